Source: an optimization exercise on an open RTL-to-GDS flow (aim: small area). Production flows keep margins and buffers that such runs may drop.
RTL that was checked went through simulation tests only; none was proved equivalent to the original.
Runs are listed by start time; runs that overlapped did not see each other's results, and the first one shown may already differ from the original design.
Not every run is shown, and edits may drop behaviour that the tests do not exercise.
No functional check of the RTL was part of run 3.

==> flow/run.sh <==
#!/bin/bash
# synth_recipe.tcl (not shown) runs the flow's synth.tcl, then flattens the netlist and writes it again
# the make line also repeats each setting of config.mk as NAME=value (left out here)
make -C /OpenROAD-flow-scripts/flow DESIGN_CONFIG=/design/flow/config.mk WORK_HOME=/design/flow/orfs CLKGATE_MAP_FILE= SYNTH_SCRIPT=/design/flow/synth_recipe.tcl finish
==> flow/config.mk <==
export PLATFORM = sky130hd
export DESIGN_NAME = DIS
export DESIGN_NICKNAME = DIS
export VERILOG_FILES = /design/flow/design.v
export SDC_FILE = /design/flow/constraint.sdc
export NUM_CORES = 4
export LEC_CHECK = 0
export CAP_MARGIN = 20
export CORE_MARGIN = 2
export CORE_UTILIZATION = 40
export SLEW_MARGIN = 20
==> flow/constraint.sdc <==
create_clock -name core_clock -period 20.0 [get_ports {CLK}]
set_input_delay 4.0000 -clock core_clock [delete_from_list [all_inputs] [get_ports {CLK}]]
set_output_delay 4.0000 -clock core_clock [all_outputs]
set_load 0.01 [all_outputs]
==> flow/design.v <==
module DIS (
    input CLK,  
    input RSTBAR,  
    input TOG,  
    input [15:0] IN,  
    output reg [1:0] ENBAR,  
    output reg [6:0] SEG1,  
    output reg [6:0] SEG2,
    output reg [6:0] SEG3
);
    wire [6:0] curSegs[5:0];  
    reg counter;
    wire [6:0] seglut[0:9];  
    assign seglut[0] = 7'b1000000;
    assign seglut[1] = 7'b1111001;
    assign seglut[2] = 7'b0100100;
    assign seglut[3] = 7'b0110000;
    assign seglut[4] = 7'b0011001;
    assign seglut[5] = 7'b0010010;
    assign seglut[6] = 7'b0000010;
    assign seglut[7] = 7'b1111000;
    assign seglut[8] = 7'b0000000;
    assign seglut[9] = 7'b0010000;
    wire [6:0] minus = 7'b0111111;
    wire [6:0] off = 7'b1111111;
    always @(posedge CLK, negedge RSTBAR) begin
        if (!RSTBAR) begin
            counter = 1'b0;
            ENBAR = 2'b01;
            SEG1 = 7'h7f;
            SEG2 = 7'h7f;
            SEG3 = 7'h7f;
        end
        else begin
            counter = ~counter;
            SEG1 = curSegs[counter];
            SEG2 = curSegs[counter+2];
            SEG3 = curSegs[counter+4];
            ENBAR = ENBAR << 1;
            if (ENBAR == 0)
                ENBAR = 1;
        end
    end
    wire [15:0] mag = TOG && IN[15] ? (~IN) + 1 : IN;
    wire [5:0] signPlace = mag < 10 ? 6'b000010 :
                          mag < 100 ? 6'b000100 :
                         mag < 1000 ? 6'b001000 :
                        mag < 10000 ? 6'b010000 :
                                      6'b100000 ;
    assign curSegs[0] = seglut[mag % 10];
    assign curSegs[1] = (mag/10) > 0 ? seglut[(mag/10) % 10] :
                 TOG && IN[15] && signPlace[1] ? minus : off;
    assign curSegs[2] = (mag/100) > 0 ? seglut[(mag/100) % 10] :
                 TOG && IN[15] && signPlace[2] ? minus : off;
    assign curSegs[3] = (mag/1000) > 0 ? seglut[(mag/1000) % 10] :
                 TOG && IN[15] && signPlace[3] ? minus : off;
    assign curSegs[4] = (mag/10000) > 0 ? seglut[(mag/10000) % 10] :
                 TOG && IN[15] && signPlace[4] ? minus : off;
    assign curSegs[5] = TOG && IN[15] && signPlace[5] ? minus : off;
endmodule
==> key figures, run 1 <==
Run status
  – Result of the run: timing/DRC/antenna clean

Timing
  – Slew Limit Fails: 0
  – RSZ-0062 raised after global routing: no
  – Total negative slack for setup checks: 0 ns
  – Maximum operating frequency: 52.7 MHz
  – Total setup violations reported at the end of the flow: 0
  – Final clock skew: 0.00158 ns
  – Post-route fraction of the period consumed by the critical path: 94.9%
  – Slew at the pin with the worst max-slew slack: 1.06 ns
  – Final count of hold timing violations: 0
  – Final critical path time including I/O delays and setup: 18.99 ns
  – Max_slew headroom: 28.7%

Routing
  – Post-detailed-route count of antenna-violating nets: 0
  – 1st-iter DRT viols: 1928
  – Aggregate routed wire length: 45.1 mm
  – Vias after detailed routing: 16100
  – Routed vias/inst: 6.75
  – Wire length per cell: 18.9 um
  – Number of search-and-repair iterations in the first detailed-routing pass: 7
  – DRC errors left: 0

Layout
  – Layout cell share with drive strength beyond 1: 7.81%
  – Filler cell count: 3259
  – Area taken by flip-flops and latches: 628 um2
  – NumNets Final: 2026
  – Area of the multi-input gates: 0.0115 mm2
  – Number of antenna cells inserted: 0
  – Area growth from synthesis to final layout: 6.89%

Logic synthesis
  – Part of the Yosys area used for sequential elements: 4.92%
  – Flip-flop and latch count after synthesis: 24
  – Number of distinct library cell variants in the gate-level netlist after synthesis: 115
  – Top cells by area in the synthesized netlist: nand2_1 (6.8%), nor2_1 (6.8%), a21oi_1 (6.3%)
  – Nets in the synthesized netlist: 2065
  – Prevailing post-synth register cell: dfstp_2
  – Async S/R FF share, synth: 100%
  – Cell area after technology mapping: 0.0128 mm2
  – Most numerous cell in the Yosys netlist: nand2_1
  – Top cell types by occurrence after synthesis: nand2_1 (232), nor2_1 (231), a21oi_1 (161), o21ai_0 (139), nand3_1 (100)
  – Post-Synthesis Cells: 2024
  – Post-synth EDFFs: 0
  – Total number of yosys warnings: 1
  – Share of the synthesized area in the top cell type: 6.82%
  – Top cell type by total area after synthesis: nand2_1
  – Per-instance average area after synthesis: 6.30 um2

Clocking
  – H-tree lvl count: 1
  – Sink count of the clock tree: 24
  – CTS Buf Count: 3
  – Cell at the root of the clock tree: clkbuf_16
  – Worst skew pair latency: 0.26 ns
  – Clock tree from TritonCTS: yes
  – Max Buffers Root-to-Sink: 2
  – Clock edge transition at the registers on the reported setup and hold paths: 0.06 ns

Hold path
  – Endpoint of the worst hold-timing path: ENBAR[1]
  – HP Class: register to register
  – Worst Min Path Start: ENBAR[0]
  – Worst hold path depth: 0

Setup path
  – Number of cells on the worst reg-to-reg path: 4
  – Critical Path Fanout Max: 19
  – Data required time at the worst endpoint: 20.17 ns
  – Max stage delay cell, worst path: nor3b_1
  – Largest incremental delay on the critical path: 0.76 ns
  – Worst EP arrival: 19.16 ns
  – Capturing point of the worst reg2reg path: SEG2[5]
  – Critical Path Sink Type: register
  – CP startpoint kind: input pin
  – Beginning of the worst register-to-register path: counter
  – Crit Path Category: input pin to register
  – Internal reg-to-reg setup slack: 18.01 ns

Floorplan
  – Total core area: 0.0315 mm2
  – Width of the die: 183 um
  – Die ar.: 0.0333 mm2
  – Height of the die: 183 um
  – I/O pin count: 42
  – Std-Cell Rows: 65
  – Effective utilization at floorplan: 40.5%

Place
  – Placed wire-length estimate: 34.7 mm
  – Final weighted congestion of routability-driven global placement: 0.998
  – PortBufs: 41

Global routing
  – Number of global-route vias before repair: 14700
  – Overflow left after global routing: 0
  – Maximum number of pins on one net before global-route repair: 33
  – Wire length of the first global-routing pass: 74.1 mm
  – Antenna violations before repair: 0
  – GR Util All Layers: 26.2%

Job
  – Number of max-cap violations: 0
[critical path, delay by kind of cell]
family	cells	cell delay, ns
xor+xnor	1	0.28
buf+inv	4	1.24
simple gates	19	7.41
fa+ha+maj	2	0.71
compound gates	19	5.46
[flip-flops by register name, indices dropped and copies added, names as in the netlist]
name     cells
SEG3         7
ENBAR        2
counter      1
SEG1         7
SEG2         7
[logic make-up after synthesis]
group	after synthesis	synth area share, %
simple gates	881	33.7
buf+inv	171	5.52
fa+ha+maj	40	3.57
mux	47	3.85
xor+xnor	107	7.52
flops	24	4.92
compound gates	754	40.9
[cell usage in the layout, fill, tap and decap left out, drive strengths merged, types with 26 or more instances in the layout]
master         netlist  layout
a31oi               51      51
o21ai              161     161
clkdlybuf4s50        0      40
nor3                72      72
mux2i               39      39
nand2              234     234
and2                34      34
inv                 38      38
nor2               231     231
nand4               27      27
o31ai               35      35
o211ai              26      26
xnor2               82      82
a211oi              35      35
a21oi              162     162
buf                 35      43
nand3              102     102
nor4                28      28
[metal layers]
metal  vias to the layer above  wire, um  GRT usage (%)
met5                         -         0              0
met4                         0      1240           7.45
met3                        96      3440           2.04
met2                       787     20900           44.2
met1                      7541     19600           35.8
li1                       7681         -              -
[cell type report]
cell class	count	share of cell area [%]
repair buffers	83	5.28
clock buffers	3	0.550
well taps	402	3.69
clock inverters	1	0.220
flip-flops and latches	24	4.60
multi-input cells	1829	84.4
inverters	44	1.21
[worst max-delay path by stage]
stage	from	end	slack [ns]	cells after the start
after floorplan	IN[5]	SEG1[6]	4.37	49
after global placement	IN[2]	SEG1[6]	1.36	46
after detailed placement	IN[7]	SEG1[6]	1.17	45
after CTS	IN[7]	SEG1[2]	1.39	43
after global routing	IN[7]	SEG1[2]	0.03	43
final	IN[2]	SEG1[6]	1.01	45
[per-stage QoR]
stage / worst slack, ns / instances / hold slack (ns) / util [%] / instance area (um2)
after CTS: 1.39 / 2386 / 0.412 / 43.3 / 13600
after global routing: 0.0321 / 2386 / 0.418 / 43.3 / 13600
final: 1.01 / 2386 / 0.409 / 43.3 / 13600
after floorplan: 4.37 / 2024 / 0.420 / - / 12800
after global placement: 1.36 / 2382 / 0.399 / 43.0 / 13500
after detailed placement: 1.17 / 2382 / 0.404 / 43.0 / 13500
[timing repair]
action	CTS	global route
hold endpoints to repair	0	0
setup endpoints to repair	0	4
gates resized for setup	0	1
hold buffers	0	0
setup buffers	0	0
Power of run 1 is not shown: the default activity estimate is doubtful for this run.
==> run 2: changes to the inputs <==
==> flow/design.v (replaced) <==
module DIS (
    input CLK,
    input RSTBAR,
    input TOG,
    input [15:0] IN,
    output [1:0] ENBAR,
    output [6:0] SEG1,
    output [6:0] SEG2,
    output [6:0] SEG3
);
    reg p;
    reg neg_r;
    reg in15_r;
    reg [14:0] in_r;
    always @(posedge CLK, negedge RSTBAR)
        if (!RSTBAR) begin
            p <= 1'b0;
            neg_r <= 1'b1;
            in15_r <= 1'b0;
        end else begin
            p <= ~p;
            neg_r <= TOG & IN[15];
            in15_r <= IN[15];
        end
    always @(posedge CLK)
        in_r <= IN[14:0];
    assign ENBAR = {p, ~p};
    wire blank = neg_r & ~in15_r;
    wire [15:0] x = {in15_r, in_r};
    wire [15:0] mag = neg_r ? -x : x;
    function [3:0] dd;
        input [3:0] d;
        case (d)
            4'd0: dd = 4'b0000;
            4'd1: dd = 4'b0001;
            4'd2: dd = 4'b0010;
            4'd3: dd = 4'b0011;
            4'd4: dd = 4'b0100;
            4'd5: dd = 4'b1000;
            4'd6: dd = 4'b1001;
            4'd7: dd = 4'b1010;
            4'd8: dd = 4'b1011;
            4'd9: dd = 4'b1100;
            default: dd = 4'bxxxx;
        endcase
    endfunction
    function [19:0] bcd;
        input [15:0] b;
        integer i, j;
        reg [19:0] r;
        reg [3:0] t;
        reg cy;
        begin
            r = 0;
            for (i = 15; i >= 0; i = i - 1) begin
                cy = b[i];
                for (j = 0; j < 5; j = j + 1) begin
                    t = dd(r[4*j +: 4]);
                    r[4*j +: 4] = {t[2:0], cy};
                    cy = t[3];
                end
            end
            bcd = r;
        end
    endfunction
    wire [19:0] d = bcd(mag);
    wire nz1 = |d[19:4];
    wire nz2 = |d[19:8];
    wire nz3 = |d[19:12];
    wire nz4 = |d[19:16];
    wire [3:0] c0 = blank ? 4'd15 : d[3:0];
    wire [3:0] c1 = nz1 ? d[7:4]   : neg_r ? 4'd10 : 4'd15;
    wire [3:0] c2 = blank ? 4'd15 : nz2 ? d[11:8]  : (neg_r & nz1) ? 4'd10 : 4'd15;
    wire [3:0] c3 = nz3 ? d[15:12] : (neg_r & nz2) ? 4'd10 : 4'd15;
    wire [3:0] c4 = blank ? 4'd15 : nz4 ? d[19:16] : (neg_r & nz3) ? 4'd10 : 4'd15;
    wire [3:0] c5 = (neg_r & nz4) ? 4'd10 : 4'd15;
    function [6:0] seg;
        input [3:0] c;
        case (c)
            4'd0: seg = 7'b1000000;
            4'd1: seg = 7'b1111001;
            4'd2: seg = 7'b0100100;
            4'd3: seg = 7'b0110000;
            4'd4: seg = 7'b0011001;
            4'd5: seg = 7'b0010010;
            4'd6: seg = 7'b0000010;
            4'd7: seg = 7'b1111000;
            4'd8: seg = 7'b0000000;
            4'd9: seg = 7'b0010000;
            4'd10: seg = 7'b0111111;
            default: seg = 7'b1111111;
        endcase
    endfunction
    assign SEG1 = seg(p ? c1 : c0);
    assign SEG2 = seg(p ? c3 : c2);
    assign SEG3 = seg(p ? c5 : c4);
endmodule
--- a/flow/config.mk
+++ b/flow/config.mk
@@ -7,2 +7,3 @@
 export LEC_CHECK = 0
+export ABC_AREA = 1
 export CAP_MARGIN = 20
==> key figures, run 2 <==
Global routing
  – Maximum number of pins on one net before global-route repair: 24 (-27%)
  – Number of global-route vias before repair: 4464 (-70%)
  – Overflow left after global routing: 0 (unchanged)
  – GR Util All Layers: 16.5% (-9.7 points)
  – Wire length of the first global-routing pass: 18.5 mm (-75%)
  – Antenna violations before repair: 0 (unchanged)

Floorplan
  – Width of the die: 112 um (-39%)
  – Height of the die: 112 um (-39%)
  – Std-Cell Rows: 39 (-40%)
  – I/O pin count: 42 (unchanged)
  – Total core area: 0.0114 mm2 (-64%)
  – Die ar.: 0.0125 mm2 (-63%)
  – Effective utilization at floorplan: 40.9% (+0.36 points)

Timing
  – Slew at the pin with the worst max-slew slack: 0.665 ns (-0.399 ns)
  – Final clock skew: 0 ns (-0.00158 ns)
  – Maximum operating frequency: 92.3 MHz (+75%)
  – RSZ-0062 raised after global routing: no
  – Max_slew headroom: 55.2% (+26 points)
  – Final count of hold timing violations: 0 (unchanged)
  – Final critical path time including I/O delays and setup: 10.83 ns (-8.15 ns)
  – Post-route fraction of the period consumed by the critical path: 54.2% (-41 points)
  – Total negative slack for setup checks: 0 ns (unchanged)
  – Slew Limit Fails: 0 (unchanged)
  – Total setup violations reported at the end of the flow: 0 (unchanged)

Place
  – PortBufs: 41 (unchanged)
  – Final weighted congestion of routability-driven global placement: 0.850 (-15%)
  – Placed wire-length estimate: 8.64 mm (-75%)

Layout
  – Area growth from synthesis to final layout: 13.8%
  – Commonest non-fill, non-tap cells in the layout: nand2_1 (294), nor2_1 (97), nand3_1 (92), inv_1 (91), nand2_2 (52)
  – Register with the most flip-flops: in_r
  – Number of antenna cells inserted: 0 (unchanged)
  – Layout cell share with drive strength beyond 1: 19.2% (+11 points)
  – Most frequent standard cell in the layout excluding fill and tap cells: nand2_1
  – NumNets Final: 955 (-53%)
  – Flip-flop count of the largest register after layout: 15

Setup path
  – Crit Path Category: register to output pin
  – Most prevalent standard cell on the critical path: nand2_1
  – Beginning of the worst register-to-register path: p
  – CP startpoint kind: register
  – Capturing point of the worst reg2reg path: p
  – Critical Path Sink Type: output pin
  – Largest incremental delay on the critical path: 0.77 ns (about the same)
  – Number of cells on the worst reg-to-reg path: 1 (-3)
  – Data required time at the worst endpoint: 16.00 ns (-4.17 ns)
  – Kind of cell with the highest combined delay on the critical path: simple AND/OR/NAND/NOR gates
  – Internal reg-to-reg setup slack: 19.08 ns (+1.07 ns)
  – Critical Path Fanout Max: 23 (+4)
  – Worst EP arrival: 6.83 ns (-12.33 ns)
  – Max stage delay cell, worst path: dfstp_2
  – Combined buffer and inverter count along the critical path: 9 (+5)

Logic synthesis
  – Number of distinct library cell variants in the gate-level netlist after synthesis: 38 (-67%)
  – Share of the synthesized area in the top cell type: 23.7% (+17 points)
  – Per-instance average area after synthesis: 5.27 um2 (-16%)
  – Synth Area in Simple Gates: 61.9% (+28 points)
  – Async S/R FF share, synth: 16.7% (-83 points)
  – Top cells by area in the synthesized netlist: nand2_1 (24%), nand3_1 (9.9%), nor2_1 (7.8%)
  – Share of synthesized area spent on multiplexers: 0% (-3.9 points)
  – Top cell type by total area after synthesis: nand2_1
  – Dominant combinational cell family by area after synthesis: simple AND/OR/NAND/NOR gates
  – Cell area after technology mapping: 0.00465 mm2 (-64%)
  – Prevailing post-synth register cell: dfxtp_1
  – Post-synth EDFFs: 0 (unchanged)
  – Total number of yosys warnings: 1 (unchanged)
  – Share of synthesized cell area in full adder, half adder and majority cells: 3.23% (-0.34 points)
  – Top cell types by occurrence after synthesis: nand2_1 (294), nor2_1 (97), nand3_1 (92), inv_1 (91), nand2_2 (52)
  – Nets in the synthesized netlist: 913 (-56%)
  – Xor and xnor area share after synthesis: 1.69% (-5.8 points)
  – Most numerous cell in the Yosys netlist: nand2_1
  – Flip-flop and latch count after synthesis: 18 (-25%)
  – Fraction of the mapped netlist area in compound gates: 13.1% (-28 points)
  – Post-Synthesis Cells: 882 (-56%)
  – Part of the Yosys area used for sequential elements: 8.10% (+3.2 points)

Routing
  – Vias after detailed routing: 5034 (-69%)
  – Aggregate routed wire length: 10.0 mm (-78%)
  – 1st-iter DRT viols: 235 (-88%)
  – DRC errors left: 0 (unchanged)
  – Number of search-and-repair iterations in the first detailed-routing pass: 4 (-3)
  – Wire length per cell: 9.40 um (-50%)
  – Routed vias/inst: 4.72 (-30%)
  – Post-detailed-route count of antenna-violating nets: 0 (unchanged)

Hold path
  – HP Class: register to register
  – Endpoint of the worst hold-timing path: p
  – Worst Min Path Start: p
  – Worst hold path depth: 1 (+1)

Clocking
  – H-tree lvl count: 1 (unchanged)
  – CTS Buf Count: 3 (unchanged)
  – Clock tree from TritonCTS: yes
  – Worst skew pair latency: 0.24 ns (-0.02 ns)
  – Post-CTS Hold Buffers: 0 (unchanged)
  – Clock edge transition at the registers on the reported setup and hold paths: 0.05 ns (about the same)
  – Cell at the root of the clock tree: clkbuf_16
  – Sink count of the clock tree: 18 (-25%)
  – CTS resizes: 0 (unchanged)
  – Number of setup buffers added after CTS: 0 (unchanged)
  – Max Buffers Root-to-Sink: 2 (unchanged)

Job
  – Number of max-cap violations: 0 (unchanged)

Run status
  – Result of the run: timing/DRC/antenna clean
-- run 2: cell count changes after synthesis, moves of 39 or more --
cell	change
nor3_1	-66
a31oi_1	-49
mux2i_1	-39
xnor2_1	-81
nand2_1	+62
inv_2	+45
inv_1	+54
o21ai_0	-123
nand2_2	+50
a21oi_1	-132
nor2_1	-134
clkbuf_1	-92
-- run 2: logic make-up after synthesis --
logic type / Yosys count
simple gates: 609
compound gates: 89
xor+xnor: 9
flops: 18
buf+inv: 145
fa+ha+maj: 12
-- run 2: metrics by stage --
step / setup WS, ns / area, um2 / hold slack (ns) / cells / utilization (%)
finish: 9.17 / 5290 / 0.814 / 1066 / 46.5
global route: 8.29 / 5290 / 0.851 / 1066 / 46.5
CTS: 9.18 / 5290 / 0.836 / 1066 / 46.5
detailed placement: 9.46 / 5210 / 0.827 / 1062 / 45.8
global placement: 9.40 / 5210 / 0.816 / 1062 / 45.8
floorplan: 10.73 / 4650 / 0.631 / 882 / -
-- run 2: final cells by class --
| type | instances | area, um2 |
|---|---|---|
| clock buffers | 4 | 78.8 |
| fillers | 1268 | 6080 |
| inverters | 141 | 532 |
| multi-input cells | 719 | 3710 |
| flip-flops and latches | 18 | 377 |
| well taps | 143 | 179 |
| repair buffers | 41 | 410 |
-- run 2: routing by layer --
layer	global-route usage, %	part of all wire [%]
met5	0	0
met4	2.39	0.46
met3	0.490	1.2
met2	27.2	42
met1	24.6	56
-- run 2: worst max-delay path by stage --
stage | from | end | slack (ns) | cells past startpoint
3_3_place_gp | neg_r | SEG1[3] | 9.40 | 51
2_1_floorplan | in_r[1] | SEG2[3] | 10.73 | 54
4_1_cts | neg_r | SEG1[3] | 9.18 | 49
6_report | neg_r | SEG1[3] | 9.17 | 51
5_1_grt | in_r[0] | SEG1[3] | 8.29 | 57
3_5_place_dp | neg_r | SEG1[3] | 9.46 | 49
Power of run 2 is left out: the tool's default activity adds up to more than one toggle a clock period on the data nets, which glitch-free logic cannot reach.
==> run 3: changes to the inputs <==
==> flow/design.v (replaced) <==
module DIS (
    input CLK,
    input RSTBAR,
    input TOG,
    input [15:0] IN,
    output [1:0] ENBAR,
    output [6:0] SEG1,
    output [6:0] SEG2,
    output [6:0] SEG3
);
    reg p;
    reg neg_r;
    reg in15_r;
    reg [14:0] in_r;
    always @(posedge CLK, negedge RSTBAR)
        if (!RSTBAR) begin
            p <= 1'b0;
            neg_r <= 1'b1;
            in15_r <= 1'b0;
        end else begin
            p <= ~p;
            neg_r <= TOG & IN[15];
            in15_r <= IN[15];
        end
    always @(posedge CLK)
        in_r <= IN[14:0];
    assign ENBAR = {p, ~p};
    wire blank = neg_r & ~in15_r;
    wire [15:0] x = {in15_r, in_r};
    wire [15:0] mag = neg_r ? -x : x;
    function [3:0] dd;
        input [2:0] c;
        input b;
        begin
        dd[3] = (~c[1] & c[0]) | (c[2] & ~c[1]) | (c[2] & b);
        dd[2] = (c[1] & ~b) | (~c[1] & c[0] & b) | (c[2] & ~c[1] & b);
        dd[1] = (~c[2] & c[0] & ~b) | (~c[2] & ~c[1] & b);
        dd[0] = (~c[2] & b) | (~c[2] & c[0]) | (c[2] & ~c[1] & ~b);
        end
    endfunction
    function [19:0] bcd;
        input [15:0] v;
        integer i, j;
        reg [19:0] r;
        reg [3:0] t;
        reg cy;
        begin
            for (j = 0; j < 5; j = j + 1) r[4*j +: 4] = {3'd0, 1'b0};
            for (i = 15; i >= 0; i = i - 1) begin
                cy = v[i];
                for (j = 0; j < 5; j = j + 1) begin
                    t = dd(r[4*j+1 +: 3], r[4*j]);
                    r[4*j +: 4] = {t[2:0], cy};
                    cy = t[3];
                end
            end
            bcd = r;
        end
    endfunction
    wire [19:0] d = bcd(mag);
    wire [4:0] z;
    genvar k;
    generate for (k = 0; k < 5; k = k + 1) begin : zd
        assign z[k] = d[4*k +: 4] == {3'd0, 1'b0};
    end endgenerate
    wire nz1 = ~&z[4:1];
    wire nz2 = ~&z[4:2];
    wire nz3 = ~&z[4:3];
    wire nz4 = ~z[4];
    localparam [3:0] MINUS = 4'b0101;
    localparam [3:0] BLANK = 4'b0100;
    wire [3:0] c0 = blank ? BLANK : d[3:0];
    wire [3:0] c1 = nz1 ? d[7:4]   : neg_r ? MINUS : BLANK;
    wire [3:0] c2 = blank ? BLANK : nz2 ? d[11:8]  : (neg_r & nz1) ? MINUS : BLANK;
    wire [3:0] c3 = nz3 ? d[15:12] : (neg_r & nz2) ? MINUS : BLANK;
    wire [3:0] c4 = blank ? BLANK : nz4 ? d[19:16] : (neg_r & nz3) ? MINUS : BLANK;
    wire [3:0] c5 = (neg_r & nz4) ? MINUS : BLANK;
    function [6:0] seg;
        input [3:0] c;
        case (c)
            4'b0000: seg = 7'b1000000;
            4'b0001: seg = 7'b1111001;
            4'b0010: seg = 7'b0000010;
            4'b0011: seg = 7'b1111000;
            4'b0100: seg = 7'b1111111;
            4'b0101: seg = 7'b0111111;
            4'b0110: seg = 7'b0100100;
            4'b0111: seg = 7'b0110000;
            4'b1000: seg = 7'b0000000;
            4'b1001: seg = 7'b0010000;
            4'b1010: seg = 7'b1111111;
            4'b1011: seg = 7'b1111111;
            4'b1100: seg = 7'b1111111;
            4'b1101: seg = 7'b1111111;
            4'b1110: seg = 7'b0011001;
            4'b1111: seg = 7'b0010010;
        endcase
    endfunction
    assign SEG1 = seg(p ? c1 : c0);
    assign SEG2 = seg(p ? c3 : c2);
    assign SEG3 = seg(p ? c5 : c4);
endmodule
==> flow/flow/run.sh (new file) <==
#!/bin/bash
# Own layout flow: the standard flow (standard.sh) with two changes:
#  - synthesis runs synth_recipe.tcl unchanged, except that the final ABC
#    technology mapping uses the area-oriented script flow/abc.script;
#  - port buffers use sky130_fd_sc_hd__buf_1 (every port still gets one).
# Each tool's output goes to a log file in the work folder.
set -euo pipefail
W=$PWD
cat > "$W/my_synth.tcl" <<T
proc abc {args} {
  set i [lsearch -exact \$args -script]
  if {\$i >= 0} { lset args [expr {\$i + 1}] $W/flow/abc.script }
  yosys abc {*}\$args
}
source $W/synth_recipe.tcl
T
bash standard.sh SYNTH_SCRIPT="$W/my_synth.tcl" synth > "$W/synth.log" 2>&1
bash standard.sh SYNTH_SCRIPT="$W/my_synth.tcl" \
  BUFFER_PORTS_ARGS="-buffer_cell sky130_fd_sc_hd__buf_1" finish > "$W/layout.log" 2>&1
test -f out/final.def
==> flow/flow/abc.script (new file) <==
strash; dc2; dch -f; map -a; strash; dc2; dch -f; map -a; topo
==> flow/standard.sh (new file) <==
#!/bin/bash
# synth_recipe.tcl (not shown) runs the flow's synth.tcl, then flattens the netlist and writes it again
# the make line also repeats each setting of config.mk as NAME=value (left out here)
make -C /OpenROAD-flow-scripts/flow DESIGN_CONFIG=/design/flow/config.mk WORK_HOME=/design/flow/orfs CLKGATE_MAP_FILE= SYNTH_SCRIPT=/design/flow/synth_recipe.tcl "${@:-finish}"
removed: flow/run.sh
==> key figures, run 3 <==
Timing
  – Post-route fraction of the period consumed by the critical path: 72.1% (+18 points)
  – Slew Limit Fails: 0 (unchanged)
  – RSZ-0062 raised after global routing: no
  – Max_slew headroom: 52.8% (-2.4 points)
  – Total setup violations reported at the end of the flow: 0 (unchanged)
  – Final count of hold timing violations: 0 (unchanged)
  – Final critical path time including I/O delays and setup: 14.41 ns (+3.58 ns)
  – Maximum operating frequency: 69.4 MHz (-25%)
  – Total negative slack for setup checks: 0 ns (unchanged)
  – Final clock skew: 0 ns (unchanged)
  – Slew at the pin with the worst max-slew slack: 0.700 ns (+0.0355 ns)

Routing
  – Post-detailed-route count of antenna-violating nets: 0 (unchanged)
  – Vias after detailed routing: 4002 (-21%)
  – Routed vias/inst: 4.92 (+4.2%)
  – Aggregate routed wire length: 7.64 mm (-24%)
  – DRC errors left: 0 (unchanged)
  – 1st-iter DRT viols: 149 (-37%)
  – Wire length per cell: 9.40 um (about the same)
  – Number of search-and-repair iterations in the first detailed-routing pass: 4 (unchanged)

Global routing
  – Maximum number of pins on one net before global-route repair: 14 (-42%)
  – Overflow left after global routing: 0 (unchanged)
  – Number of global-route vias before repair: 3510 (-21%)
  – Antenna violations before repair: 0 (unchanged)
  – Wire length of the first global-routing pass: 13.4 mm (-28%)
  – GR Util All Layers: 17.1% (+0.61 points)

Setup path
  – Largest incremental delay on the critical path: 0.43 ns (-0.34 ns)
  – Internal reg-to-reg setup slack: 18.95 ns (-0.13 ns)
  – Data required time at the worst endpoint: 16.00 ns (about the same)
  – Number of cells on the worst reg-to-reg path: 1 (unchanged)
  – CP startpoint kind: register
  – Max stage delay cell, worst path: o21ai_0
  – Crit Path Category: register to output pin
  – Critical Path Fanout Max: 7 (-70%)
  – Most prevalent standard cell on the critical path: clkinv_1
  – Capturing point of the worst reg2reg path: p
  – Critical Path Sink Type: output pin
  – Beginning of the worst register-to-register path: p
  – Worst EP arrival: 10.41 ns (+3.58 ns)

Logic synthesis
  – Cell area after technology mapping: 0.00342 mm2 (-26%)
  – Share of synthesized area spent on multiplexers: 0.292% (+0.29 points)
  – Share of synthesized cell area in full adder, half adder and majority cells: 7.68% (+4.4 points)
  – Share of the synthesized area in the top cell type: 17.8% (-6.0 points)
  – Prevailing post-synth register cell: dfxtp_1
  – Xor and xnor area share after synthesis: 3.33% (+1.6 points)
  – Number of distinct library cell variants in the gate-level netlist after synthesis: 29 (-24%)
  – Flip-flop and latch count after synthesis: 18 (unchanged)
  – Top cells by area in the synthesized netlist: nand2_1 (18%), clkinv_1 (14%), o21ai_0 (12%)
  – Synth Area in Simple Gates: 35.5% (-26 points)
  – Nets in the synthesized netlist: 704 (-23%)
  – Most numerous cell in the Yosys netlist: nand2_1
  – Post-synth EDFFs: 0 (unchanged)
  – Top cell type by total area after synthesis: nand2_1
  – Part of the Yosys area used for sequential elements: 11.0% (+2.9 points)
  – Async S/R FF share, synth: 16.7% (unchanged)
  – Top cell types by occurrence after synthesis: nand2_1 (162), clkinv_1 (132), nor2_1 (99), o21ai_0 (84), a21oi_1 (58)
  – Post-Synthesis Cells: 664 (-25%)
  – Fraction of the mapped netlist area in compound gates: 27.5% (+14 points)
  – Dominant combinational cell family by area after synthesis: simple AND/OR/NAND/NOR gates
  – Total number of yosys warnings: 1 (unchanged)
  – Per-instance average area after synthesis: 5.16 um2 (-2.2%)

Clocking
  – Sink count of the clock tree: 18 (unchanged)
  – Post-CTS Hold Buffers: 0 (unchanged)
  – Cell at the root of the clock tree: clkbuf_8
  – CTS Buf Count: 3 (unchanged)
  – Clock edge transition at the registers on the reported setup and hold paths: 0.06 ns (about the same)
  – Number of setup buffers added after CTS: 0 (unchanged)
  – Worst skew pair latency: 0.25 ns (about the same)
  – CTS resizes: 0 (unchanged)
  – H-tree lvl count: 1 (unchanged)
  – Max Buffers Root-to-Sink: 2 (unchanged)
  – Clock tree from TritonCTS: yes

Layout
  – Flip-flop count of the largest register after layout: 15 (unchanged)
  – Commonest non-fill, non-tap cells in the layout: nand2_1 (162), clkinv_1 (132), nor2_1 (99), o21ai_0 (84), a21oi_1 (58)
  – NumNets Final: 749 (-22%)
  – Number of standard cells in the layout, taps in and fillers out: 813 (-24%)
  – Most frequent standard cell in the layout excluding fill and tap cells: nand2_1
  – End-of-flow core utilization: 45.4% (-1.2 points)
  – Register with the most flip-flops: in_r
  – Number of antenna cells inserted: 0 (unchanged)
  – Layout cell share with drive strength beyond 1: 2.68% (-16 points)
  – Area growth from synthesis to final layout: 9.43%

Place
  – Post-Place Cells: 809 (-24%)
  – Placed wire-length estimate: 6.50 mm (-25%)
  – Final weighted congestion of routability-driven global placement: 0.831 (-2.3%)
  – PortBufs: 41 (unchanged)

Floorplan
  – Total core area: 0.00826 mm2 (-27%)
  – I/O pin count: 42 (unchanged)
  – Width of the die: 96.5 um (-14%)
  – Std-Cell Rows: 33 (-15%)
  – Effective utilization at floorplan: 41.5% (+0.55 points)
  – Die ar.: 0.00931 mm2 (-26%)
  – Height of the die: 96.5 um (-14%)

Hold path
  – Worst Min Path Start: p
  – Endpoint of the worst hold-timing path: p
  – Worst hold path depth: 1 (unchanged)
  – HP Class: register to register

Run status
  – Result of the run: timing/DRC/antenna clean

Job
  – Number of max-cap violations: 0 (unchanged)
## run 3: changes by cell type after synthesis, sizes merged, moves of 5 or more
cell,change
or2,+11
clkinv,+129
nor2,-31
nand4,-17
o21ai,+45
nor3,+5
a21oi,+17
inv,-138
nand2,-190
ha,+9
o21bai,+5
nand3,-84
## run 3: area by class of cell
type,count,area [um2]
fill,904,4510
multi-input combinational,513,2540
inverter,132,495
sequential,18,377
timing repair buffer,41,154
tap,105,131
clock buffer,4,45.0
## run 3: worst max-delay path by stage
stage	start	end	slack [ns]	depth (start not counted)
after global routing	in_r[2]	SEG1[3]	4.10	64
after floorplan	in_r[1]	SEG1[3]	7.28	66
final	in_r[2]	SEG1[3]	5.59	64
after global placement	in_r[2]	SEG1[3]	6.39	64
after detailed placement	in_r[2]	SEG1[3]	5.95	64
after CTS	in_r[2]	SEG1[3]	5.63	64
## run 3: routing by layer
metal | vias to the layer above | share of wire (%) | track usage, %
li1 | 2235 | - | -
met1 | 1706 | 49 | 21.6
met2 | 52 | 48 | 31.9
met3 | 9 | 2.1 | 0.621
met4 | 0 | 1.2 | 4.34
met5 | - | 0 | 0
## run 3: stage by stage
step                      setup WS, ns  instance area (um2)  hold slack (ns)
after floorplan                   7.28                 3420            0.610
after global placement            6.39                 3700            0.737
after detailed placement          5.95                 3700            0.735
after CTS                         5.63                 3750            0.751
after global routing              4.10                 3750            0.781
final                             5.59                 3750            0.771
## run 3: worst max-delay path: cells and delay by family, from the launching register on
family,cells,cell delay [ns]
fa+ha+maj,3,0.92
xor+xnor,1,0.24
flops,1,0.33
compound gates,18,3.43
buf+inv,16,1.81
simple gates,26,3.42
## run 3: kinds of logic (layout without fill, tap and decap cells)
group	count (synthesis)	in the layout
simple gates	304	304
compound gates	174	174
buf+inv	133	177
fa+ha+maj	21	21
flops	18	18
xor+xnor	13	13
mux	1	1
Power of run 3 is left out for the same reason.
==> run 4: changes to the inputs <==
--- a/flow/design.v
+++ b/flow/design.v
@@ -29,3 +29,9 @@
     wire [15:0] x = {in15_r, in_r};
-    wire [15:0] mag = neg_r ? -x : x;
+    wire [15:0] t;
+    assign t[0] = 1'b0;
+    genvar i;
+    generate for (i = 1; i < 16; i = i + 1) begin : ng
+        assign t[i] = t[i-1] | (neg_r & x[i-1]);
+    end endgenerate
+    wire [15:0] mag = x ^ t;
     function [3:0] dd;
@@ -34,6 +40,6 @@
         begin
-        dd[3] = (~c[1] & c[0]) | (c[2] & ~c[1]) | (c[2] & b);
-        dd[2] = (c[1] & ~b) | (~c[1] & c[0] & b) | (c[2] & ~c[1] & b);
-        dd[1] = (~c[2] & c[0] & ~b) | (~c[2] & ~c[1] & b);
-        dd[0] = (~c[2] & b) | (~c[2] & c[0]) | (c[2] & ~c[1] & ~b);
+        dd[3] = (c[2] & c[0]) | (c[2] & b);
+        dd[2] = (c[0] & b) | (~c[2] & c[0]) | (c[2] & ~c[1] & ~b);
+        dd[1] = (~c[2] & b) | (c[2] & c[0] & ~b);
+        dd[0] = (~c[1] & c[0]) | (~c[2] & b) | (c[2] & ~b);
         end
@@ -69,4 +75,4 @@
     wire nz4 = ~z[4];
-    localparam [3:0] MINUS = 4'b0101;
-    localparam [3:0] BLANK = 4'b0100;
+    localparam [3:0] MINUS = 4'b0011;
+    localparam [3:0] BLANK = 4'b0010;
     wire [3:0] c0 = blank ? BLANK : d[3:0];
@@ -82,16 +88,16 @@
             4'b0001: seg = 7'b1111001;
-            4'b0010: seg = 7'b0000010;
-            4'b0011: seg = 7'b1111000;
+            4'b0010: seg = 7'b1111111;
+            4'b0011: seg = 7'b0111111;
             4'b0100: seg = 7'b1111111;
-            4'b0101: seg = 7'b0111111;
+            4'b0101: seg = 7'b1111111;
             4'b0110: seg = 7'b0100100;
             4'b0111: seg = 7'b0110000;
-            4'b1000: seg = 7'b0000000;
-            4'b1001: seg = 7'b0010000;
-            4'b1010: seg = 7'b1111111;
-            4'b1011: seg = 7'b1111111;
+            4'b1000: seg = 7'b0011001;
+            4'b1001: seg = 7'b0010010;
+            4'b1010: seg = 7'b0000000;
+            4'b1011: seg = 7'b0010000;
             4'b1100: seg = 7'b1111111;
             4'b1101: seg = 7'b1111111;
-            4'b1110: seg = 7'b0011001;
-            4'b1111: seg = 7'b0010010;
+            4'b1110: seg = 7'b0000010;
+            4'b1111: seg = 7'b1111000;
         endcase
--- a/flow/flow/run.sh
+++ b/flow/flow/run.sh
@@ -2,4 +2,5 @@
 # Own layout flow: the standard flow (standard.sh) with two changes:
-#  - synthesis runs synth_recipe.tcl unchanged, except that the final ABC
-#    technology mapping uses the area-oriented script flow/abc.script;
+#  - synthesis runs synth_recipe.tcl unchanged, except that adders are not
+#    extracted into ha/fa cells and the final ABC technology mapping uses
+#    the area-oriented script flow/abc.script;
 #  - port buffers use sky130_fd_sc_hd__buf_1 (every port still gets one).
@@ -9,2 +10,3 @@
 cat > "$W/my_synth.tcl" <<T
+proc extract_fa {args} {}
 proc abc {args} {
==> flow/flow/abc.script (replaced) <==
strash; &get -n; &deepsyn -T 120; &put; dch -f; amap; topo
==> key figures, run 4 <==
Timing
  – RSZ-0062 raised after global routing: no
  – Total negative slack for setup checks: 0 ns (unchanged)
  – Maximum operating frequency: 62.8 MHz (-9.5%)
  – Post-route fraction of the period consumed by the critical path: 79.7% (+7.6 points)
  – Total setup violations reported at the end of the flow: 0 (unchanged)
  – Max_slew headroom: 59.9% (+7.1 points)
  – Final setup slack of the worst path: 4.07 ns (-1.52 ns)
  – Final critical path time including I/O delays and setup: 15.93 ns (+1.52 ns)
  – Final count of hold timing violations: 0 (unchanged)
  – Slew at the pin with the worst max-slew slack: 0.599 ns (-0.101 ns)
  – Slew Limit Fails: 0 (unchanged)
  – Final clock skew: 0 ns (unchanged)

Logic synthesis
  – Nets in the synthesized netlist: 419 (-40%)
  – Post-Synthesis Cells: 400 (-40%)
  – Total number of yosys warnings: 1 (unchanged)
  – Share of the synthesized area in the top cell type: 20.6% (+2.8 points)
  – Per-instance average area after synthesis: 5.48 um2 (+6.2%)
  – Part of the Yosys area used for sequential elements: 17.2% (+6.2 points)
  – Cell area after technology mapping: 0.00219 mm2 (-36%)
  – Post-synth EDFFs: 0 (unchanged)
  – Prevailing post-synth register cell: dfxtp_1
  – Async S/R FF share, synth: 16.7% (unchanged)
  – Flip-flop and latch count after synthesis: 18 (unchanged)
  – Top cell type by total area after synthesis: nor2_1
  – Top cells by area in the synthesized netlist: nor2_1 (21%), dfxtp_1 (14%), o21ai_0 (11%)
  – Number of distinct library cell variants in the gate-level netlist after synthesis: 31 (+6.9%)
  – Most numerous cell in the Yosys netlist: nor2_1
  – Top cell types by occurrence after synthesis: nor2_1 (120), o21ai_0 (50), a21oi_1 (49), clkinv_1 (46), nand2_1 (27)

Setup path
  – Crit Path Category: register to output pin
  – Largest incremental delay on the critical path: 0.63 ns (+0.20 ns)
  – Critical Path Fanout Max: 15 (+8)
  – Critical Path Sink Type: output pin
  – Max stage delay cell, worst path: dfstp_2
  – Internal reg-to-reg setup slack: 19.10 ns (+0.15 ns)
  – CP startpoint kind: register
  – Worst EP arrival: 11.93 ns (+1.52 ns)
  – Most prevalent standard cell on the critical path: nor2_1
  – Data required time at the worst endpoint: 16.00 ns (about the same)

Clocking
  – CTS resizes: 0 (unchanged)
  – Post-CTS Hold Buffers: 0 (unchanged)
  – CTS Buf Count: 3 (unchanged)
  – Clock edge transition at the registers on the reported setup and hold paths: 0.06 ns (about the same)
  – Sink count of the clock tree: 18 (unchanged)
  – Cell at the root of the clock tree: clkbuf_8
  – H-tree lvl count: 1 (unchanged)
  – Number of setup buffers added after CTS: 0 (unchanged)
  – Max Buffers Root-to-Sink: 2 (unchanged)
  – Worst skew pair latency: 0.25 ns (about the same)
  – Clock tree from TritonCTS: yes

Floorplan
  – Effective utilization at floorplan: 42.1% (+0.64 points)
  – Total core area: 0.00520 mm2 (-37%)
  – Width of the die: 78.0 um (-19%)
  – Std-Cell Rows: 26 (-21%)
  – Height of the die: 78.0 um (-19%)
  – I/O pin count: 42 (unchanged)
  – Die ar.: 0.00608 mm2 (-35%)

Layout
  – Finished layout cell area: 0.00248 mm2 (-34%)
  – Layout cell share with drive strength beyond 1: 1.35% (-1.3 points)
  – Register with the most flip-flops: in_r
  – NumNets Final: 464 (-38%)
  – Flip-flop count of the largest register after layout: 15 (unchanged)
  – Commonest non-fill, non-tap cells in the layout: nor2_1 (120), o21ai_0 (50), a21oi_1 (49), clkinv_1 (46), buf_1 (41)
  – Number of antenna cells inserted: 0 (unchanged)
  – Area growth from synthesis to final layout: 13.4%
  – Most frequent standard cell in the layout excluding fill and tap cells: nor2_1

Place
  – Place WS: 4.47 ns (-1.48 ns)
  – PortBufs: 41 (unchanged)
  – Placed wire-length estimate: 4.35 mm (-33%)
  – Standard cell area after detailed placement: 0.00243 mm2 (-34%)
  – Final weighted congestion of routability-driven global placement: 0.798 (-4.0%)

Job
  – Number of max-cap violations: 0 (unchanged)

Routing
  – Wire length per cell: 10.2 um (+8.2%)
  – 1st-iter DRT viols: 152 (+2.0%)
  – Routed vias/inst: 5.15 (+4.5%)
  – DRC errors left: 0 (unchanged)
  – Number of search-and-repair iterations in the first detailed-routing pass: 4 (unchanged)
  – Aggregate routed wire length: 5.23 mm (-32%)
  – Vias after detailed routing: 2645 (-34%)
  – Post-detailed-route count of antenna-violating nets: 0 (unchanged)

Global routing
  – Number of global-route vias before repair: 2171 (-38%)
  – Maximum number of pins on one net before global-route repair: 16 (+2)
  – GR Util All Layers: 17.3% (+0.21 points)
  – Wire length of the first global-routing pass: 8.91 mm (-34%)
  – Antenna violations before repair: 0 (unchanged)
  – Overflow left after global routing: 0 (unchanged)

Hold path
  – HP Class: register to register

Run status
  – Result of the run: timing/DRC/antenna clean
==> run 4: area by class of cell <==
| type | instances | area, um2 |
|---|---|---|
| Sequential cell | 18 | 377 |
| Inverter | 46 | 173 |
| Clock buffer | 4 | 55.1 |
| Fill cell | 578 | 2720 |
| Multi-Input combinational cell | 334 | 1630 |
| Tap cell | 70 | 87.6 |
| Timing Repair Buffer | 42 | 161 |
==> run 4: cell families (layout without fill, tap and decap cells) <==
kind of cell	count (synthesis)	after routing	synth area share [%]
compound gates	147	147	38.6
buf+inv	48	92	8.40
flops	18	18	17.2
simple gates	187	187	35.8
==> run 4: stage by stage <==
step	hold slack [ns]	cells	utilization, %
floorplan	0.604	400	-
global placement	0.669	510	46.7
detailed placement	0.665	510	46.7
CTS	0.681	514	47.7
global route	0.723	514	47.7
finish	0.678	514	47.7
==> run 4: path summary, 6_finish.rpt <==
path,from,to,cells past startpoint
max,neg_r,SEG1[0],69
min,p,p,1
max reg2reg,p,p,1
min reg2reg,p,p,1
max in group asynchronous,RSTBAR,neg_r,1
min in group asynchronous,RSTBAR,in15_r,1
==> run 4: worst max-delay path: cells and delay by family (launching register included) <==
| kind | cells | cell delay [ns] |
|---|---|---|
| compound gates | 24 | 5.07 |
| flops | 1 | 0.63 |
| simple gates | 35 | 4.29 |
| buf+inv | 10 | 1.68 |
==> run 4: per-layer routing <==
metal  part of all wire (%)  global-route usage, %  wire length (um)
met1                     53                   24.4              2770
met2                     44                   28.9              2290
met3                    2.6                   1.40               136
met4                   0.65                   3.68                34
met5                      0                      0                 0
Power of run 4 is left out for the same reason.
==> run 5: changes to the inputs <==
--- a/flow/config.mk
+++ b/flow/config.mk
@@ -11,2 +11,5 @@
 export CORE_UTILIZATION = 40
+export CTS_BUF_LIST = sky130_fd_sc_hd__clkbuf_4
+export CTS_CLUSTER_DIAMETER = 100
+export CTS_CLUSTER_SIZE = 20
 export SLEW_MARGIN = 20
==> key figures, run 5 <==
Run status
  – Result of the run: timing/DRC/antenna clean

Logic synthesis
  – Async S/R FF share, synth: 16.7% (unchanged)
  – Most numerous cell in the Yosys netlist: nor2_1
  – Post-synth EDFFs: 0 (unchanged)
  – Share of the synthesized area in the top cell type: 20.6% (unchanged)
  – Top cell types by occurrence after synthesis: nor2_1 (120), o21ai_0 (50), a21oi_1 (49), clkinv_1 (46), nand2_1 (27)
  – Nets in the synthesized netlist: 419 (unchanged)
  – Number of distinct library cell variants in the gate-level netlist after synthesis: 31 (unchanged)
  – Post-Synthesis Cells: 400 (unchanged)
  – Prevailing post-synth register cell: dfxtp_1
  – Top cell type by total area after synthesis: nor2_1
  – Part of the Yosys area used for sequential elements: 17.2% (unchanged)
  – Total number of yosys warnings: 1 (unchanged)
  – Cell area after technology mapping: 0.00219 mm2 (unchanged)
  – Top cells by area in the synthesized netlist: nor2_1 (21%), dfxtp_1 (14%), o21ai_0 (11%)
  – Flip-flop and latch count after synthesis: 18 (unchanged)
  – Per-instance average area after synthesis: 5.48 um2 (unchanged)

Routing
  – Number of search-and-repair iterations in the first detailed-routing pass: 4 (unchanged)
  – 1st-iter DRT viols: 169 (+11%)
  – Wire length per cell: 10.1 um (-0.75%)
  – Post-detailed-route count of antenna-violating nets: 0 (unchanged)
  – Routed vias/inst: 5.15 (+0.11%)
  – Vias after detailed routing: 2648 (+0.11%)
  – Aggregate routed wire length: 5.19 mm (-0.75%)
  – DRC errors left: 0 (unchanged)

Floorplan
  – Die ar.: 0.00608 mm2 (unchanged)
  – Std-Cell Rows: 26 (unchanged)
  – I/O pin count: 42 (unchanged)
  – Height of the die: 78.0 um (unchanged)
  – Effective utilization at floorplan: 42.1% (unchanged)
  – Width of the die: 78.0 um (unchanged)
  – Total core area: 0.00520 mm2 (unchanged)

Clocking
  – CTS Buf Count: 3 (unchanged)
  – Max Buffers Root-to-Sink: 2 (unchanged)
  – Number of setup buffers added after CTS: 0 (unchanged)
  – Post-CTS Hold Buffers: 0 (unchanged)
  – H-tree lvl count: 1 (unchanged)
  – Clock tree from TritonCTS: yes
  – Sink count of the clock tree: 18 (unchanged)
  – Clock edge transition at the registers on the reported setup and hold paths: 0.09 ns (+0.03 ns)
  – CTS resizes: 0 (unchanged)
  – Cell at the root of the clock tree: clkbuf_4
  – Worst skew pair latency: 0.29 ns (+0.04 ns)

Layout
  – Finished layout cell area: 0.00245 mm2 (-1.2%)
  – NumNets Final: 464 (unchanged)
  – Register with the most flip-flops: in_r
  – Filler cell count: 584 (+1.0%)
  – Number of antenna cells inserted: 0 (unchanged)
  – Area growth from synthesis to final layout: 12.1%
  – Commonest non-fill, non-tap cells in the layout: nor2_1 (120), o21ai_0 (50), a21oi_1 (49), clkinv_1 (47), buf_1 (41)
  – Most frequent standard cell in the layout excluding fill and tap cells: nor2_1
  – Flip-flop count of the largest register after layout: 15 (unchanged)
  – Layout cell share with drive strength beyond 1: 1.13% (-0.23 points)

Timing
  – Final clock skew: 0 ns (unchanged)
  – Final count of hold timing violations: 0 (unchanged)
  – Maximum operating frequency: 62.8 MHz (about the same)
  – Total negative slack for setup checks: 0 ns (unchanged)
  – Slew at the pin with the worst max-slew slack: 0.624 ns (+0.0253 ns)
  – Slew Limit Fails: 0 (unchanged)
  – Total setup violations reported at the end of the flow: 0 (unchanged)
  – Final critical path time including I/O delays and setup: 15.93 ns (-0.00751 ns)
  – RSZ-0062 raised after global routing: no
  – Post-route fraction of the period consumed by the critical path: 79.6% (about the same)
  – Max_slew headroom: 58.2% (-1.7 points)
  – Tightest hold margin: 0.689 ns (+0.0108 ns)

Setup path
  – Data required time at the worst endpoint: 16.00 ns (about the same)
  – Crit Path Category: register to output pin
  – Most prevalent standard cell on the critical path: nor2_1
  – CP startpoint kind: register
  – Largest incremental delay on the critical path: 0.64 ns (about the same)
  – Max stage delay cell, worst path: dfstp_2
  – Critical Path Fanout Max: 15 (unchanged)
  – Worst EP arrival: 11.93 ns (about the same)
  – Critical Path Sink Type: output pin

Place
  – Standard cell area after detailed placement: 0.00243 mm2 (unchanged)
  – Placed wire-length estimate: 4.35 mm (unchanged)
  – PortBufs: 41 (unchanged)
  – Final weighted congestion of routability-driven global placement: 0.798 (unchanged)

Global routing
  – GR Util All Layers: 17.3% (-0.024 points)
  – Overflow left after global routing: 0 (unchanged)
  – Maximum number of pins on one net before global-route repair: 16 (unchanged)
  – Antenna violations before repair: 0 (unchanged)
  – Number of global-route vias before repair: 2173 (+0.092%)
  – Wire length of the first global-routing pass: 8.90 mm (about the same)

Hold path
  – HP Class: register to register

Job
  – Number of max-cap violations: 0 (unchanged)
-- run 5: metrics by stage --
step | util (%) | std cells | setup slack (ns)
2_1_floorplan | - | 400 | 6.20
3_3_place_gp | 46.7 | 510 | 4.80
3_5_place_dp | 46.7 | 510 | 4.47
4_1_cts | 47.2 | 514 | 4.07
5_1_grt | 47.2 | 514 | 2.29
6_report | 47.2 | 514 | 4.07
-- run 5: layout make-up --
class                   instances  area, um2  share of cell area [%]
multi-input cells             334       1630                    66.4
flip-flops and latches         18        377                    15.3
clock buffers                   3       22.5                   0.917
well taps                      70       87.6                    3.57
repair buffers                 42        161                    6.57
inverters                      46        173                    7.03
clock inverters                 1       3.75                   0.153
-- run 5: logic make-up (layout without fill, tap and decap cells) --
kind of cell,Yosys count,count (layout),synth area share [%]
and+or+nand+nor,187,187,35.8
AOI/OAI and AO/OA,147,147,38.6
buffers and inverters,48,92,8.40
DFF,18,18,17.2
-- run 5: layer usage --
metal,global-route usage (%),wire (um),vias to the layer above
li1,-,-,1482
met3,1.05,125,5
met4,4.21,53,0
met2,28.6,2260,40
met5,0,0,-
met1,24.5,2750,1121
-- run 5: worst paths after layout --
kind	start	endpoint	slack, ns	cells past startpoint
max in group asynchronous	RSTBAR	neg_r	16.29	1
setup reg to reg	p	p	19.09	1
min in group asynchronous	RSTBAR	in15_r	3.49	1
setup / recovery	neg_r	SEG1[0]	4.07	69
hold / removal	p	p	0.69	1
hold reg to reg	p	p	0.69	1
-- run 5: critical path, delay by kind of cell, from the launching register on --
family	cells	cell delay [ns]
AO/OA/AOI/OAI	24	5.04
buffers and inverters	10	1.67
flip-flops	1	0.64
AND/OR/NAND/NOR	35	4.27
Power of run 5 is left out for the same reason.
==> run 6: changes to the inputs <==
--- a/flow/config.mk
+++ b/flow/config.mk
@@ -12,4 +12,2 @@
 export CTS_BUF_LIST = sky130_fd_sc_hd__clkbuf_4
-export CTS_CLUSTER_DIAMETER = 100
-export CTS_CLUSTER_SIZE = 20
 export SLEW_MARGIN = 20
==> key figures, run 6 <==
Floorplan
  – I/O pin count: 42 (unchanged)
  – Std-Cell Rows: 26 (unchanged)
  – Height of the die: 78.0 um (unchanged)
  – Effective utilization at floorplan: 42.1% (unchanged)
  – Die ar.: 0.00608 mm2 (unchanged)
  – Width of the die: 78.0 um (unchanged)
  – Total core area: 0.00520 mm2 (unchanged)

Place
  – Post-Place Cells: 510 (unchanged)
  – Placed wire-length estimate: 4.35 mm (unchanged)
  – Final weighted congestion of routability-driven global placement: 0.798 (unchanged)
  – PortBufs: 41 (unchanged)

Setup path
  – Critical Path Fanout Max: 15 (unchanged)
  – Critical Path Sink Type: output pin
  – Data required time at the worst endpoint: 16.00 ns (about the same)
  – Largest incremental delay on the critical path: 0.64 ns (about the same)
  – CP startpoint kind: register
  – Worst EP arrival: 11.93 ns (about the same)
  – Crit Path Category: register to output pin
  – Beginning of the worst register-to-register path: p
  – Most prevalent standard cell on the critical path: nor2_1
  – Capturing point of the worst reg2reg path: p
  – Internal reg-to-reg setup slack: 19.09 ns (about the same)
  – Max stage delay cell, worst path: dfstp_2
  – Number of cells on the worst reg-to-reg path: 1 (unchanged)

Timing
  – Maximum operating frequency: 62.8 MHz (unchanged)
  – Final count of hold timing violations: 0 (unchanged)
  – Max_slew headroom: 58.2% (unchanged)
  – Total negative slack for setup checks: 0 ns (unchanged)
  – Total setup violations reported at the end of the flow: 0 (unchanged)
  – Post-route fraction of the period consumed by the critical path: 79.6% (unchanged)
  – Slew at the pin with the worst max-slew slack: 0.624 ns (unchanged)
  – Final clock skew: 0 ns (unchanged)
  – Slew Limit Fails: 0 (unchanged)
  – Final critical path time including I/O delays and setup: 15.93 ns (unchanged)
  – RSZ-0062 raised after global routing: no

Layout
  – Register with the most flip-flops: in_r
  – Flip-flop count of the largest register after layout: 15 (unchanged)
  – Area growth from synthesis to final layout: 12.1% (unchanged)
  – Layout cell share with drive strength beyond 1: 1.13% (unchanged)
  – Commonest non-fill, non-tap cells in the layout: nor2_1 (120), o21ai_0 (50), a21oi_1 (49), clkinv_1 (47), buf_1 (41)
  – Number of antenna cells inserted: 0 (unchanged)
  – NumNets Final: 464 (unchanged)
  – Number of standard cells in the layout, taps in and fillers out: 514 (unchanged)
  – Most frequent standard cell in the layout excluding fill and tap cells: nor2_1

Logic synthesis
  – Post-synth EDFFs: 0 (unchanged)
  – Post-Synthesis Cells: 400 (unchanged)
  – Prevailing post-synth register cell: dfxtp_1
  – Most numerous cell in the Yosys netlist: nor2_1
  – Flip-flop and latch count after synthesis: 18 (unchanged)
  – Async S/R FF share, synth: 16.7% (unchanged)
  – Number of distinct library cell variants in the gate-level netlist after synthesis: 31 (unchanged)
  – Part of the Yosys area used for sequential elements: 17.2% (unchanged)
  – Share of the synthesized area in the top cell type: 20.6% (unchanged)
  – Nets in the synthesized netlist: 419 (unchanged)
  – Cell area after technology mapping: 0.00219 mm2 (unchanged)
  – Top cells by area in the synthesized netlist: nor2_1 (21%), dfxtp_1 (14%), o21ai_0 (11%)
  – Top cell types by occurrence after synthesis: nor2_1 (120), o21ai_0 (50), a21oi_1 (49), clkinv_1 (46), nand2_1 (27)
  – Top cell type by total area after synthesis: nor2_1
  – Per-instance average area after synthesis: 5.48 um2 (unchanged)
  – Total number of yosys warnings: 1 (unchanged)

Run status
  – Result of the run: timing/DRC/antenna clean

Routing
  – Vias after detailed routing: 2648 (unchanged)
  – Post-detailed-route count of antenna-violating nets: 0 (unchanged)
  – Routed vias/inst: 5.15 (unchanged)
  – 1st-iter DRT viols: 169 (unchanged)
  – Aggregate routed wire length: 5.19 mm (unchanged)
  – DRC errors left: 0 (unchanged)
  – Wire length per cell: 10.1 um (unchanged)
  – Number of search-and-repair iterations in the first detailed-routing pass: 4 (unchanged)

Clocking
  – CTS resizes: 0 (unchanged)
  – Max Buffers Root-to-Sink: 2 (unchanged)
  – H-tree lvl count: 1 (unchanged)
  – Clock tree from TritonCTS: yes
  – Cell at the root of the clock tree: clkbuf_4
  – Post-CTS Hold Buffers: 0 (unchanged)
  – CTS Buf Count: 3 (unchanged)
  – Worst skew pair latency: 0.29 ns (about the same)
  – Number of setup buffers added after CTS: 0 (unchanged)
  – Clock edge transition at the registers on the reported setup and hold paths: 0.09 ns (about the same)
  – Sink count of the clock tree: 18 (unchanged)

Hold path
  – Worst hold path depth: 1 (unchanged)
  – Endpoint of the worst hold-timing path: p
  – HP Class: register to register
  – Worst Min Path Start: p

Global routing
  – Antenna violations before repair: 0 (unchanged)
  – Wire length of the first global-routing pass: 8.90 mm (unchanged)
  – Number of global-route vias before repair: 2173 (unchanged)
  – Maximum number of pins on one net before global-route repair: 16 (unchanged)
  – Overflow left after global routing: 0 (unchanged)
  – GR Util All Layers: 17.3% (unchanged)

Job
  – Number of max-cap violations: 0 (unchanged)
[run 6: layout make-up]
class | count | area [um2]
multi-input combinational | 334 | 1630
inverter | 46 | 173
fill | 584 | 2750
timing repair buffer | 42 | 161
sequential | 18 | 377
clock buffer | 3 | 22.5
tap | 70 | 87.6
clock inverter | 1 | 3.75
[run 6: stage by stage]
stage / hold WS [ns] / instance area [um2] / util [%] / worst slack [ns]
after floorplan: 0.604 / 2190 / - / 6.20
final: 0.689 / 2450 / 47.2 / 4.07
after CTS: 0.689 / 2450 / 47.2 / 4.07
after global routing: 0.731 / 2450 / 47.2 / 2.29
after global placement: 0.669 / 2430 / 46.7 / 4.80
after detailed placement: 0.665 / 2430 / 46.7 / 4.47
[run 6: how the worst max path moves through the flow]
stage,startpoint,to,slack (ns),depth (start not counted)
after floorplan,neg_r,SEG1[0],6.20,67
after global placement,neg_r,SEG1[0],4.80,69
after detailed placement,neg_r,SEG1[0],4.47,69
after CTS,neg_r,SEG1[0],4.07,69
after global routing,neg_r,SEG1[0],2.29,69
final,neg_r,SEG1[0],4.07,69
[run 6: worst max-delay path, delay by kind of cell, from the launching register on]
kind / cells / cell delay (ns)
compound gates: 24 / 5.04
simple gates: 35 / 4.27
buf+inv: 10 / 1.67
flops: 1 / 0.64
[run 6: metal layers]
| layer | up-vias | share of wire, % | global-route usage [%] |
|---|---|---|---|
| li1 | 1482 | - | - |
| met1 | 1121 | 53 | 24.5 |
| met2 | 40 | 43 | 28.6 |
| met3 | 5 | 2.4 | 1.05 |
| met4 | 0 | 1.0 | 4.21 |
| met5 | - | 0 | 0 |
[run 6: logic make-up after synthesis]
| group | synth area share (%) |
|---|---|
| flops | 17.2 |
| compound gates | 38.6 |
| simple gates | 35.8 |
| buf+inv | 8.40 |
Power of run 6 is left out for the same reason.
==> run 7: changes to the inputs <==
==> flow/design.v (replaced) <==
module DIS (
    input CLK,
    input RSTBAR,
    input TOG,
    input [15:0] IN,
    output [1:0] ENBAR,
    output [6:0] SEG1,
    output [6:0] SEG2,
    output [6:0] SEG3
);
    reg p;
    reg pos_r;
    reg in15_r;
    reg [14:0] in_r;
    always @(posedge CLK, negedge RSTBAR)
        if (!RSTBAR) begin
            p <= 1'b0;
            pos_r <= 1'b0;
            in15_r <= 1'b0;
        end else begin
            p <= ~p;
            pos_r <= ~(TOG & IN[15]);
            in15_r <= IN[15];
        end
    always @(posedge CLK)
        in_r <= IN[14:0];
    assign ENBAR = {p, ~p};
    wire neg_r = ~pos_r;
    wire blank = neg_r & ~in15_r;
    wire [15:0] x = {in15_r, in_r};
    wire [15:0] t;
    assign t[0] = 1'b0;
    genvar i;
    generate for (i = 1; i < 16; i = i + 1) begin : ng
        assign t[i] = t[i-1] | (neg_r & x[i-1]);
    end endgenerate
    wire [15:0] mag = x ^ t;
    function [3:0] dstep;
        input [2:0] r;
        input [0:0] b;
        begin
            dstep[3] = (r[2] & r[0]) | (r[2] & b[0]);
            dstep[2] = (r[0] & b[0]) | (~r[2] & r[0]) | (r[2] & ~r[1] & ~b[0]);
            dstep[1] = (~r[2] & b[0]) | (r[2] & r[0] & ~b[0]);
            dstep[0] = (~r[1] & r[0]) | (~r[2] & b[0]) | (r[2] & ~b[0]);
        end
    endfunction
    function [3:0] dstepF;
        input [2:0] r;
        input [0:0] b;
        begin
            dstepF[3] = (r[2] & r[0]) | (r[2] & b[0]);
            dstepF[2] = (~r[2] & b[0]) | (r[2] & r[0] & ~b[0]);
            dstepF[1] = (r[2] & r[1]) | (r[1] & ~b[0]) | (~r[2] & ~r[1] & b[0]);
            dstepF[0] = (r[0]) | (~r[2] & b[0]) | (r[2] & ~b[0]);
        end
    endfunction
    wire [14:0] qq0;
    reg [2:0] r0_0;
    always @* case (mag[15:14])
        2'd0: r0_0 = 3'd0;
        2'd1: r0_0 = 3'd3;
        2'd2: r0_0 = 3'd4;
        2'd3: r0_0 = 3'd7;
        default: r0_0 = 3'd0;
    endcase
    assign qq0[14] = 1'b0;
    assign qq0[13] = 1'b0;
    wire [2:0] r0_1;
    assign {qq0[12], r0_1} = dstep(r0_0, mag[13]);
    wire [2:0] r0_2;
    assign {qq0[11], r0_2} = dstep(r0_1, mag[12]);
    wire [2:0] r0_3;
    assign {qq0[10], r0_3} = dstep(r0_2, mag[11]);
    wire [2:0] r0_4;
    assign {qq0[9], r0_4} = dstep(r0_3, mag[10]);
    wire [2:0] r0_5;
    assign {qq0[8], r0_5} = dstep(r0_4, mag[9]);
    wire [2:0] r0_6;
    assign {qq0[7], r0_6} = dstep(r0_5, mag[8]);
    wire [2:0] r0_7;
    assign {qq0[6], r0_7} = dstep(r0_6, mag[7]);
    wire [2:0] r0_8;
    assign {qq0[5], r0_8} = dstep(r0_7, mag[6]);
    wire [2:0] r0_9;
    assign {qq0[4], r0_9} = dstep(r0_8, mag[5]);
    wire [2:0] r0_10;
    assign {qq0[3], r0_10} = dstep(r0_9, mag[4]);
    wire [2:0] r0_11;
    assign {qq0[2], r0_11} = dstep(r0_10, mag[3]);
    wire [2:0] r0_12;
    assign {qq0[1], r0_12} = dstep(r0_11, mag[2]);
    wire [2:0] r0_13;
    assign {qq0[0], r0_13} = dstepF(r0_12, mag[1]);
    wire [3:0] d0 = {r0_13, mag[0]};
    wire [12:0] q1 = qq0[12:0];
    wire [11:0] qq1;
    reg [2:0] r1_0;
    always @* case (q1[12:11])
        2'd0: r1_0 = 3'd0;
        2'd1: r1_0 = 3'd3;
        2'd2: r1_0 = 3'd4;
        2'd3: r1_0 = 3'd7;
        default: r1_0 = 3'd0;
    endcase
    assign qq1[11] = 1'b0;
    assign qq1[10] = 1'b0;
    wire [2:0] r1_1;
    assign {qq1[9], r1_1} = dstep(r1_0, q1[10]);
    wire [2:0] r1_2;
    assign {qq1[8], r1_2} = dstep(r1_1, q1[9]);
    wire [2:0] r1_3;
    assign {qq1[7], r1_3} = dstep(r1_2, q1[8]);
    wire [2:0] r1_4;
    assign {qq1[6], r1_4} = dstep(r1_3, q1[7]);
    wire [2:0] r1_5;
    assign {qq1[5], r1_5} = dstep(r1_4, q1[6]);
    wire [2:0] r1_6;
    assign {qq1[4], r1_6} = dstep(r1_5, q1[5]);
    wire [2:0] r1_7;
    assign {qq1[3], r1_7} = dstep(r1_6, q1[4]);
    wire [2:0] r1_8;
    assign {qq1[2], r1_8} = dstep(r1_7, q1[3]);
    wire [2:0] r1_9;
    assign {qq1[1], r1_9} = dstep(r1_8, q1[2]);
    wire [2:0] r1_10;
    assign {qq1[0], r1_10} = dstepF(r1_9, q1[1]);
    wire [3:0] d1 = {r1_10, q1[0]};
    wire [9:0] q2 = qq1[9:0];
    wire [8:0] qq2;
    reg [2:0] r2_0;
    always @* case (q2[9:8])
        2'd0: r2_0 = 3'd0;
        2'd1: r2_0 = 3'd3;
        2'd2: r2_0 = 3'd4;
        2'd3: r2_0 = 3'd7;
        default: r2_0 = 3'd0;
    endcase
    assign qq2[8] = 1'b0;
    assign qq2[7] = 1'b0;
    wire [2:0] r2_1;
    assign {qq2[6], r2_1} = dstep(r2_0, q2[7]);
    wire [2:0] r2_2;
    assign {qq2[5], r2_2} = dstep(r2_1, q2[6]);
    wire [2:0] r2_3;
    assign {qq2[4], r2_3} = dstep(r2_2, q2[5]);
    wire [2:0] r2_4;
    assign {qq2[3], r2_4} = dstep(r2_3, q2[4]);
    wire [2:0] r2_5;
    assign {qq2[2], r2_5} = dstep(r2_4, q2[3]);
    wire [2:0] r2_6;
    assign {qq2[1], r2_6} = dstep(r2_5, q2[2]);
    wire [2:0] r2_7;
    assign {qq2[0], r2_7} = dstepF(r2_6, q2[1]);
    wire [3:0] d2 = {r2_7, q2[0]};
    wire [6:0] q3 = qq2[6:0];
    wire [5:0] qq3;
    reg [2:0] r3_0;
    always @* case (q3[6:4])
        3'd0: r3_0 = 3'd0;
        3'd1: r3_0 = 3'd3;
        3'd2: r3_0 = 3'd4;
        3'd3: r3_0 = 3'd7;
        3'd4: r3_0 = 3'd5;
        default: r3_0 = 3'd0;
    endcase
    assign qq3[5] = 1'b0;
    assign qq3[4] = 1'b0;
    assign qq3[3] = 1'b0;
    wire [2:0] r3_1;
    assign {qq3[2], r3_1} = dstep(r3_0, q3[3]);
    wire [2:0] r3_2;
    assign {qq3[1], r3_2} = dstep(r3_1, q3[2]);
    wire [2:0] r3_3;
    assign {qq3[0], r3_3} = dstepF(r3_2, q3[1]);
    wire [3:0] d3 = {r3_3, q3[0]};
    wire [2:0] q4 = qq3[2:0];
    reg [2:0] r4;
    always @* case (q4[2:1])
        2'd0: r4 = 3'd0;
        2'd1: r4 = 3'd7;
        2'd2: r4 = 3'd3;
        2'd3: r4 = 3'd5;
        default: r4 = 3'd0;
    endcase
    wire [3:0] d4 = {r4, q4[0]};
    wire [4:0] z = {d4 == 4'b0000, d3 == 4'b0000, d2 == 4'b0000, d1 == 4'b0000, d0 == 4'b0000};
    wire nz1 = ~&z[4:1];
    wire nz2 = ~&z[4:2];
    wire nz3 = ~&z[4:3];
    wire nz4 = ~z[4];
    localparam [3:0] MINUS = 4'b0101;
    localparam [3:0] BLANK = 4'b0100;
    wire [3:0] c0 = blank ? BLANK : d0;
    wire [3:0] c1 = nz1 ? d1 : neg_r ? MINUS : BLANK;
    wire [3:0] c2 = blank ? BLANK : nz2 ? d2 : (neg_r & nz1) ? MINUS : BLANK;
    wire [3:0] c3 = nz3 ? d3 : (neg_r & nz2) ? MINUS : BLANK;
    wire [3:0] c4 = blank ? BLANK : nz4 ? d4 : (neg_r & nz3) ? MINUS : BLANK;
    wire [3:0] c5 = (neg_r & nz4) ? MINUS : BLANK;
    function [6:0] seg;
        input [3:0] c;
        case (c)
            4'b0000: seg = 7'b1000000;
            4'b0001: seg = 7'b1111001;
            4'b0010: seg = 7'b0000000;
            4'b0011: seg = 7'b0010000;
            4'b0100: seg = 7'b1111111;
            4'b0101: seg = 7'b0111111;
            4'b0110: seg = 7'b0011001;
            4'b0111: seg = 7'b0010010;
            4'b1000: seg = 7'b1111111;
            4'b1001: seg = 7'b1111111;
            4'b1010: seg = 7'b0000010;
            4'b1011: seg = 7'b1111000;
            4'b1100: seg = 7'b1111111;
            4'b1101: seg = 7'b1111111;
            4'b1110: seg = 7'b0100100;
            4'b1111: seg = 7'b0110000;
        endcase
    endfunction
    assign SEG1 = seg(p ? c1 : c0);
    assign SEG2 = seg(p ? c3 : c2);
    assign SEG3 = seg(p ? c5 : c4);
endmodule
--- a/flow/flow/run.sh
+++ b/flow/flow/run.sh
@@ -1,6 +1,6 @@
 #!/bin/bash
-# Own layout flow: the standard flow (standard.sh) with two changes:
+# Own layout flow: the standard flow (standard.sh) with these changes:
 #  - synthesis runs synth_recipe.tcl unchanged, except that adders are not
-#    extracted into ha/fa cells and the final ABC technology mapping uses
-#    the area-oriented script flow/abc.script;
+#    extracted into ha/fa cells and the final ABC technology mapping is run
+#    once per script in flow/abc*.script, keeping the smallest result;
 #  - port buffers use sky130_fd_sc_hd__buf_1 (every port still gets one).
@@ -13,4 +13,21 @@
   set i [lsearch -exact \$args -script]
-  if {\$i >= 0} { lset args [expr {\$i + 1}] $W/flow/abc.script }
-  yosys abc {*}\$args
+  design -save pre_abc
+  set best_area 1e18
+  foreach s [lsort [glob $W/flow/abc*.script]] {
+    design -load pre_abc
+    lset args [expr {\$i + 1}] \$s
+    yosys abc {*}\$args
+    tee -q -o $W/abc_stat.txt stat {*}\$::lib_args
+    set f [open $W/abc_stat.txt r]
+    set txt [read \$f]
+    close \$f
+    regexp {Chip area for module \S+: ([0-9.]+)} \$txt -> area
+    puts "ABC script \$s: area \$area"
+    if {\$area < \$best_area} {
+      set best_area \$area
+      design -save best_abc
+    }
+  }
+  design -load best_abc
+  puts "ABC best area \$best_area"
 }
==> flow/flow/abc0.script (new file) <==
strash; dc2; dch -f; amap; strash; dc2; dch -f; amap; topo
==> flow/flow/abc1.script (new file) <==
strash; &get -n; &deepsyn -T 100 -S 1; &put; dch -f; amap; topo
==> flow/flow/abc2.script (new file) <==
strash; &get -n; &deepsyn -T 100 -S 2; &put; dch -f; amap; topo
==> flow/flow/abc3.script (new file) <==
strash; &get -n; &deepsyn -T 100 -S 3; &put; dch -f; amap; topo
==> flow/flow/abc4.script (new file) <==
strash; &get -n; &deepsyn -T 100 -S 4; &put; dch -f; amap; topo
removed: flow/flow/abc.script
==> key figures, run 7 <==
Layout
  – Commonest non-fill, non-tap cells in the layout: nor2_1 (134), o21ai_0 (65), clkinv_1 (46), nand2_1 (42), buf_1 (41)
  – Filler cell count: 567 (-2.9%)
  – Area growth from synthesis to final layout: 12.1% (about the same)
  – End-of-flow core utilization: 47.1% (-0.072 points)
  – NumNets Final: 475 (+2.4%)
  – Flip-flop count of the largest register after layout: 15 (unchanged)
  – Layout cell share with drive strength beyond 1: 0.879% (-0.25 points)
  – Number of antenna cells inserted: 0 (unchanged)
  – Most frequent standard cell in the layout excluding fill and tap cells: nor2_1
  – Area of the multi-input gates: 0.00163 mm2 (about the same)
  – Register with the most flip-flops: in_r
  – Area taken by flip-flops and latches: 375 um2 (-0.33%)

Job
  – Number of max-cap violations: 0 (unchanged)

Setup path
  – Start point of the critical path: pos_r
  – Largest incremental delay on the critical path: 0.66 ns (+0.02 ns)
  – Crit Path Category: register to output pin
  – Data required time at the worst endpoint: 16.00 ns (about the same)
  – Beginning of the worst register-to-register path: p
  – Worst EP arrival: 10.57 ns (-1.36 ns)
  – Critical Path Sink Type: output pin
  – CP startpoint kind: register
  – Critical Path Fanout Max: 14 (-1)
  – Most prevalent standard cell on the critical path: nor2_1
  – Max stage delay cell, worst path: dfrtp_1

Logic synthesis
  – Top cells by area in the synthesized netlist: nor2_1 (23%), o21ai_0 (15%), dfxtp_1 (14%)
  – Async S/R FF share, synth: 16.7% (unchanged)
  – Most numerous cell in the Yosys netlist: nor2_1
  – Per-instance average area after synthesis: 5.32 um2 (-2.8%)
  – Cell area after technology mapping: 0.00219 mm2 (-0.17%)
  – Flip-flop and latch count after synthesis: 18 (unchanged)
  – Top cell type by total area after synthesis: nor2_1
  – Nets in the synthesized netlist: 430 (+2.6%)
  – Number of distinct library cell variants in the gate-level netlist after synthesis: 31 (unchanged)
  – Post-Synthesis Cells: 411 (+2.8%)
  – Top cell types by occurrence after synthesis: nor2_1 (134), o21ai_0 (65), clkinv_1 (45), nand2_1 (42), a21oi_1 (39)
  – Share of the synthesized area in the top cell type: 23.0% (+2.4 points)
  – Prevailing post-synth register cell: dfxtp_1
  – Total number of yosys warnings: 1 (unchanged)
  – Post-synth EDFFs: 0 (unchanged)
  – Part of the Yosys area used for sequential elements: 17.2% (-0.028 points)

Floorplan
  – Effective utilization at floorplan: 42.0% (-0.072 points)
  – Width of the die: 77.9 um (about the same)
  – Die ar.: 0.00608 mm2 (-0.15%)
  – Total core area: 0.00520 mm2 (unchanged)
  – Height of the die: 77.9 um (about the same)
  – I/O pin count: 42 (unchanged)
  – Std-Cell Rows: 26 (unchanged)

Timing
  – Slew Limit Fails: 0 (unchanged)
  – Total setup violations reported at the end of the flow: 0 (unchanged)
  – Final clock skew: 0 ns (unchanged)
  – Final count of hold timing violations: 0 (unchanged)
  – Maximum operating frequency: 68.7 MHz (+9.3%)
  – Post-route fraction of the period consumed by the critical path: 72.8% (-6.8 points)
  – Total negative slack for setup checks: 0 ns (unchanged)
  – Max_slew headroom: 59.6% (+1.3 points)
  – RSZ-0062 raised after global routing: no
  – Final critical path time including I/O delays and setup: 14.57 ns (-1.36 ns)
  – Slew at the pin with the worst max-slew slack: 0.600 ns (-0.0240 ns)

Routing
  – Aggregate routed wire length: 5.09 mm (-1.9%)
  – 1st-iter DRT viols: 123 (-27%)
  – Number of search-and-repair iterations in the first detailed-routing pass: 4 (unchanged)
  – Wire length per cell: 9.69 um (-4.0%)
  – Post-detailed-route count of antenna-violating nets: 0 (unchanged)
  – Vias after detailed routing: 2715 (+2.5%)
  – Routed vias/inst: 5.17 (+0.38%)
  – DRC errors left: 0 (unchanged)

Run status
  – Result of the run: timing/DRC/antenna clean

Clocking
  – Worst skew pair latency: 0.30 ns (about the same)
  – Cell at the root of the clock tree: clkbuf_4
  – H-tree lvl count: 1 (unchanged)
  – Sink count of the clock tree: 18 (unchanged)
  – Post-CTS Hold Buffers: 0 (unchanged)
  – Clock edge transition at the registers on the reported setup and hold paths: 0.10 ns (about the same)
  – Number of setup buffers added after CTS: 0 (unchanged)
  – Clock tree from TritonCTS: yes
  – CTS resizes: 0 (unchanged)
  – Max Buffers Root-to-Sink: 2 (unchanged)
  – CTS Buf Count: 3 (unchanged)

Global routing
  – Maximum number of pins on one net before global-route repair: 15 (-1)
  – Antenna violations before repair: 0 (unchanged)
  – Number of global-route vias before repair: 2218 (+2.1%)
  – Overflow left after global routing: 0 (unchanged)
  – GR Util All Layers: 17.1% (-0.23 points)
  – Wire length of the first global-routing pass: 8.89 mm (about the same)

Place
  – Final weighted congestion of routability-driven global placement: 0.834 (+4.5%)
  – Placed wire-length estimate: 4.25 mm (-2.3%)
  – PortBufs: 41 (unchanged)

Hold path
  – Worst Min Path Start: p
  – HP Class: register to register
run 7: cell types whose count changed after synthesis, sizes merged, moves of 5 or more:
cell,before,now
o32ai,8,1
o21ai,50,65
a21oi,49,39
or2,10,3
nand2b,5,0
nor2,120,134
nand2,27,42
nor3,13,7
run 7: path summary, 6_finish.rpt:
path	end	slack, ns	depth (start not counted)
min in group asynchronous	in15_r	3.48	1
worst min-delay path	p	0.69	1
worst max register to register	p	19.10	1
max in group asynchronous	p	16.37	1
worst min register to register	p	0.69	1
worst max-delay path	SEG2[1]	5.43	59
run 7: layout make-up:
cell class | count | area share [%]
sequential | 18 | 15.3
multi-input combinational | 346 | 66.6
tap | 70 | 3.57
clock inverter | 1 | 0.153
clock buffer | 3 | 0.919
inverter | 45 | 6.89
timing repair buffer | 42 | 6.59
run 7: per-stage QoR:
stage / cells / setup slack [ns] / instance area [um2] / hold slack (ns)
final: 525 / 5.43 / 2450 / 0.686
after CTS: 525 / 5.52 / 2450 / 0.670
after detailed placement: 521 / 5.95 / 2420 / 0.648
after global routing: 525 / 3.78 / 2450 / 0.721
after floorplan: 411 / 7.39 / 2190 / 0.602
after global placement: 521 / 6.09 / 2420 / 0.673
run 7: logic make-up (layout without fill, tap and decap cells):
| kind of cell | count (synthesis) | in the layout | synth area share (%) |
|---|---|---|---|
| DFF | 18 | 18 | 17.2 |
| AOI/OAI and AO/OA | 147 | 147 | 38.3 |
| and+or+nand+nor | 198 | 198 | 35.9 |
| xor gates and xnor gates | 1 | 1 | 0.401 |
| buffers and inverters | 47 | 91 | 8.24 |
run 7: metal layers:
layer	vias up	GRT usage, %	routed length, um
li1	1507	-	-
met1	1144	23.3	2570
met2	59	29.0	2210
met3	5	1.05	251
met4	0	4.91	57
met5	-	0	0
run 7: critical path, delay by kind of cell, from the launching register on:
family | cells | cell delay (ns)
buffers and inverters | 10 | 1.50
DFF | 1 | 0.66
and+or+nand+nor | 22 | 2.49
AOI/OAI and AO/OA | 27 | 5.60
Power of run 7 is left out for the same reason.
==> run 8: changes to the inputs <==
==> flow/flow/abc1.script (replaced) <==
strash; &get -n; &deepsyn -T 90 -S 1; &put; dch -f; amap; topo
==> flow/flow/abc2.script (replaced) <==
strash; &get -n; &deepsyn -T 90 -S 2; &put; dch -f; amap; topo
==> flow/flow/abc3.script (replaced) <==
strash; &get -n; &deepsyn -T 90 -S 3; &put; dch -f; amap; topo
==> flow/flow/abc4.script (replaced) <==
strash; &get -n; &deepsyn -T 90 -S 4; &put; dch -f; amap; topo
==> flow/flow/abc5.script (new file) <==
strash; &get -n; &deepsyn -T 90 -S 5; &put; dch -f; amap; topo
==> flow/flow/abc6.script (new file) <==
strash; &get -n; &deepsyn -T 90 -S 6; &put; dch -f; amap; topo
==> flow/flow/abc7.script (new file) <==
strash; &get -n; &deepsyn -T 90 -S 7; &put; dch -f; amap; topo
==> flow/flow/abc8.script (new file) <==
strash; &get -n; &deepsyn -T 90 -S 8; &put; dch -f; amap; topo
removed: flow/flow/abc0.script
==> key figures, run 8 <==
Timing
  – Final critical path time including I/O delays and setup: 16.02 ns (+1.45 ns)
  – RSZ-0062 raised after global routing: no
  – Final clock skew: 0 ns (unchanged)
  – Max_slew headroom: 65.6% (+6.1 points)
  – Slew Limit Fails: 0 (unchanged)
  – Total setup violations reported at the end of the flow: 0 (unchanged)
  – Final count of hold timing violations: 0 (unchanged)
  – Total negative slack for setup checks: 0 ns (unchanged)
  – Slew at the pin with the worst max-slew slack: 0.516 ns (-0.0848 ns)
  – Post-route fraction of the period consumed by the critical path: 80.1% (+7.3 points)
  – Maximum operating frequency: 62.4 MHz (-9.1%)

Run status
  – Result of the run: timing/DRC/antenna clean

Layout
  – Area taken by flip-flops and latches: 375 um2 (unchanged)
  – Flip-flop count of the largest register after layout: 15 (unchanged)
  – Area of the multi-input gates: 0.00163 mm2 (-0.15%)
  – Commonest non-fill, non-tap cells in the layout: nor2_1 (141), o21ai_0 (58), buf_1 (41), clkinv_1 (38), a21oi_1 (34)
  – Area growth from synthesis to final layout: 12.3%
  – Filler cell count: 578 (+1.9%)
  – Number of antenna cells inserted: 0 (unchanged)
  – Most frequent standard cell in the layout excluding fill and tap cells: nor2_1
  – NumNets Final: 462 (-2.7%)
  – Layout cell share with drive strength beyond 1: 0.905% (+0.026 points)
  – Register with the most flip-flops: in_r

Global routing
  – Number of global-route vias before repair: 2302 (+3.8%)
  – Overflow left after global routing: 0 (unchanged)
  – Wire length of the first global-routing pass: 8.82 mm (-0.85%)
  – Antenna violations before repair: 0 (unchanged)
  – GR Util All Layers: 17.0% (-0.087 points)
  – Maximum number of pins on one net before global-route repair: 17 (+2)

Floorplan
  – Total core area: 0.00514 mm2 (-1.2%)
  – Width of the die: 77.4 um (-0.71%)
  – I/O pin count: 42 (unchanged)
  – Die ar.: 0.00599 mm2 (-1.4%)
  – Std-Cell Rows: 26 (unchanged)
  – Effective utilization at floorplan: 41.9% (-0.10 points)
  – Height of the die: 77.4 um (-0.71%)

Logic synthesis
  – Nets in the synthesized netlist: 417 (-3.0%)
  – Most numerous cell in the Yosys netlist: nor2_1
  – Part of the Yosys area used for sequential elements: 17.4% (+0.26 points)
  – Flip-flop and latch count after synthesis: 18 (unchanged)
  – Total number of yosys warnings: 1 (unchanged)
  – Top cells by area in the synthesized netlist: nor2_1 (25%), dfxtp_1 (14%), o21ai_0 (13%)
  – Top cell type by total area after synthesis: nor2_1
  – Async S/R FF share, synth: 16.7% (unchanged)
  – Post-Synthesis Cells: 398 (-3.2%)
  – Per-instance average area after synthesis: 5.41 um2 (+1.7%)
  – Post-synth EDFFs: 0 (unchanged)
  – Prevailing post-synth register cell: dfxtp_1
  – Top cell types by occurrence after synthesis: nor2_1 (141), o21ai_0 (58), clkinv_1 (37), a21oi_1 (34), nand2_1 (33)
  – Cell area after technology mapping: 0.00215 mm2 (-1.5%)
  – Share of the synthesized area in the top cell type: 24.6% (+1.6 points)
  – Number of distinct library cell variants in the gate-level netlist after synthesis: 27 (-13%)

Routing
  – 1st-iter DRT viols: 90 (-27%)
  – Post-detailed-route count of antenna-violating nets: 0 (unchanged)
  – DRC errors left: 0 (unchanged)
  – Routed vias/inst: 5.07 (-2.0%)
  – Aggregate routed wire length: 5.09 mm (about the same)
  – Wire length per cell: 9.94 um (+2.5%)
  – Vias after detailed routing: 2595 (-4.4%)
  – Number of search-and-repair iterations in the first detailed-routing pass: 4 (unchanged)

Job
  – Number of max-cap violations: 0 (unchanged)

Place
  – Placed wire-length estimate: 4.33 mm (+1.9%)
  – Final weighted congestion of routability-driven global placement: 0.838 (+0.43%)
  – PortBufs: 41 (unchanged)

Setup path
  – Critical Path Sink Type: output pin
  – Data required time at the worst endpoint: 16.00 ns (about the same)
  – Crit Path Category: register to output pin
  – Start point of the critical path: pos_r
  – Max stage delay cell, worst path: dfrtp_1
  – Critical Path Fanout Max: 16 (+2)
  – Most prevalent standard cell on the critical path: nor2_1
  – CP startpoint kind: register
  – Largest incremental delay on the critical path: 0.68 ns (+0.02 ns)
  – Beginning of the worst register-to-register path: p
  – Worst EP arrival: 12.02 ns (+1.45 ns)

Clocking
  – Post-CTS Hold Buffers: 0 (unchanged)
  – Max Buffers Root-to-Sink: 2 (unchanged)
  – CTS Buf Count: 3 (unchanged)
  – Cell at the root of the clock tree: clkbuf_4
  – Worst skew pair latency: 0.28 ns (-0.02 ns)
  – Number of setup buffers added after CTS: 0 (unchanged)
  – Clock tree from TritonCTS: yes
  – H-tree lvl count: 1 (unchanged)
  – CTS resizes: 0 (unchanged)
  – Sink count of the clock tree: 18 (unchanged)
  – Clock edge transition at the registers on the reported setup and hold paths: 0.09 ns (about the same)

Hold path
  – HP Class: register to register
  – Worst Min Path Start: p
[run 8: cell count changes in the layout (fill, tap and decap cells not counted), sizes merged, moves of 3 or more]
cell,change
nand2,-9
clkinv,-8
nor2,+7
o21ai,-7
a21oi,-5
nor2b,+4
o32a,+4
a22oi,-3
o32ai,+3
[run 8: cells by family (layout without fill, tap and decap cells)]
logic type	Yosys count	in the layout	share of synthesized area (%)
compound gates	140	140	38.1
flops	18	18	17.4
buf+inv	39	83	6.97
simple gates	201	201	37.5
[run 8: final timing paths]
check                           to  slack [ns]  cells after the start
min in group asynchronous    pos_r        3.50                      1
min reg2reg                      p        0.65                      1
min                              p        0.65                      1
max in group asynchronous   in15_r       16.34                      1
max reg2reg                      p       19.14                      1
max                        SEG1[4]        3.98                     73
[run 8: stage by stage]
stage / cell area [um2] / worst slack, ns / cells / hold slack [ns] / util (%)
2_1_floorplan: 2150 / 5.88 / 398 / 0.591 / -
3_3_place_gp: 2390 / 4.61 / 508 / 0.643 / 46.5
3_5_place_dp: 2390 / 4.33 / 508 / 0.639 / 46.5
4_1_cts: 2420 / 3.96 / 512 / 0.664 / 47.1
5_1_grt: 2420 / 1.75 / 512 / 0.724 / 47.1
6_report: 2420 / 3.98 / 512 / 0.651 / 47.1
[run 8: layout make-up]
class,count,share of cell area (%)
Tap cell,70,3.62
Inverter,37,5.74
Sequential cell,18,15.5
Multi-Input combinational cell,341,67.4
Timing Repair Buffer,42,6.67
Clock buffer,3,0.931
Clock inverter,1,0.155
[run 8: metal layers]
layer	part of all wire [%]	global-route usage [%]	vias to the layer above
met5	0	0	-
met4	0.75	3.21	0
met3	4.4	3.49	4
met2	47	31.8	48
met1	48	20.0	1069
li1	-	-	1474
[run 8: critical path, delay by kind of cell (launching register included)]
| kind | cells | cell delay (ns) |
|---|---|---|
| and+or+nand+nor | 38 | 4.39 |
| AOI/OAI and AO/OA | 26 | 5.63 |
| buffers and inverters | 9 | 1.02 |
| DFF | 1 | 0.68 |
Power of run 8 is left out for the same reason.
==> run 9: changes to the inputs <==
==> flow/flow/abc_s14.script (new file) <==
strash; &get -n; &deepsyn -T 90 -S 14; &put; dch -f; amap; topo
==> flow/flow/abc_s26.script (new file) <==
strash; &get -n; &deepsyn -T 90 -S 26; &put; dch -f; amap; topo
==> flow/flow/abc_s36.script (new file) <==
strash; &get -n; &deepsyn -T 90 -S 36; &put; dch -f; amap; topo
==> flow/flow/abc_s44.script (new file) <==
strash; &get -n; &deepsyn -T 90 -S 44; &put; dch -f; amap; topo
==> flow/flow/abc_s8.script (new file) <==
strash; &get -n; &deepsyn -T 90 -S 8; &put; dch -f; amap; topo
removed: flow/flow/abc1.script
removed: flow/flow/abc2.script
removed: flow/flow/abc3.script
removed: flow/flow/abc4.script
removed: flow/flow/abc5.script
removed: flow/flow/abc6.script
removed: flow/flow/abc7.script
removed: flow/flow/abc8.script
==> key figures, run 9 <==
Layout
  – Number of antenna cells inserted: 0 (unchanged)
  – Commonest non-fill, non-tap cells in the layout: nor2_1 (130), o21ai_0 (56), clkinv_1 (41), buf_1 (41), a21oi_1 (40)
  – Layout cell share with drive strength beyond 1: 0.924% (+0.019 points)
  – Area growth from synthesis to final layout: 12.5%
  – NumNets Final: 453 (-1.9%)
  – Flip-flop count of the largest register after layout: 15 (unchanged)
  – Most frequent standard cell in the layout excluding fill and tap cells: nor2_1
  – Register with the most flip-flops: in_r

Logic synthesis
  – Post-Synthesis Cells: 389 (-2.3%)
  – Number of distinct library cell variants in the gate-level netlist after synthesis: 30 (+11%)
  – Post-synth EDFFs: 0 (unchanged)
  – Cell area after technology mapping: 0.00212 mm2 (-1.6%)
  – Top cells by area in the synthesized netlist: nor2_1 (23%), dfxtp_1 (14%), o21ai_0 (13%)
  – Per-instance average area after synthesis: 5.45 um2 (+0.65%)
  – Async S/R FF share, synth: 16.7% (unchanged)
  – Prevailing post-synth register cell: dfxtp_1
  – Part of the Yosys area used for sequential elements: 17.7% (+0.29 points)
  – Top cell type by total area after synthesis: nor2_1
  – Nets in the synthesized netlist: 408 (-2.2%)
  – Flip-flop and latch count after synthesis: 18 (unchanged)
  – Share of the synthesized area in the top cell type: 23.0% (-1.5 points)
  – Total number of yosys warnings: 1 (unchanged)
  – Most numerous cell in the Yosys netlist: nor2_1
  – Top cell types by occurrence after synthesis: nor2_1 (130), o21ai_0 (56), a21oi_1 (40), clkinv_1 (40), nand2_1 (31)

Floorplan
  – Std-Cell Rows: 26 (unchanged)
  – Die ar.: 0.00590 mm2 (-1.5%)
  – Total core area: 0.00511 mm2 (-0.63%)
  – I/O pin count: 42 (unchanged)
  – Effective utilization at floorplan: 41.5% (-0.42 points)
  – Height of the die: 76.8 um (-0.77%)
  – Width of the die: 76.8 um (-0.77%)

Timing
  – Final clock skew: 0 ns (unchanged)
  – Post-route fraction of the period consumed by the critical path: 86.0% (+5.9 points)
  – Tightest hold margin: 0.726 ns (+0.0759 ns)
  – Final critical path time including I/O delays and setup: 17.20 ns (+1.18 ns)
  – Total setup violations reported at the end of the flow: 0 (unchanged)
  – Total negative slack for setup checks: 0 ns (unchanged)
  – RSZ-0062 raised after global routing: no
  – Maximum operating frequency: 58.1 MHz (-6.9%)
  – Slew at the pin with the worst max-slew slack: 0.577 ns (+0.0615 ns)
  – Slew Limit Fails: 0 (unchanged)
  – Max_slew headroom: 61.1% (-4.5 points)
  – Final count of hold timing violations: 0 (unchanged)
  – Final setup slack of the worst path: 2.80 ns (-1.18 ns)

Global routing
  – Maximum number of pins on one net before global-route repair: 18 (+1)
  – GR Util All Layers: 17.4% (+0.38 points)
  – Overflow left after global routing: 0 (unchanged)
  – Wire length of the first global-routing pass: 9.04 mm (+2.5%)
  – Antenna violations before repair: 0 (unchanged)
  – Number of global-route vias before repair: 2276 (-1.1%)
  – Global routing's busiest layer: met2
  – Global-route met3 utilization: 0.941% (-2.5 points)
  – Met2 demand-to-capacity share in global routing: 29.5% (-2.4 points)
  – Global-route met1 utilization: 24.1% (+4.1 points)

Job
  – Number of max-cap violations: 0 (unchanged)

Setup path
  – Largest incremental delay on the critical path: 0.72 ns (+0.04 ns)
  – Worst EP arrival: 13.20 ns (+1.18 ns)
  – Most prevalent standard cell on the critical path: nor2_1
  – CP startpoint kind: register
  – Crit Path Category: register to output pin
  – Data required time at the worst endpoint: 16.00 ns (about the same)
  – Max stage delay cell, worst path: dfrtp_1
  – Critical Path Fanout Max: 17 (+1)
  – Critical Path Sink Type: output pin

Clocking
  – Post-CTS Hold Buffers: 0 (unchanged)
  – Worst skew pair latency: 0.27 ns (about the same)
  – CTS Buf Count: 3 (unchanged)
  – Clock tree from TritonCTS: yes
  – Number of setup buffers added after CTS: 0 (unchanged)
  – Clock edge transition at the registers on the reported setup and hold paths: 0.09 ns (about the same)
  – CTS resizes: 0 (unchanged)
  – Cell at the root of the clock tree: clkbuf_4
  – Sink count of the clock tree: 18 (unchanged)
  – Max Buffers Root-to-Sink: 2 (unchanged)
  – H-tree lvl count: 1 (unchanged)

Place
  – PortBufs: 41 (unchanged)
  – Placed wire-length estimate: 4.07 mm (-6.0%)
  – Place WS: 3.22 ns (-1.11 ns)
  – Final weighted congestion of routability-driven global placement: 0.829 (-1.0%)

Hold path
  – HP Class: register to register

Run status
  – Result of the run: timing/DRC/antenna clean

Routing
  – Vias after detailed routing: 2609 (+0.54%)
  – DRC errors left: 0 (unchanged)
  – Number of search-and-repair iterations in the first detailed-routing pass: 4 (unchanged)
  – Post-detailed-route count of antenna-violating nets: 0 (unchanged)
  – Routed vias/inst: 5.19 (+2.3%)
  – 1st-iter DRT viols: 180 (+100%)
  – Aggregate routed wire length: 4.89 mm (-3.9%)
  – Wire length per cell: 9.72 um (-2.2%)
==> run 9: area by class of cell <==
cell class                 instances  area (um2)
clock buffer                       3        22.5
clock inverter                     1        3.75
fill                             584        2720
inverter                          40         150
multi-input combinational        329        1580
sequential                        18         375
tap                               70        87.6
timing repair buffer              42         161
==> run 9: routing by layer <==
layer	routed length [um]	vias up
met4	19	0
met1	2580	1106
met2	2110	50
li1	-	1451
met5	0	-
met3	178	2
==> run 9: logic make-up after synthesis <==
logic type	after synthesis	synth area share (%)
AO/OA/AOI/OAI	147	40.6
AND/OR/NAND/NOR	182	34.1
buffers and inverters	42	7.61
flip-flops	18	17.7
==> run 9: worst max-delay path, delay by kind of cell (launching register included) <==
family | cells | cell delay [ns]
and+or+nand+nor | 38 | 4.55
DFF | 1 | 0.72
AOI/OAI and AO/OA | 29 | 6.13
buffers and inverters | 9 | 1.50
==> run 9: stage by stage <==
stage                     utilization, %  cells  area, um2
after CTS                           46.7    503       2380
final                               46.7    503       2380
after global routing                46.7    503       2380
after global placement              46.2    499       2360
after detailed placement            46.2    499       2360
after floorplan                        -    389       2120
==> run 9: final timing paths <==
check,start,endpoint,slack [ns],depth (start not counted)
hold / removal,p,p,0.73,1
hold reg to reg,p,p,0.73,1
max in group asynchronous,RSTBAR,pos_r,16.33,1
min in group asynchronous,RSTBAR,p,3.51,1
setup reg to reg,p,p,19.03,1
setup / recovery,pos_r,SEG1[4],2.80,76
Power of run 9 is left out for the same reason.
==> run 10: changes to the inputs <==
--- a/flow/config.mk
+++ b/flow/config.mk
@@ -12,2 +12,3 @@
 export CTS_BUF_LIST = sky130_fd_sc_hd__clkbuf_4
+export GPL_TIMING_DRIVEN = 0
 export SLEW_MARGIN = 20
removed: flow/flow/abc_s36.script
removed: flow/flow/abc_s44.script
removed: flow/flow/abc_s8.script
==> key figures, run 10 <==
Layout
  – Layout cell share with drive strength beyond 1: 0.922% (-0.0021 points)
  – Register with the most flip-flops: in_r
  – Number of antenna cells inserted: 0 (unchanged)
  – End-of-flow core utilization: 46.7% (+0.073 points)
  – Most frequent standard cell in the layout excluding fill and tap cells: nor2_1
  – Commonest non-fill, non-tap cells in the layout: nor2_1 (130), o21ai_0 (56), buf_1 (42), clkinv_1 (41), a21oi_1 (40)
  – Area growth from synthesis to final layout: 12.6%
  – Filler cell count: 560 (-4.1%)
  – Flip-flop count of the largest register after layout: 15 (unchanged)
  – NumNets Final: 454 (+0.22%)

Clocking
  – CTS Buf Count: 3 (unchanged)
  – Clock tree from TritonCTS: yes
  – Number of setup buffers added after CTS: 0 (unchanged)
  – Worst skew pair latency: 0.27 ns (about the same)
  – Cell at the root of the clock tree: clkbuf_4
  – Sink count of the clock tree: 18 (unchanged)
  – Max Buffers Root-to-Sink: 2 (unchanged)
  – Clock edge transition at the registers on the reported setup and hold paths: 0.09 ns (about the same)
  – Post-CTS Hold Buffers: 0 (unchanged)
  – H-tree lvl count: 1 (unchanged)
  – CTS resizes: 0 (unchanged)

Place
  – Placed wire-length estimate: 4.08 mm (about the same)
  – Place WS: 3.20 ns (-0.0200 ns)
  – Final weighted congestion of routability-driven global placement: 0.864 (+4.1%)
  – PortBufs: 41 (unchanged)

Logic synthesis
  – Top cell type by total area after synthesis: nor2_1
  – Nets in the synthesized netlist: 408 (unchanged)
  – Number of distinct library cell variants in the gate-level netlist after synthesis: 30 (unchanged)
  – Share of the synthesized area in the top cell type: 23.0% (unchanged)
  – Async S/R FF share, synth: 16.7% (unchanged)
  – Per-instance average area after synthesis: 5.45 um2 (unchanged)
  – Top cells by area in the synthesized netlist: nor2_1 (23%), dfxtp_1 (14%), o21ai_0 (13%)
  – Most numerous cell in the Yosys netlist: nor2_1
  – Post-synth EDFFs: 0 (unchanged)
  – Total number of yosys warnings: 1 (unchanged)
  – Post-Synthesis Cells: 389 (unchanged)
  – Part of the Yosys area used for sequential elements: 17.7% (unchanged)
  – Cell area after technology mapping: 0.00212 mm2 (unchanged)
  – Flip-flop and latch count after synthesis: 18 (unchanged)
  – Top cell types by occurrence after synthesis: nor2_1 (130), o21ai_0 (56), a21oi_1 (40), clkinv_1 (40), nand2_1 (31)
  – Prevailing post-synth register cell: dfxtp_1

Setup path
  – Most prevalent standard cell on the critical path: nor2_1
  – Number of cells on the worst reg-to-reg path: 1 (unchanged)
  – Largest incremental delay on the critical path: 0.72 ns (about the same)
  – Kind of cell with the highest combined delay on the critical path: compound AO/OA/AOI/OAI gates
  – Combined buffer and inverter count along the critical path: 9 (unchanged)
  – Critical Path Sink Type: output pin
  – Crit Path Category: register to output pin
  – Max stage delay cell, worst path: dfrtp_1
  – Beginning of the worst register-to-register path: p
  – Critical Path Fanout Max: 17 (unchanged)
  – Worst EP arrival: 13.16 ns (-0.04 ns)
  – Data required time at the worst endpoint: 16.00 ns (about the same)
  – Internal reg-to-reg setup slack: 19.03 ns (about the same)
  – Start point of the critical path: pos_r
  – CP startpoint kind: register
  – Capturing point of the worst reg2reg path: p

Timing
  – Post-route fraction of the period consumed by the critical path: 85.8% (-0.21 points)
  – Final setup slack of the worst path: 2.84 ns (+0.0411 ns)
  – Slew Limit Fails: 0 (unchanged)
  – Slew at the pin with the worst max-slew slack: 0.938 ns (+0.361 ns)
  – Total setup violations reported at the end of the flow: 0 (unchanged)
  – Maximum operating frequency: 58.3 MHz (+0.24%)
  – Final clock skew: 0 ns (unchanged)
  – Final count of hold timing violations: 0 (unchanged)
  – Total negative slack for setup checks: 0 ns (unchanged)
  – RSZ-0062 raised after global routing: no
  – Max_slew headroom: 36.8% (-24 points)
  – Final critical path time including I/O delays and setup: 17.16 ns (-0.0411 ns)

Routing
  – Post-detailed-route count of antenna-violating nets: 0 (unchanged)
  – 1st-iter DRT viols: 126 (-30%)
  – Routed vias/inst: 5.14 (-0.96%)
  – Vias after detailed routing: 2589 (-0.77%)
  – Wire length per cell: 9.72 um (about the same)
  – DRC errors left: 0 (unchanged)
  – Aggregate routed wire length: 4.90 mm (+0.20%)
  – Number of search-and-repair iterations in the first detailed-routing pass: 5 (+1)

Hold path
  – Endpoint of the worst hold-timing path: p
  – Worst Min Path Start: p
  – Worst hold path depth: 1 (unchanged)
  – HP Class: register to register

Global routing
  – Overflow left after global routing: 0 (unchanged)
  – Maximum number of pins on one net before global-route repair: 18 (unchanged)
  – Number of global-route vias before repair: 2205 (-3.1%)
  – GR Util All Layers: 17.0% (-0.40 points)
  – Antenna violations before repair: 0 (unchanged)
  – Wire length of the first global-routing pass: 8.75 mm (-3.2%)

Job
  – Number of max-cap violations: 0 (unchanged)

Floorplan
  – Effective utilization at floorplan: 41.5% (unchanged)
  – Height of the die: 76.8 um (unchanged)
  – I/O pin count: 42 (unchanged)
  – Die ar.: 0.00590 mm2 (unchanged)
  – Std-Cell Rows: 26 (unchanged)
  – Width of the die: 76.8 um (unchanged)
  – Total core area: 0.00511 mm2 (unchanged)

Run status
  – Result of the run: timing/DRC/antenna clean
## run 10: cell families after synthesis
family,share of synthesized area (%)
AOI/OAI and AO/OA,40.6
buffers and inverters,7.61
DFF,17.7
and+or+nand+nor,34.1
## run 10: final cells by class
type                       count  area (um2)  share of cell area, %
multi-input combinational    329        1580                   66.3
sequential                    18         375                   15.7
timing repair buffer          41         154                   6.45
inverter                      40         150                   6.29
tap                           70        87.6                   3.67
clock buffer                   3        22.5                  0.943
buffer                         2        11.3                  0.472
clock inverter                 1        3.75                  0.157
## run 10: worst max path at each step
stage / slack (ns) / to / cells after the start
floorplan: 5.17 / SEG1[4] / 75
global placement: 3.46 / SEG1[4] / 76
detailed placement: 3.20 / SEG1[4] / 76
CTS: 2.84 / SEG1[4] / 76
global route: 0.75 / SEG1[4] / 76
finish: 2.84 / SEG1[4] / 76
## run 10: routing by layer
layer	track usage, %	up-vias	wire length [um]
met3	0.471	2	243
met1	25.1	1093	2520
met2	27.5	50	2110
met4	3.64	0	19
li1	-	1444	-
met5	0	-	0
## run 10: metrics by stage
stage	cells	cell area, um2	hold WS [ns]
floorplan	389	2120	0.616
global placement	500	2360	0.711
detailed placement	500	2360	0.704
CTS	504	2390	0.728
global route	504	2390	0.776
finish	504	2390	0.726
Power of run 10 is left out for the same reason.

-- re-timing with driven ports --
How much do the figures lean on ideal ports? The routed layouts below were timed once more, with nothing changed but the port constraints.
Step 1 assumes that a clkbuf_16 drives the clock port and a buf_2 every other input.
Step 2 also shifts input and output timing later by t, the mid clock arrival at the registers, as if the neighbouring blocks saw the same clock.
Slacks: ideal ports / drivers / drivers and shift; pairs: ideal ports / drivers.
run	t (ns)	setup slack, ns	hold slack, ns	slew at the worst register clock pin (ns)
run 1	0.289	1.013 / 1.026 / 0.737	0.409 / 0.409 / 0.409	0.06 / 0.06
run 2	0.268	9.166 / 9.139 / 9.406	0.814 / 0.814 / 0.814	0.05 / 0.05
run 3	0.269	5.586 / 5.565 / 5.834	0.771 / 0.771 / 0.771	0.06 / 0.06
run 4	0.278	4.066 / 4.043 / 4.320	0.678 / 0.678 / 0.678	0.07 / 0.07
run 5	0.316	4.074 / 4.055 / 4.371	0.689 / 0.689 / 0.689	0.10 / 0.10
run 6	0.316	4.074 / 4.055 / 4.371	0.689 / 0.689 / 0.689	0.10 / 0.10
run 7	0.319	5.435 / 5.413 / 5.732	0.686 / 0.686 / 0.686	0.10 / 0.10
run 8	0.304	3.983 / 3.962 / 4.266	0.651 / 0.651 / 0.651	0.09 / 0.09
run 9	0.292	2.801 / 2.782 / 3.075	0.726 / 0.726 / 0.726	0.09 / 0.09
run 10	0.295	2.842 / 2.823 / 3.118	0.726 / 0.726 / 0.726	0.09 / 0.09
After both steps setup and hold are still met in every run listed. For run 1, which loses most, drivers alone change the setup slack by +0.013 ns; drivers and shift together by -0.276 ns.
